What follows belongs to an exercise in optimizing a design on an open flow for small area; a production flow would make more cautious choices.
Only simulation tests tie the RTL to the original design; equivalence was not proved.
Runs are listed by start time; runs that overlapped did not see each other's results, and the first one shown may already differ from the original design.
Not every run is shown, and edits may drop behaviour that the tests do not exercise.
Power and IR drop assume default switching activity. The clock port is modelled as an ideal driver; clocking choices that lean on that would not hold on a real chip.

File: flow/run.sh
#!/bin/bash
# synth_recipe.tcl (not shown) runs the flow's synth.tcl, then flattens the netlist and writes it again
# the make line also repeats each setting of config.mk as NAME=value (left out here)
make -C /OpenROAD-flow-scripts/flow DESIGN_CONFIG=/design/flow/config.mk WORK_HOME=/design/flow/orfs CLKGATE_MAP_FILE= SYNTH_SCRIPT=/design/flow/synth_recipe.tcl finish
File: flow/config.mk
export PLATFORM = sky130hd
export DESIGN_NAME = regfile
export DESIGN_NICKNAME = regfile
export VERILOG_FILES = /design/flow/design.v
export SDC_FILE = /design/flow/constraint.sdc
export NUM_CORES = 4
export LEC_CHECK = 0
export CAP_MARGIN = 20
export CORE_MARGIN = 2
export CORE_UTILIZATION = 30
export PLACE_DENSITY = 0.5
export SLEW_MARGIN = 20
export SYNTH_HIERARCHICAL = 1
File: flow/constraint.sdc
create_clock -name core_clock -period 5.0 [get_ports {clk_i}]
set_input_delay 1.0000 -clock core_clock [delete_from_list [all_inputs] [get_ports {clk_i}]]
set_output_delay 1.0000 -clock core_clock [all_outputs]
set_load 0.01 [all_outputs]
File: flow/design.v
`timescale 1ns / 1ps
module regfile_aoi222(
input wire [2:0] a,
input wire [2:0] b,
output wire y
    );
 assign y = ~|(a & b);
endmodule
module regfile_rdbit(
input wire [32:0] d,
input wire [32:0] s,
output wire y
    );
 wire [10:0] t;
 genvar g;
 generate for (g=0; g<11; g=g+1) begin : grp
  regfile_aoi222 u (.a(d[3*g+2:3*g]), .b(s[3*g+2:3*g]), .y(t[g]));
 end endgenerate
 assign y = ~&t;
endmodule
module regfile(
input wire clk_i,
input wire rst_n_i,
input wire [4:0] rs1_addr_i,
input wire [4:0] rs2_addr_i,
input wire [4:0] rsd_addr_i,
input wire [31:0] rsd_i,
input wire rd_wren_i,
output reg [31:0] rs1_data_o,
output reg [31:0] rs2_data_o
    );
 reg [31:0] array [0:31];
 reg [31:0] valid;
 wire       rden = rst_n_i & ~rd_wren_i;
 integer i;
 always @( posedge clk_i or negedge rst_n_i) begin
 if(!rst_n_i) begin
  valid <= 32'd0;
 end
 else if(rd_wren_i) begin
  valid[rsd_addr_i] <= 1'b1;
 end
 end
 always @( posedge clk_i) begin
 if(rd_wren_i) begin
  array[rsd_addr_i] <= rsd_i;
 end
 end
 reg [32:0] sel1, sel2;
 always @(*) begin
  for (i=0; i<32; i=i+1) begin
   sel1[i] = rden & valid[i] & (rs1_addr_i == i);
   sel2[i] = rden & valid[i] & (rs2_addr_i == i);
  end
  sel1[32] = ~rden;
  sel2[32] = ~rden;
 end
 wire [31:0] nxt1, nxt2;
 genvar b, r;
 generate for (b=0; b<32; b=b+1) begin : bit_g
  wire [32:0] d1, d2;
  for (r=0; r<32; r=r+1) begin : row_g
   assign d1[r] = array[r][b];
  end
  assign d1[32] = rs1_data_o[b];
  assign d2[31:0] = d1[31:0];
  assign d2[32] = rs2_data_o[b];
  regfile_rdbit u1 (.d(d1), .s(sel1), .y(nxt1[b]));
  regfile_rdbit u2 (.d(d2), .s(sel2), .y(nxt2[b]));
 end endgenerate
 always @( posedge clk_i) begin
  rs1_data_o <= nxt1;
  rs2_data_o <= nxt2;
 end
endmodule
==> flow_metrics.tcl, run 1 <==
set metrics [dict create \
    drtIter0Drc 7999 \
    criticalPathCategory "input pin to flop" \
    cts_buffers 113 \
    synth_nets 2420 \
    syn_area_mm2 0.04311 \
    gp_congestion 0.9281 \
    start_util 0.3012 \
    path_cells "clkdlybuf4s50_1 > nand3b_1 > nor2_1 > and3_2 > buf_4 > a222oi_1 > nand4_1 > or3_1" \
    dieArea_mm2 0.1468 \
    clkLatencyLatePin_ns 0.72 \
    clock.fmax_mhz 268.6 \
    cts_tree "yes" \
    first_global_vias 31340 \
    cts_buffer_depth 3 \
    rsz0062_at_grt "no" \
    powerDensity_mw_per_mm2 385.6 \
    ir_drop_mv 0.3186 \
    tns_ns 0 \
    ys_top_cells_by_area "edfxtp_1 71%, a222oi_1 16%, dfxtp_1 3.0%" \
    rows 139 \
    clk_pin_slew_ns 0.06 \
    io_pins 114 \
    crit_fanout 18 \
    cts_root_buffer "clkbuf_16" \
    syn_to_final_growth_pct 20.33 \
    fill_cells 13280 \
    slew_violations 0 \
    die_w_um 383.1 \
    num_vias 31950 \
    syn_area_per_cell_um2 18.22 \
    viasPerCell 6.768 \
    clock-sinks 1120 \
    start_kind "input pin" \
    dp_hpwl_um 108100 \
    ctsHoldBuffers 0 \
    detail-route-antenna-nets 0 \
    ys_types 40 \
    antenna_found_initial 16 \
    relSlewSlack 0.1483 \
    cts_resized 0 \
    drc 0 \
    final_util 0.3624 \
    grt_max_degree 44 \
    core_area_mm2 0.1431 \
    synth_edf_count 1024 \
    synth_top_area_frac 0.7132 \
    worstPathArrival_ns 4.32 \
    die_h_um 383.1 \
    period_share 0.7447 \
    track_usage 0.2377 \
    avgRoutedWirePerCell_um 38.28 \
    cap_violations 0 \
    hold_viol 0 \
    fin_nets 2763 \
    yosys_most_used_dff "edfxtp_1" \
    async_reset_ff_frac 0.02857 \
    min_path_type "input pin to async pin" \
    htree_levels 3 \
    cp-end-kind "flop" \
    setup_viol 0 \
    drive_above_1_share 0.1511 \
    path_buf_inv 2 \
    worst_slew_pin_slew_ns 1.278 \
    ys_warn_count 7 \
    required_ns 5.59 \
    fin_crit_ns 3.724 \
    synth_top_area_cell "edfxtp_1" \
    postCtsSetupBuffers 0 \
    slowest_delay_ns 0.67 \
    synthCells 2366 \
    fin_skew_ns 0.02445 \
    path_delay_family "simple AND/OR/NAND/NOR gates" \
    status "timing/DRC/antenna clean" \
    grt_first_pass_wirelength_um 246900 \
    slowest_stage "clkdlybuf4s50_1" \
    portBuffers 113 \
    yosysSeqAreaShare 0.7615 \
    firstDrtPassIters 14 \
    grt_overflow_total 0 \
    total_leakage_power_nw 16.60 \
    finalWirelength_um 180700 \
    ys_ff_latch 1120 \
]
routing by layer:
| layer | share of wire | vias up | wire length (um) | global-route usage |
|---|---|---|---|---|
| met3 | 0.13 | 453 | 23230 | 0.05778 |
| met2 | 0.45 | 2792 | 80600 | 0.3620 |
| met4 | 0.055 | 6 | 9876 | 0.1188 |
| li1 | - | 12370 | - | - |
| met1 | 0.37 | 16340 | 66950 | 0.3156 |
| met5 | 0.00023 | - | 41 | 0 |
per-stage QoR:
stage / power (mW) / hold WS (ns) / instance area, um2 / worst slack (ns) / instances
detailed placement: 11.50 / 0.4811 / 48100 / 0.6632 / 4497
CTS: 20.09 / 0.1983 / 51900 / 1.425 / 4710
finish: 20.01 / 0.2352 / 51880 / 1.276 / 4721
global placement: 11.49 / 0.4746 / 48180 / 0.7463 / 4497
global route: 20.51 / 0.2324 / 51860 / 1.273 / 4714
floorplan: 10.90 / 0.4332 / 43110 / 0.6076 / 2366
path summary, 6_finish.rpt:
path	start	to	slack, ns	cells past startpoint
setup / recovery	rd_wren_i	rs1_data_o[0]	1.28	8
hold / removal	rst_n_i	valid[27]	0.24	1
setup reg to reg	valid[27]	rs1_data_o[0]	2.15	5
hold reg to reg	valid[5]	valid[5]	0.50	2
max in group asynchronous	rst_n_i	valid[17]	4.10	2
min in group core_clock	valid[5]	valid[5]	0.50	2
per-module statistics from Yosys (local to each module, per instance):
module | flip-flops and latches | cells inside | copies in the design
regfile | 1120 | 1406 | 1
regfile_rdbit | 0 | 4 | 64
regfile_aoi222 | 0 | 1 | 704
synth_stat cells (2+ instances only):
master / instances
nor3b_1: 2
a222oi_1: 704
nor2_1: 61
a2bb2oi_1: 12
dfxtp_1: 64
mux2_2: 3
or3_1: 66
nand3_1: 69
or3b_2: 3
buf_2: 2
nor2b_1: 10
nor3_1: 15
nand4_1: 129
edfxtp_1: 1024
xnor2_1: 2
and2_0: 2
dfrtp_1: 32
a211oi_2: 3
mux2i_1: 6
a21oi_1: 9
ha_1: 4
nand3b_1: 7
buf_6: 2
inv_1: 17
and3_1: 66
clkbuf_1: 6
buf_1: 3
nand2_1: 10
and3b_1: 2
a31oi_1: 4
o31ai_1: 10
nand2b_1: 8
a211o_4: 2
area by class of cell:
cell class	instances	area (um2)	share of cell area
repair buffers	242	2347	0.04525
inverters	17	63.81	0.001230
diodes	11	27.53	0.0005306
clock inverters	59	591.8	0.01141
multi-input cells	1215	10430	0.2010
well taps	1903	2381	0.04590
clock buffers	154	3209	0.06186
flip-flops and latches	1120	32830	0.6329
cells in the final DEF, fill, tap and decap left out, types with 49 or more instances in the layout:
cell             count
clkbuf_16          119
clkdlybuf4s50_1     85
edfxtp_1          1024
dfxtp_1             64
nand3_1             69
and3_2              49
a222oi_1           704
nand4_1            129
or3_1               66
buf_4               98
cells by family (layout without fill, tap and decap cells):
group,Yosys count,in the layout,synth area share
compound gates,747,747,0.1715
xor+xnor,2,2,0.0004064
buf+inv,31,472,0.003134
fa+ha+maj,4,4,0.001161
simple gates,453,453,0.06010
other cells,0,11,0
flops,1120,1120,0.7615
mux,9,9,0.002177
registers in the layout (all words and copies together) (netlist names):
signal      cells
array        1024
rs1_data_o     32
rs2_data_o     32
valid          32
report_power, final:
group / switching [mW] / leakage (nW) / internal (mW)
combinational: 0.480 / 4.60 / 0.252
sequential: 0.188 / 10.1 / 10.4
clock: 3.65 / 1.85 / 5.05
==> run 2, diff against run 1 <==
--- a/flow/design.v
+++ b/flow/design.v
@@ -19,4 +19,23 @@
  assign y = ~&t;
 endmodule
+module regfile_dec #(parameter MASKED = 1) (
+input wire [4:0] a,
+input wire en,
+input wire [31:0] m,
+output wire [31:0] y
+    );
+ wire [3:0] lo;
+ wire [7:0] hi;
+ genvar g;
+ generate for (g=0; g<4; g=g+1) begin : lo_g
+  assign lo[g] = en & (a[1:0] == g);
+ end
+ for (g=0; g<8; g=g+1) begin : hi_g
+  assign hi[g] = (a[4:2] == g);
+ end
+ for (g=0; g<32; g=g+1) begin : y_g
+  assign y[g] = lo[g%4] & hi[g/4] & (m[g] | !MASKED);
+ end endgenerate
+endmodule
 module regfile(
 input wire clk_i,
@@ -33,27 +52,23 @@
  reg [31:0] valid;
  wire       rden = rst_n_i & ~rd_wren_i;
+ wire [31:0] dec1, dec2, decw;
  integer i;
+ regfile_dec #(.MASKED(0)) u_decw (.a(rsd_addr_i), .en(rd_wren_i), .m(32'hffffffff), .y(decw));
+ regfile_dec u_dec1 (.a(rs1_addr_i), .en(rden), .m(valid), .y(dec1));
+ regfile_dec u_dec2 (.a(rs2_addr_i), .en(rden), .m(valid), .y(dec2));
  always @( posedge clk_i or negedge rst_n_i) begin
  if(!rst_n_i) begin
   valid <= 32'd0;
  end
- else if(rd_wren_i) begin
-  valid[rsd_addr_i] <= 1'b1;
+ else begin
+  valid <= valid | decw;
  end
  end
  always @( posedge clk_i) begin
- if(rd_wren_i) begin
-  array[rsd_addr_i] <= rsd_i;
+ for (i=0; i<32; i=i+1)
+  if(decw[i]) array[i] <= rsd_i;
  end
- end
- reg [32:0] sel1, sel2;
- always @(*) begin
-  for (i=0; i<32; i=i+1) begin
-   sel1[i] = rden & valid[i] & (rs1_addr_i == i);
-   sel2[i] = rden & valid[i] & (rs2_addr_i == i);
-  end
-  sel1[32] = ~rden;
-  sel2[32] = ~rden;
- end
+ wire [32:0] sel1 = {~rden, dec1};
+ wire [32:0] sel2 = {~rden, dec2};
  wire [31:0] nxt1, nxt2;
  genvar b, r;
==> flow/flow/run.sh (new file) <==
#!/bin/bash
# The standard ORFS layout (standard.sh, standard synthesis unchanged) with two
# options changed through ORFS's own variables:
#  - clock tree synthesis without dummy loads, with the buffers and sink clusters set below;
#  - port buffers of cell buf_1 (every input and output port still gets its buffer).
set -euo pipefail
export CTS_ARGS="-sink_clustering_enable -repair_clock_nets -dont_use_dummy_load -buf_list {sky130_fd_sc_hd__clkbuf_8 sky130_fd_sc_hd__clkbuf_16} -root_buf sky130_fd_sc_hd__clkbuf_16 -tree_buf sky130_fd_sc_hd__clkbuf_16 -sink_clustering_buffer sky130_fd_sc_hd__clkbuf_8 -sink_clustering_size 16 -sink_clustering_max_diameter 50"
export BUFFER_PORTS_ARGS="-buffer_cell sky130_fd_sc_hd__buf_1"
bash standard.sh finish > flow_make.log 2>&1
==> flow/standard.sh (new file) <==
#!/bin/bash
# synth_recipe.tcl (not shown) runs the flow's synth.tcl, then flattens the netlist and writes it again
# the make line also repeats each setting of config.mk as NAME=value (left out here)
make -C /OpenROAD-flow-scripts/flow DESIGN_CONFIG=/design/flow/config.mk WORK_HOME=/design/flow/orfs CLKGATE_MAP_FILE= SYNTH_SCRIPT=/design/flow/synth_recipe.tcl "${@:-finish}"
--- a/flow/config.mk
+++ b/flow/config.mk
@@ -6,8 +6,8 @@
 export NUM_CORES = 4
 export LEC_CHECK = 0
-export CAP_MARGIN = 20
+export CAP_MARGIN = 0
 export CORE_MARGIN = 2
-export CORE_UTILIZATION = 30
-export PLACE_DENSITY = 0.5
-export SLEW_MARGIN = 20
+export CORE_UTILIZATION = 40
+export PLACE_DENSITY = 0.6
+export SLEW_MARGIN = 0
 export SYNTH_HIERARCHICAL = 1
removed: flow/run.sh
==> flow_metrics.tcl, run 2 <==
set metrics [dict create \
    combPwrFrac 0.054 \
    rrSetupSlack_ns 2.38 \
    die_h_um 329.8 \
    cap_violations 0 \
    hold_viol 0 \
    htree_levels 3 \
    finalWirelength_um 162800 \
    fin_cells 3968 \
    cts_buffer_depth 3 \
    synth_nets 2299 \
    grt_max_degree 65 \
    firstDrtPassIters 13 \
    mostFrequentLayoutCells "1024 x edfxtp_1, 704 x a222oi_1, 129 x nand4_1, 112 x buf_1, 108 x buf_4" \
    viasPerCell 7.685 \
    endpoint "rs2_data_o[6]" \
    setup_viol 0 \
    total_leakage_power_nw 14.83 \
    status "timing/DRC/antenna clean" \
    dp_hpwl_um 94610 \
    track_usage 0.2923 \
    portBuffers 113 \
    p_int_mw 12.78 \
    ctsHoldBuffers 0 \
    clock-sinks 1120 \
    slew_violations 0 \
    fin_crit_ns 3.560 \
    core_area_mm2 0.1053 \
    path_buf_inv 2 \
    drive_above_1_share 0.1141 \
    cts_root_buffer "clkbuf_16" \
    place_inst 3863 \
    path_depth 8 \
    grt_first_pass_wirelength_um 224400 \
    num_vias 30500 \
    post-layout-total-power_mw 16.59 \
    crit_fanout 27 \
    fin_nets 2628 \
    synthCells 2249 \
    path_cells "buf_1 > nor2b_1 > nor3b_2 > and3_2 > buf_4 > a222oi_1 > nand4_1 > or3_1" \
    rows 119 \
    pwr-share-clk 0.296 \
    cp-end-kind "flop" \
    cts_tree "yes" \
    syn_area_mm2 0.04247 \
    powerDensity_mw_per_mm2 350.4 \
    io_pins 114 \
    avgRoutedWirePerCell_um 41.02 \
    slowest_stage "and3_2" \
    syn_to_final_growth_pct 11.50 \
    seqPwrFrac 0.651 \
    worst_slew_pin_slew_ns 1.332 \
    period_share 0.7119 \
    ir_drop_mv 0.2467 \
    required_ns 5.56 \
    clk_pin_slew_ns 0.09 \
    detail-route-antenna-nets 0 \
    cts_resized 0 \
    drtIter0Drc 8026 \
    rsz0062_at_grt "no" \
    slowest_delay_ns 1.09 \
    min_path_type "input pin to async pin" \
    cts_buffers 103 \
    grt_overflow_total 0 \
    ys_warn_count 8 \
    final_util 0.4498 \
    r2r_end "rs2_data_o[18]" \
    clkLatencyLatePin_ns 0.66 \
    fin_skew_ns 0.07043 \
    syn_area_per_cell_um2 18.88 \
    timing.rr.start "valid[14]" \
    p_switching_mw 3.816 \
    antenna_found_initial 7 \
    first_global_vias 30450 \
    postCtsSetupBuffers 0 \
    drc 0 \
    dieArea_mm2 0.1088 \
    clock.fmax_mhz 280.9 \
    crit_path_start "rd_wren_i" \
    gp_congestion 0.8853 \
    criticalPathCategory "input pin to flop" \
    start_util 0.4034 \
    start_kind "input pin" \
    largest_reg_flops 1024 \
    die_w_um 329.8 \
    regMostFlops "array" \
    dpl_cell_area_mm2 0.04582 \
    path_delay_family "simple AND/OR/NAND/NOR gates" \
    r2r_cells 4 \
    design_area_mm2 0.04735 \
    final_common_cell "edfxtp_1" \
    relSlewSlack 0.1123 \
    tns_ns 0 \
    swShare 0.2300 \
    fill_cells 8935 \
    worstPathArrival_ns 4.12 \
]
run 2: layer usage:
| layer | GRT usage | share of wire | up-vias |
|---|---|---|---|
| met5 | 0 | 0.00031 | - |
| met4 | 0.1695 | 0.062 | 8 |
| met3 | 0.08485 | 0.16 | 507 |
| met2 | 0.4406 | 0.44 | 3055 |
| met1 | 0.3777 | 0.34 | 15160 |
| li1 | - | - | 11770 |
run 2: worst min path at each step:
stage	cells after the start	endpoint	start
detailed placement	1	valid[18]	valid[18]
CTS	2	valid[17]	rst_n_i
global route	2	valid[17]	rst_n_i
finish	2	valid[17]	rst_n_i
floorplan	1	valid[0]	valid[0]
global placement	1	valid[10]	valid[10]
run 2: final cells by class:
class,instances,area [um2],share of cell area
clock buffer,103,1519,0.03208
timing repair buffer,227,1351,0.02854
antenna,1,2.502,0.00005285
multi-input combinational,1126,9908,0.2092
sequential,1120,32830,0.6933
tap,1391,1740,0.03675
run 2: through the flow:
step,hold slack [ns],setup WS [ns]
floorplan,0.4371,1.577
global placement,0.4526,0.9581
detailed placement,0.4533,0.8978
CTS,0.4256,1.566
global route,0.4549,1.364
finish,0.4466,1.440
run 2: power by group through the flow:
stage | combinational [mW] | sequential, mW | clock [mW]
floorplan | 0.318 | 10.9 | 0
global placement | 0.861 | 11.0 | 0
detailed placement | 0.880 | 11.0 | 0
CTS | 0.881 | 10.8 | 4.93
global route | 0.942 | 10.8 | 5.27
finish | 0.890 | 10.8 | 4.91
run 2: worst register-to-register path: stages (launching register included):
cell      delay [ns]
dfrtp_1         0.39
and3_1          0.40
a222oi_1        0.70
nand4_1         0.53
or3_1           0.49
==> run 3, diff against run 2 <==
--- a/flow/design.v
+++ b/flow/design.v
@@ -51,17 +51,22 @@
  reg [31:0] array [0:31];
  reg [31:0] valid;
+ reg        rst_seen;
  wire       rden = rst_n_i & ~rd_wren_i;
+ wire       rsel = rden & rst_seen;
  wire [31:0] dec1, dec2, decw;
  integer i;
- regfile_dec #(.MASKED(0)) u_decw (.a(rsd_addr_i), .en(rd_wren_i), .m(32'hffffffff), .y(decw));
- regfile_dec u_dec1 (.a(rs1_addr_i), .en(rden), .m(valid), .y(dec1));
- regfile_dec u_dec2 (.a(rs2_addr_i), .en(rden), .m(valid), .y(dec2));
+ regfile_dec #(.MASKED(0)) u_decw (.a(rsd_addr_i), .en(rd_wren_i), .m(valid), .y(decw));  
+ regfile_dec u_dec1 (.a(rs1_addr_i), .en(rsel), .m(valid), .y(dec1));
+ regfile_dec u_dec2 (.a(rs2_addr_i), .en(rsel), .m(valid), .y(dec2));
  always @( posedge clk_i or negedge rst_n_i) begin
  if(!rst_n_i) begin
-  valid <= 32'd0;
+  rst_seen <= 1'b0;
  end
  else begin
-  valid <= valid | decw;
+  rst_seen <= rst_n_i;  
  end
+ end
+ always @( posedge clk_i) begin
+  valid <= (valid & {32{rst_seen}}) | decw;
  end
  always @( posedge clk_i) begin
==> flow/flow/run.sh (replaced) <==
#!/bin/bash
# The standard ORFS layout (standard.sh, standard synthesis unchanged) with two
# options changed through ORFS's own variables:
#  - clock tree synthesis without dummy loads, with the buffers and sink clusters set below;
#  - port buffers of cell buf_1 (every input and output port still gets its buffer).
set -euo pipefail
export CTS_ARGS="-sink_clustering_enable -repair_clock_nets -dont_use_dummy_load -buf_list sky130_fd_sc_hd__clkbuf_16 -root_buf sky130_fd_sc_hd__clkbuf_16 -tree_buf sky130_fd_sc_hd__clkbuf_16 -sink_clustering_buffer sky130_fd_sc_hd__clkbuf_16 -sink_clustering_size 28 -sink_clustering_max_diameter 80"
export BUFFER_PORTS_ARGS="-buffer_cell sky130_fd_sc_hd__buf_1"
bash standard.sh finish > flow_make.log 2>&1
==> flow_metrics.tcl, run 3 <==
set metrics [dict create \
    status "timing/DRC/antenna clean" \
    viasPerCell 7.761 \
    firstDrtPassIters 14 \
    htree_levels 2 \
    cts_root_buffer "clkbuf_16" \
    mostFrequentLayoutCells "1024 x edfxtp_1, 704 x a222oi_1, 129 x nand4_1, 118 x buf_4, 113 x buf_1" \
    ys_top_cells_by_area "edfxtp_1 72%, a222oi_1 17%, dfxtp_1 4.5%" \
    fill_cells 8994 \
    ctsHoldBuffers 0 \
    dp_hpwl_um 89950 \
    tns_ns 0 \
    setup_ws_ns 1.240 \
    fin_nets 2578 \
    cap_violations 0 \
    relSlewSlack 0.04788 \
    synth_nets 2304 \
    period_share 0.7521 \
    fin_skew_ns 0.06276 \
    synth_common_cells "1024 x edfxtp_1, 704 x a222oi_1, 129 x nand4_1" \
    synth_top_area_frac 0.7248 \
    rsz0062_at_grt "no" \
    pwr-share-clk 0.294 \
    yosysSeqAreaShare 0.7707 \
    grt_max_degree 42 \
    fin_cells 3918 \
    slew_violations 0 \
    slowest_delay_ns 1.22 \
    p_switching_mw 3.070 \
    drive_above_1_share 0.09066 \
    clk_pin_slew_ns 0.10 \
    avgRoutedWirePerCell_um 40.40 \
    portBuffers 113 \
    yosysMostFrequentCell "edfxtp_1" \
    clkLatencyLatePin_ns 0.66 \
    design_area_mm2 0.04689 \
    postCtsSetupBuffers 0 \
    ys_warn_count 8 \
    timing.rr.start "rst_seen" \
    path_cells "buf_1 > and3b_2 > nor3b_2 > and3_1 > buf_4 > a222oi_1 > nand4_1 > or3_1" \
    cts_resized 0 \
    ys_ff_latch 1121 \
    cts_buffers 48 \
    yosys_most_used_dff "edfxtp_1" \
    synth_top_area_cell "edfxtp_1" \
    cts_buffer_depth 3 \
    clock.fmax_mhz 265.9 \
    p_int_mw 12.10 \
    drtIter0Drc 8115 \
    criticalPathCategory "input pin to flop" \
    slowest_stage "and3_1" \
    syn_area_per_cell_um2 18.82 \
    place_inst 3869 \
    total_leakage_power_nw 14.93 \
    largest_reg_flops 1024 \
    cts_tree "yes" \
    crit_path_start "rd_wren_i" \
    grt_first_pass_wirelength_um 217900 \
    rows 119 \
    synthCells 2254 \
    final_common_cell "edfxtp_1" \
    async_reset_ff_frac 0.0008921 \
    num_vias 30410 \
    hold_viol 0 \
    ys_types 24 \
    combPwrFrac 0.021 \
    cp-end-kind "flop" \
    dieArea_mm2 0.1087 \
    post-place-ws_ns 0.9354 \
    detail-route-antenna-nets 0 \
    powerDensity_mw_per_mm2 323.6 \
    min_path_type "input pin to async pin" \
    post-layout-total-power_mw 15.17 \
    dpl_cell_area_mm2 0.04568 \
    fin_crit_ns 3.760 \
    drc 0 \
    finalWirelength_um 158300 \
    start_util 0.4030 \
    die_h_um 329.7 \
    start_kind "input pin" \
    seqPwrFrac 0.685 \
    core_area_mm2 0.1053 \
    syn_to_final_growth_pct 10.51 \
    ir_drop_mv 0.2442 \
    track_usage 0.2809 \
    worstPathArrival_ns 4.36 \
    clock-sinks 1121 \
    first_global_vias 29790 \
    syn_area_mm2 0.04242 \
    whs_ns 0.1865 \
    swShare 0.2023 \
    regMostFlops "array" \
    worst_slew_pin_slew_ns 1.428 \
    antenna_found_initial 4 \
    gp_congestion 0.8989 \
    required_ns 5.60 \
    crit_fanout 15 \
    grt_overflow_total 0 \
    final_util 0.4454 \
    io_pins 114 \
    die_w_um 329.7 \
    synth_edf_count 1024 \
    setup_viol 0 \
]
[run 3: final cells by class]
cell class / count / area [um2] / share of cell area
multi-input combinational: 1126 / 9935 / 0.2119
tap: 1391 / 1740 / 0.03712
sequential: 1121 / 32700 / 0.6974
clock buffer: 48 / 1201 / 0.02562
antenna: 1 / 2.502 / 0.00005337
timing repair buffer: 231 / 1310 / 0.02794
[run 3: final timing paths]
| check | to | cells after the start | slack, ns |
|---|---|---|---|
| max in group asynchronous | rst_seen | 1 | 4.64 |
| min reg2reg | valid[26] | 1 | 0.48 |
| max reg2reg | rs2_data_o[0] | 7 | 1.54 |
| min | rst_seen | 1 | 0.19 |
| min in group core_clock | valid[26] | 1 | 0.48 |
| max | rs2_data_o[0] | 8 | 1.24 |
[run 3: cell families after synthesis]
kind of cell	Yosys count	synth area share
flops	1121	0.7707
simple gates	390	0.05615
buf+inv	7	0.001327
compound gates	736	0.1718
[run 3: power groups by stage]
stage	clock network (mW)	logic (mW)	registers [mW]
after floorplan	0	0.0679	10.6
after global placement	0	0.299	10.6
after detailed placement	0	0.313	10.6
after CTS	4.48	0.312	10.4
after global routing	4.81	0.334	10.4
final	4.46	0.320	10.4
[run 3: modules after synthesis (local to each module, per instance), a selection]
module | flops+latches | cells inside
regfile | 1121 | 1159
regfile_dec | 0 | 44
regfile_aoi222 | 0 | 1
regfile_rdbit | 0 | 4
[run 3: worst max-delay path: cells and delay by family]
| kind | cells | cell delay, ns |
|---|---|---|
| compound gates | 1 | 0.14 |
| buf+inv | 2 | 0.57 |
| simple gates | 5 | 2.64 |
[run 3: routing by layer]
metal / routed length [um] / up-vias / GRT usage / part of all wire
met3: 25120 / 453 / 0.08125 / 0.16
met2: 69680 / 2974 / 0.4211 / 0.44
met1: 54920 / 15260 / 0.3750 / 0.35
met4: 8521 / 6 / 0.1388 / 0.054
met5: 32 / - / 0 / 0.00020
li1: - / 11710 / - / -
==> run 4, diff against run 3 <==
==> flow/flow/run.sh (replaced) <==
#!/bin/bash
# The standard ORFS layout (standard.sh, standard synthesis unchanged) with two
# options changed through ORFS's own variables:
#  - clock tree synthesis without dummy loads, with the buffers and sink clusters set below;
#  - port buffers of cell buf_1 (every input and output port still gets its buffer).
set -euo pipefail
export CTS_ARGS="-sink_clustering_enable -repair_clock_nets -dont_use_dummy_load -buf_list {sky130_fd_sc_hd__clkbuf_8 sky130_fd_sc_hd__clkbuf_16} -root_buf sky130_fd_sc_hd__clkbuf_16 -tree_buf sky130_fd_sc_hd__clkbuf_16 -sink_clustering_buffer sky130_fd_sc_hd__clkbuf_8 -sink_clustering_size 16 -sink_clustering_max_diameter 80"
export BUFFER_PORTS_ARGS="-buffer_cell sky130_fd_sc_hd__buf_1"
bash standard.sh finish > flow_make.log 2>&1
==> flow_metrics.tcl, run 4 <==
set metrics [dict create \
    status "timing/DRC/antenna clean" \
    synth_common_cells "1024 x edfxtp_1, 704 x a222oi_1, 129 x nand4_1" \
    fin_crit_ns 3.697 \
    dpl_cell_area_mm2 0.04568 \
    hold_viol 0 \
    synth_top_area_cell "edfxtp_1" \
    tns_ns 0 \
    avgRoutedWirePerCell_um 40.31 \
    synth_top_area_frac 0.7248 \
    synthCells 2254 \
    crit_fanout 15 \
    p_int_mw 11.99 \
    synth_nets 2304 \
    worst_slew_pin_slew_ns 1.423 \
    antenna_found_initial 6 \
    num_vias 30830 \
    start_util 0.4030 \
    viasPerCell 7.798 \
    crit_path_start "rd_wren_i" \
    cts_resized 0 \
    async_reset_ff_frac 0.0008921 \
    dieArea_mm2 0.1087 \
    relSlewSlack 0.05134 \
    rows 119 \
    yosysMostFrequentCell "edfxtp_1" \
    setup_ws_ns 1.303 \
    design_area_mm2 0.04689 \
    dp_hpwl_um 89950 \
    drive_above_1_share 0.1020 \
    die_h_um 329.7 \
    slowest_stage "and3_1" \
    seqPwrFrac 0.686 \
    post-layout-total-power_mw 15.13 \
    yosys_most_used_dff "edfxtp_1" \
    cap_violations 0 \
    pwr-share-clk 0.292 \
    die_w_um 329.7 \
    cp-end-kind "flop" \
    drtIter0Drc 7950 \
    cts_buffer_depth 3 \
    grt_max_degree 42 \
    mostFrequentLayoutCells "1024 x edfxtp_1, 704 x a222oi_1, 129 x nand4_1, 118 x buf_4, 113 x buf_1" \
    start_kind "input pin" \
    first_global_vias 30280 \
    ys_warn_count 8 \
    total_leakage_power_nw 14.96 \
    largest_reg_flops 1024 \
    worstPathArrival_ns 4.27 \
    postCtsSetupBuffers 0 \
    firstDrtPassIters 14 \
    ys_top_cells_by_area "edfxtp_1 72%, a222oi_1 17%, dfxtp_1 4.5%" \
    io_pins 114 \
    cts_tree "yes" \
    htree_levels 3 \
    post-place-ws_ns 0.9354 \
    track_usage 0.2837 \
    fin_nets 2610 \
    finalWirelength_um 159300 \
    ir_drop_mv 0.2126 \
    powerDensity_mw_per_mm2 322.7 \
    syn_area_per_cell_um2 18.82 \
    path_buf_inv 2 \
    drc 0 \
    rsz0062_at_grt "no" \
    setup_viol 0 \
    slowest_delay_ns 1.20 \
    timing.rr.start "rst_seen" \
    ys_ff_latch 1121 \
    clock-sinks 1121 \
    portBuffers 113 \
    syn_to_final_growth_pct 10.53 \
    fin_cells 3953 \
    final_common_cell "edfxtp_1" \
    criticalPathCategory "input pin to flop" \
    path_cells "buf_1 > and3b_2 > nor3b_2 > and3_1 > buf_4 > a222oi_1 > nand4_1 > or3_1" \
    core_area_mm2 0.1053 \
    gp_congestion 0.8989 \
    yosysSeqAreaShare 0.7707 \
    regMostFlops "array" \
    synth_edf_count 1024 \
    path_delay_family "simple AND/OR/NAND/NOR gates" \
    ctsHoldBuffers 0 \
    period_share 0.7394 \
    grt_first_pass_wirelength_um 219400 \
    ys_types 24 \
    place_inst 3869 \
    fill_cells 9003 \
    cts_root_buffer "clkbuf_16" \
    cts_buffers 80 \
    fin_skew_ns 0.05229 \
    swShare 0.2077 \
    syn_area_mm2 0.04242 \
    grt_overflow_total 0 \
    min_path_type "input pin to async pin" \
    p_switching_mw 3.144 \
    clkLatencyLatePin_ns 0.65 \
    slew_violations 0 \
    required_ns 5.57 \
    detail-route-antenna-nets 0 \
    combPwrFrac 0.021 \
    clk_pin_slew_ns 0.11 \
    clock.fmax_mhz 270.5 \
]
==> run 4: cell types whose count changed in the layout (fill, tap and decap cells not counted) <==
cell,change
clkbuf_8,+71
clkbuf_16,-39
diode_2,+3
==> run 4: per-layer routing <==
metal,share of wire,track usage,vias to the layer above
met5,0.00046,0,-
met4,0.057,0.1495,14
met3,0.17,0.08894,484
met2,0.44,0.4213,3210
met1,0.34,0.3738,15360
li1,-,-,11750
==> run 4: path summary, 6_finish.rpt <==
check	slack [ns]	depth (start not counted)	end
max	1.30	8	rs2_data_o[0]
min	0.19	1	rst_seen
max reg2reg	1.60	7	rs2_data_o[0]
min reg2reg	0.48	1	valid[26]
max in group asynchronous	4.64	1	rst_seen
min in group core_clock	0.48	1	valid[26]
==> run 4: cell type report <==
cell class                 instances  area [um2]  area share
antenna                            4       10.01   0.0002135
timing repair buffer             231        1310     0.02794
sequential                      1121       32700      0.6972
clock buffer                      80        1202     0.02564
tap                             1391        1740     0.03711
multi-input combinational       1126        9935      0.2119
==> run 4: per-stage QoR <==
stage / hold slack [ns] / util
6_report: 0.1859 / 0.4455
5_1_grt: 0.1644 / 0.4454
4_1_cts: 0.1695 / 0.4454
3_5_place_dp: 0.4543 / 0.4340
3_3_place_gp: 0.4481 / 0.4340
2_1_floorplan: 0.4361 / -
==> run 4: power by group through the flow <==
stage | registers [mW] | clock network [mW] | logic, mW
CTS | 10.4 | 4.44 | 0.312
floorplan | 10.6 | 0 | 0.0679
global route | 10.4 | 4.77 | 0.334
finish | 10.4 | 4.42 | 0.321
detailed placement | 10.6 | 0 | 0.313
global placement | 10.6 | 0 | 0.299
==> run 4: kinds of logic after synthesis <==
kind of cell | synth area share
simple gates | 0.05615
compound gates | 0.1718
flops | 0.7707
buf+inv | 0.001327
==> run 4: modules after synthesis (local to each module, per instance), a selection <==
| module | times used | flops+latches | cells | cell area, um2 |
|---|---|---|---|---|
| regfile | 1 | 1121 | 1159 | 33000 |
| regfile_dec | 2 | 0 | 44 | 312.8 |
| regfile_rdbit | 64 | 0 | 4 | 23.77 |
| regfile_aoi222 | 704 | 0 | 1 | 10.01 |
==> run 5, diff against run 4 <==
==> flow/flow/run.sh (replaced) <==
#!/bin/bash
# The standard ORFS layout (standard.sh, standard synthesis unchanged) with two
# options changed through ORFS's own variables:
#  - clock tree synthesis without dummy loads, with the buffers and sink clusters set below;
#  - port buffers of cell buf_1 (every input and output port still gets its buffer).
set -euo pipefail
export CTS_ARGS="-sink_clustering_enable -repair_clock_nets -dont_use_dummy_load -buf_list sky130_fd_sc_hd__clkbuf_16 -root_buf sky130_fd_sc_hd__clkbuf_16 -tree_buf sky130_fd_sc_hd__clkbuf_16 -sink_clustering_buffer sky130_fd_sc_hd__clkbuf_16 -sink_clustering_size 32 -sink_clustering_max_diameter 90"
export BUFFER_PORTS_ARGS="-buffer_cell sky130_fd_sc_hd__buf_1"
bash standard.sh finish > flow_make.log 2>&1
==> flow_metrics.tcl, run 5 <==
set metrics [dict create \
    status "timing/DRC/antenna clean" \
    ys_warn_count 8 \
    min_path_type "input pin to async pin" \
    synth_common_cells "1024 x edfxtp_1, 704 x a222oi_1, 129 x nand4_1" \
    fin_skew_ns 0.04653 \
    die_w_um 329.7 \
    ir_drop_mv 0.2360 \
    portBuffers 113 \
    finalWirelength_um 158200 \
    synth_edf_count 1024 \
    p_switching_mw 3.021 \
    rrSetupSlack_ns 1.56 \
    synth_top_area_frac 0.7248 \
    synth_nets 2304 \
    clkLatencyLatePin_ns 0.66 \
    grt_overflow_total 0 \
    period_share 0.7491 \
    setup_viol 0 \
    syn_to_final_growth_pct 10.17 \
    setup_ws_ns 1.255 \
    clock-sinks 1121 \
    slew_violations 0 \
    powerDensity_mw_per_mm2 319.4 \
    seqPwrFrac 0.696 \
    combPwrFrac 0.021 \
    viasPerCell 7.784 \
    num_vias 30460 \
    mostFrequentLayoutCells "1024 x edfxtp_1, 704 x a222oi_1, 129 x nand4_1, 118 x buf_4, 113 x buf_1" \
    ys_ff_latch 1121 \
    firstDrtPassIters 14 \
    antenna_found_initial 4 \
    cap_violations 0 \
    yosysSeqAreaShare 0.7707 \
    required_ns 5.58 \
    syn_area_mm2 0.04242 \
    regMostFlops "array" \
    drc 0 \
    largest_reg_flops 1024 \
    avgRoutedWirePerCell_um 40.42 \
    ys_types 24 \
    fin_crit_ns 3.745 \
    tns_ns 0 \
    ctsHoldBuffers 0 \
    drive_above_1_share 0.08849 \
    p_int_mw 11.91 \
    first_global_vias 29820 \
    cts_resized 0 \
    swShare 0.2024 \
    grt_max_degree 42 \
    syn_area_per_cell_um2 18.82 \
    worstPathArrival_ns 4.33 \
    async_reset_ff_frac 0.0008921 \
    synth_top_area_cell "edfxtp_1" \
    yosys_most_used_dff "edfxtp_1" \
    yosysMostFrequentCell "edfxtp_1" \
    rsz0062_at_grt "no" \
    dieArea_mm2 0.1087 \
    worst_slew_pin_slew_ns 1.453 \
    cp-end-kind "flop" \
    clock.fmax_mhz 267.0 \
    hold_viol 0 \
    io_pins 114 \
    fin_nets 2572 \
    cts_buffer_depth 3 \
    total_leakage_power_nw 14.85 \
    htree_levels 2 \
    core_area_mm2 0.1053 \
    die_h_um 329.7 \
    cts_buffers 42 \
    dp_hpwl_um 89950 \
    start_kind "input pin" \
    synthCells 2254 \
    post-place-ws_ns 0.9354 \
    ys_top_cells_by_area "edfxtp_1 72%, a222oi_1 17%, dfxtp_1 4.5%" \
    grt_first_pass_wirelength_um 217800 \
    cts_tree "yes" \
    final_common_cell "edfxtp_1" \
    relSlewSlack 0.03140 \
    start_util 0.4030 \
    criticalPathCategory "input pin to flop" \
    cts_root_buffer "clkbuf_16" \
    postCtsSetupBuffers 0 \
    detail-route-antenna-nets 0 \
    pwr-share-clk 0.283 \
    rows 119 \
    track_usage 0.2809 \
    clk_pin_slew_ns 0.12 \
    crit_fanout 15 \
    gp_congestion 0.8989 \
    drtIter0Drc 7936 \
]
==> run 5: cell types whose count changed in the layout (fill, tap and decap cells not counted), sizes merged <==
cell / previous run / this run
clkbuf: 80 / 42
diode: 4 / 2
==> run 5: path summary, 6_finish.rpt <==
kind | from | end | cells after the start
hold reg to reg | valid[25] | valid[25] | 1
hold / removal | rst_n_i | rst_seen | 1
max in group asynchronous | rst_n_i | rst_seen | 1
min in group core_clock | valid[25] | valid[25] | 1
setup reg to reg | rst_seen | rs2_data_o[0] | 7
setup / recovery | rd_wren_i | rs2_data_o[0] | 8
==> run 5: routing by layer <==
metal  global-route usage  up-vias  wire, um
met4               0.1442        4      8677
met5                    0        -        21
met1               0.3731    15360     54710
met2               0.4203     2969     69460
li1                     -    11680         -
met3              0.08173      438     25290
==> run 5: cell families (layout without fill, tap and decap cells) <==
family,count (synthesis),after routing,synth area share
other,0,2,0
flip-flops,1121,1121,0.7707
AND/OR/NAND/NOR,390,390,0.05615
buffers and inverters,7,273,0.001327
AO/OA/AOI/OAI,736,736,0.1718
==> run 5: metrics by stage <==
stage | hold WS, ns | area, um2 | power, mW | utilization | instances
final | 0.1880 | 46740 | 14.93 | 0.4440 | 3913
after CTS | 0.1635 | 46730 | 14.95 | 0.4439 | 3911
after global placement | 0.4481 | 45680 | 10.89 | 0.4340 | 3869
after floorplan | 0.4361 | 42420 | 10.65 | - | 2254
after global routing | 0.1773 | 46730 | 15.28 | 0.4440 | 3912
after detailed placement | 0.4543 | 45680 | 10.91 | 0.4340 | 3869
==> run 5: modules after synthesis (local to each module, per instance), a selection <==
module	cells	cell area [um2]	flops+latches
regfile_rdbit	4	23.77	0
regfile_dec	44	312.8	0
regfile	1159	33000	1121
regfile_aoi222	1	10.01	0
==> run 5: layout make-up <==
| cell class | instances | area (um2) |
|---|---|---|
| tap | 1391 | 1740 |
| sequential | 1121 | 32700 |
| clock buffer | 42 | 1051 |
| multi-input combinational | 1126 | 9935 |
| fill | 9015 | 58530 |
| antenna | 2 | 5.005 |
| timing repair buffer | 231 | 1310 |
==> run 5: worst max-delay path: stages <==
cell,delay (ns)
buf_1,0.18
and3b_2,0.36
nor3b_2,0.51
and3_1,1.23
buf_4,0.39
a222oi_1,0.14
nand4_1,0.33
or3_1,0.16
==> run 5: power by group through the flow <==
stage               Clock, mW  Sequential [mW]  Combinational (mW)
finish                   4.22             10.4               0.319
global route             4.54             10.4               0.333
CTS                      4.25             10.4               0.312
detailed placement          0             10.6               0.313
global placement            0             10.6               0.299
floorplan                   0             10.6              0.0679
==> run 6, diff against run 5 <==
==> flow/run.sh (new file) <==
#!/bin/bash
# synth_recipe.tcl (not shown) runs the flow's synth.tcl, then flattens the netlist and writes it again
# the make line also repeats each setting of config.mk as NAME=value (left out here)
make -C /OpenROAD-flow-scripts/flow DESIGN_CONFIG=/design/flow/config.mk WORK_HOME=/design/flow/orfs CLKGATE_MAP_FILE= SYNTH_SCRIPT=/design/flow/synth_recipe.tcl finish
--- a/flow/config.mk
+++ b/flow/config.mk
@@ -9,4 +9,7 @@
 export CORE_MARGIN = 2
 export CORE_UTILIZATION = 40
+export CTS_BUF_LIST = sky130_fd_sc_hd__clkbuf_16
+export CTS_CLUSTER_DIAMETER = 80
+export CTS_CLUSTER_SIZE = 28
 export PLACE_DENSITY = 0.6
 export SLEW_MARGIN = 0
removed: flow/flow/run.sh
removed: flow/standard.sh
==> flow_metrics.tcl, run 6 <==
set metrics [dict create \
    status "timing/DRC/antenna clean" \
    drc 0 \
    synthCells 2254 \
    async_reset_ff_frac 0.0008921 \
    antenna_found_initial 5 \
    cts_buffer_depth 3 \
    cts_buffers 49 \
    fin_nets 2577 \
    synth_top_area_frac 0.7248 \
    crit_path_start "rd_wren_i" \
    portBuffers 113 \
    cap_violations 0 \
    drive_above_1_share 0.09052 \
    crit_fanout 19 \
    setup_viol 0 \
    clk_pin_slew_ns 0.10 \
    hold_viol 0 \
    drtIter0Drc 8771 \
    mostFrequentLayoutCells "1024 x edfxtp_1, 704 x a222oi_1, 129 x nand4_1, 113 x clkdlybuf4s50_1, 107 x buf_4" \
    tns_ns 0 \
    num_vias 30630 \
    post-place-ws_ns 0.6050 \
    largest_reg_flops 1024 \
    r2r_end "rs1_data_o[27]" \
    viasPerCell 7.735 \
    final_common_cell "edfxtp_1" \
    cts_root_buffer "clkbuf_16" \
    finalWirelength_um 160700 \
    endpoint "rs1_data_o[27]" \
    cp-end-kind "flop" \
    track_usage 0.2854 \
    syn_area_mm2 0.04242 \
    ys_ff_latch 1121 \
    rsz0062_at_grt "no" \
    min_path_type "flop to flop" \
    dieArea_mm2 0.1087 \
    gp_congestion 0.8779 \
    place_inst 3867 \
    cts_resized 0 \
    rows 119 \
    wl_met2_um 69920 \
    core_area_mm2 0.1053 \
    total_leakage_power_nw 15.43 \
    start_kind "input pin" \
    ctsHoldBuffers 0 \
    clkLatencyLatePin_ns 0.67 \
    setup_ws_ns 1.169 \
    cts_tree "yes" \
    synth_nets 2304 \
    io_pins 114 \
    relSlewSlack 0.07264 \
    dr.max_layer_used "met5" \
    rrSetupSlack_ns 1.80 \
    ys_top_cells_by_area "edfxtp_1 72%, a222oi_1 17%, dfxtp_1 4.5%" \
    slew_violations 0 \
    yosys_most_used_dff "edfxtp_1" \
    dp_hpwl_um 92170 \
    wl_met3_um 26770 \
    required_ns 5.55 \
    yosysSeqAreaShare 0.7707 \
    r2r_cells 7 \
    detail-route-antenna-nets 0 \
    avgRoutedWirePerCell_um 40.57 \
    fin_cells 3960 \
    whs_ns 0.4794 \
    start_util 0.4030 \
    synth_common_cells "1024 x edfxtp_1, 704 x a222oi_1, 129 x nand4_1" \
    ir_drop_mv 0.3748 \
    yosysMostFrequentCell "edfxtp_1" \
    grt_first_pass_wirelength_um 219700 \
    die_w_um 329.7 \
    ys_warn_count 8 \
    clock-sinks 1121 \
    syn_to_final_growth_pct 13.09 \
    timing.rr.start "rst_seen" \
    postCtsSetupBuffers 0 \
    criticalPathCategory "input pin to flop" \
    worst_slew_pin_slew_ns 1.387 \
    fin_skew_ns 0.02777 \
    syn_area_per_cell_um2 18.82 \
    grt_max_degree 38 \
    powerDensity_mw_per_mm2 324.6 \
    clock.fmax_mhz 261.0 \
    fin_crit_ns 3.831 \
    synth_top_area_cell "edfxtp_1" \
    grt_overflow_total 0 \
    htree_levels 2 \
    period_share 0.7663 \
    firstDrtPassIters 15 \
    die_h_um 329.7 \
    first_global_vias 29970 \
    synth_edf_count 1024 \
    wl_met1_um 55390 \
    regMostFlops "array" \
    worstPathArrival_ns 4.38 \
    ys_types 24 \
    post-layout-total-power_mw 15.57 \
]
[run 6: changes by cell type in the layout (fill, tap and decap cells not counted), sizes merged]
cell           change
clkbuf             +9
inv               +24
clkdlybuf4s50    +113
clkinvlp           +4
clkinv             +8
diode              +4
buf              -115
[run 6: cell type report]
class	instances	area [um2]
Antenna cell	6	15.01
Clock buffer	51	1276
Clock inverter	36	214.0
Fill cell	8835	57290
Multi-Input combinational cell	1126	9922
Sequential cell	1121	32700
Tap cell	1391	1740
Timing Repair Buffer	229	2115
[run 6: logic make-up after synthesis]
kind of cell | count (synthesis) | share of synthesized area
AOI/OAI and AO/OA | 736 | 0.1718
buffers and inverters | 7 | 0.001327
DFF | 1121 | 0.7707
and+or+nand+nor | 390 | 0.05615
[run 6: worst min path at each step]
| stage | from | end | slack (ns) | depth (start not counted) |
|---|---|---|---|---|
| floorplan | valid[0] | valid[0] | 0.44 | 1 |
| global placement | valid[24] | valid[24] | 0.44 | 1 |
| detailed placement | valid[24] | valid[24] | 0.45 | 1 |
| CTS | valid[24] | valid[24] | 0.47 | 1 |
| global route | valid[7] | valid[7] | 0.49 | 1 |
| finish | valid[24] | valid[24] | 0.48 | 1 |
[run 6: report_power, final]
group	leakage (nW)	internal, mW	switching [mW]
registers	10.0	10.3	0.0645
clock network	0.789	1.91	2.93
logic	4.63	0.0754	0.262
[run 6: metrics by stage]
| step | instance area (um2) | util |
|---|---|---|
| floorplan | 42420 | - |
| global placement | 46470 | 0.4415 |
| detailed placement | 46470 | 0.4415 |
| CTS | 47960 | 0.4556 |
| global route | 47960 | 0.4556 |
| finish | 47980 | 0.4558 |
[run 6: Yosys stat by module (local to each module, per instance), excerpt]
| module | cell area, um2 | flip-flops and latches | copies in the design |
|---|---|---|---|
| regfile_aoi222 | 10.01 | 0 | 704 |
| regfile_dec | 312.8 | 0 | 2 |
| regfile_rdbit | 23.77 | 0 | 64 |
| regfile | 33000 | 1121 | 1 |
[run 6: routing by layer]
metal / vias to the layer above / global-route usage
li1: 11760 / -
met3: 464 / 0.08155
met4: 2 / 0.1384
met5: - / 0
met1: 15250 / 0.3846
met2: 3150 / 0.4258
[run 6: critical path, cell delays in order]
cell and delay (ns):
clkdlybuf4s50_1 0.63, and3b_2 0.30, and3b_1 0.30, and3_1 0.59, buf_12 0.35, a222oi_1 0.37
nand4_1 0.37, or3_1 0.44
==> run 7, diff against run 6 <==
--- a/flow/design.v
+++ b/flow/design.v
@@ -54,7 +54,8 @@
  wire       rden = rst_n_i & ~rd_wren_i;
  wire       rsel = rden & rst_seen;
- wire [31:0] dec1, dec2, decw;
+ wire [31:0] dec1, dec2, decw, decw2;
  integer i;
  regfile_dec #(.MASKED(0)) u_decw (.a(rsd_addr_i), .en(rd_wren_i), .m(valid), .y(decw));  
+ regfile_dec #(.MASKED(0)) u_decw2 (.a(rsd_addr_i), .en(rd_wren_i), .m(valid), .y(decw2));  
  regfile_dec u_dec1 (.a(rs1_addr_i), .en(rsel), .m(valid), .y(dec1));
  regfile_dec u_dec2 (.a(rs2_addr_i), .en(rsel), .m(valid), .y(dec2));
@@ -71,6 +72,8 @@
  end
  always @( posedge clk_i) begin
- for (i=0; i<32; i=i+1)
-  if(decw[i]) array[i] <= rsd_i;
+ for (i=0; i<32; i=i+1) begin
+  if(decw[i]) array[i][15:0] <= rsd_i[15:0];
+  if(decw2[i]) array[i][31:16] <= rsd_i[31:16];
+ end
  end
  wire [32:0] sel1 = {~rden, dec1};
==> flow/flow/run.sh (new file) <==
#!/bin/bash
# The standard ORFS layout (standard.sh, standard synthesis unchanged) with two
# options changed through ORFS's own variables:
#  - clock tree synthesis without dummy loads, with the buffers and sink clusters set below;
#  - port buffers of cell buf_1 (every input and output port still gets its buffer).
set -euo pipefail
export CTS_ARGS="-sink_clustering_enable -repair_clock_nets -dont_use_dummy_load -buf_list sky130_fd_sc_hd__clkbuf_16 -root_buf sky130_fd_sc_hd__clkbuf_16 -tree_buf sky130_fd_sc_hd__clkbuf_16 -sink_clustering_buffer sky130_fd_sc_hd__clkbuf_16 -sink_clustering_size 32 -sink_clustering_max_diameter 90"
export BUFFER_PORTS_ARGS="-buffer_cell sky130_fd_sc_hd__buf_1"
bash standard.sh finish > flow_make.log 2>&1
==> flow/standard.sh (new file) <==
#!/bin/bash
# synth_recipe.tcl (not shown) runs the flow's synth.tcl, then flattens the netlist and writes it again
# the make line also repeats each setting of config.mk as NAME=value (left out here)
make -C /OpenROAD-flow-scripts/flow DESIGN_CONFIG=/design/flow/config.mk WORK_HOME=/design/flow/orfs CLKGATE_MAP_FILE= SYNTH_SCRIPT=/design/flow/synth_recipe.tcl "${@:-finish}"
--- a/flow/config.mk
+++ b/flow/config.mk
@@ -9,7 +9,4 @@
 export CORE_MARGIN = 2
 export CORE_UTILIZATION = 40
-export CTS_BUF_LIST = sky130_fd_sc_hd__clkbuf_16
-export CTS_CLUSTER_DIAMETER = 80
-export CTS_CLUSTER_SIZE = 28
 export PLACE_DENSITY = 0.6
 export SLEW_MARGIN = 0
removed: flow/run.sh
==> flow_metrics.tcl, run 7 <==
set metrics [dict create \
    relSlewSlack 0.1631 \
    cap_violations 0 \
    io_pins 114 \
    criticalPathCategory "flop to flop" \
    gp_congestion 0.9229 \
    fin_cells 3987 \
    setup_viol 0 \
    async_reset_ff_frac 0.0008921 \
    cts_buffers 42 \
    synth_top_area_frac 0.7209 \
    largest_reg_flops 1024 \
    drc 0 \
    grt_overflow_total 0 \
    synth_edf_count 1024 \
    final_util 0.4459 \
    mostFrequentLayoutCells "1024 x edfxtp_1, 704 x a222oi_1, 145 x buf_4, 130 x nand4_1, 107 x buf_1" \
    yosysSeqAreaShare 0.7665 \
    cts_resized 0 \
    ir_drop_mv 0.2787 \
    rows 119 \
    setup_ws_ns 1.552 \
    post-layout-total-power_mw 14.90 \
    die_w_um 330.6 \
    path_buf_inv 1 \
    detail-route-antenna-nets 0 \
    first_global_vias 29130 \
    synth_top_area_cell "edfxtp_1" \
    cp-end-kind "flop" \
    slowest_delay_ns 0.96 \
    clk_pin_slew_ns 0.11 \
    start_kind "flop" \
    die_h_um 330.6 \
    ys_types 24 \
    tns_ns 0 \
    ctsHoldBuffers 0 \
    start_util 0.4041 \
    grt_max_degree 39 \
    cts_buffer_depth 3 \
    core_area_mm2 0.1056 \
    status "timing/DRC/antenna clean" \
    num_vias 30110 \
    finalWirelength_um 151300 \
    dp_hpwl_um 89940 \
    dieArea_mm2 0.1093 \
    cts_tree "yes" \
    min_path_type "input pin to async pin" \
    syn_area_mm2 0.04265 \
    fin_skew_ns 0.04929 \
    portBuffers 113 \
    hold_viol 0 \
    syn_area_per_cell_um2 18.54 \
    track_usage 0.2671 \
    yosysMostFrequentCell "edfxtp_1" \
    antenna_found_initial 15 \
    cts_root_buffer "clkbuf_16" \
    slew_violations 0 \
    path_cells "buf_4 > and3b_2 > nor3b_2 > and3_2 > a222oi_1 > nand4_1 > or3_1" \
    ys_ff_latch 1121 \
    powerDensity_mw_per_mm2 316.5 \
    fin_nets 2643 \
    drtIter0Drc 7732 \
    worstPathArrival_ns 4.03 \
    drive_above_1_share 0.1061 \
    yosys_most_used_dff "edfxtp_1" \
    clock-sinks 1121 \
    firstDrtPassIters 12 \
    grt_first_pass_wirelength_um 208500 \
    total_leakage_power_nw 15.07 \
    postCtsSetupBuffers 0 \
    period_share 0.6895 \
    clkLatencyLatePin_ns 0.66 \
    ys_warn_count 8 \
    synth_common_cells "1024 x edfxtp_1, 704 x a222oi_1, 130 x nand4_1" \
    regMostFlops "array" \
    path_delay_family "simple AND/OR/NAND/NOR gates" \
    post-place-ws_ns 0.9649 \
    viasPerCell 7.552 \
    worst_slew_pin_slew_ns 1.254 \
    final_common_cell "edfxtp_1" \
    clock.fmax_mhz 290.1 \
    avgRoutedWirePerCell_um 37.96 \
    slowest_stage "and3_2" \
    place_inst 3940 \
    synth_nets 2351 \
    crit_fanout 33 \
    required_ns 5.58 \
    rsz0062_at_grt "no" \
    ys_top_cells_by_area "edfxtp_1 72%, a222oi_1 17%, dfxtp_1 4.5%" \
    fill_cells 8927 \
    syn_to_final_growth_pct 10.35 \
    fin_crit_ns 3.448 \
    synthCells 2301 \
    htree_levels 2 \
]
run 7: cell count changes after synthesis, moves of 2 or more:
cell / previous run / this run
nor2_1: 32 / 64
clkbuf_1: 3 / 6
nand4b_1: 3 / 6
nand4bb_1: 3 / 6
nand2b_1: 3 / 5
run 7: per-stage QoR:
step                area [um2]  hold slack [ns]
CTS                      47050           0.1364
detailed placement       46000           0.4549
global placement         46000           0.4443
finish                   47070           0.1677
global route             47060           0.1500
floorplan                42650           0.4361
run 7: per-layer routing:
layer | up-vias | part of all wire | GRT usage
li1 | 11900 | - | -
met1 | 15190 | 0.35 | 0.3523
met2 | 2635 | 0.46 | 0.4226
met3 | 372 | 0.15 | 0.07019
met4 | 10 | 0.038 | 0.1064
met5 | - | 0.00044 | 0
run 7: area by class of cell:
type / count / area (um2) / area share
diodes: 5 / 12.51 / 0.0002658
well taps: 1391 / 1740 / 0.03698
flip-flops and latches: 1121 / 32700 / 0.6946
repair buffers: 258 / 1520 / 0.03230
multi-input cells: 1170 / 10050 / 0.2135
clock buffers: 42 / 1051 / 0.02233
run 7: final timing paths:
path                            from              to  slack [ns]  cells after the start
setup reg to reg            rst_seen  rs2_data_o[22]        1.55                      7
max in group asynchronous    rst_n_i        rst_seen        4.67                      1
hold reg to reg            valid[22]       valid[22]        0.48                      1
min in group core_clock    valid[22]       valid[22]        0.48                      1
hold / removal               rst_n_i        rst_seen        0.17                      1
setup / recovery            rst_seen  rs2_data_o[22]        1.55                      7
run 7: worst register-to-register path, stage by stage (launching register included):
cell and delay (ns):
dfrtp_1 0.34, buf_4 0.35, and3b_2 0.31, nor3b_2 0.65, and3_2 0.96, a222oi_1 0.23, nand4_1 0.39, or3_1 0.17
run 7: kinds of logic (layout without fill, tap and decap cells):
kind of cell | count (synthesis) | count (layout) | share of synthesized area
other | 0 | 5 | 0
AO/OA/AOI/OAI | 736 | 736 | 0.1709
flip-flops | 1121 | 1121 | 0.7665
buffers and inverters | 10 | 300 | 0.001584
AND/OR/NAND/NOR | 434 | 434 | 0.06098
run 7: modules after synthesis, one instance, submodules excluded, a selection:
module          times used  cells
regfile_dec              2     44
regfile_rdbit           64      4
regfile                  1   1159
regfile_aoi222         704      1
run 7: power by group:
part           switching, mW  internal, mW
combinational          0.277        0.0593
sequential            0.0639          10.3
clock                   2.65          1.53
==> run 8, diff against run 7 <==
--- a/flow/design.v
+++ b/flow/design.v
@@ -54,8 +54,7 @@
  wire       rden = rst_n_i & ~rd_wren_i;
  wire       rsel = rden & rst_seen;
- wire [31:0] dec1, dec2, decw, decw2;
+ wire [31:0] dec1, dec2, decw;
  integer i;
  regfile_dec #(.MASKED(0)) u_decw (.a(rsd_addr_i), .en(rd_wren_i), .m(valid), .y(decw));  
- regfile_dec #(.MASKED(0)) u_decw2 (.a(rsd_addr_i), .en(rd_wren_i), .m(valid), .y(decw2));  
  regfile_dec u_dec1 (.a(rs1_addr_i), .en(rsel), .m(valid), .y(dec1));
  regfile_dec u_dec2 (.a(rs2_addr_i), .en(rsel), .m(valid), .y(dec2));
@@ -72,8 +71,6 @@
  end
  always @( posedge clk_i) begin
- for (i=0; i<32; i=i+1) begin
-  if(decw[i]) array[i][15:0] <= rsd_i[15:0];
-  if(decw2[i]) array[i][31:16] <= rsd_i[31:16];
- end
+ for (i=0; i<32; i=i+1)
+  if(decw[i]) array[i] <= rsd_i;
  end
  wire [32:0] sel1 = {~rden, dec1};
--- a/flow/config.mk
+++ b/flow/config.mk
@@ -9,4 +9,5 @@
 export CORE_MARGIN = 2
 export CORE_UTILIZATION = 40
+export GPL_ROUTABILITY_DRIVEN = 0
 export PLACE_DENSITY = 0.6
 export SLEW_MARGIN = 0
==> flow_metrics.tcl, run 8 <==
set metrics [dict create \
    core_area_mm2 0.1053 \
    die_h_um 329.7 \
    io_pins 114 \
    cts_root_buffer "clkbuf_16" \
    slowest_delay_ns 1.23 \
    cap_violations 0 \
    grt_first_pass_wirelength_um 217800 \
    dp_hpwl_um 89950 \
    fin_crit_ns 3.745 \
    ctsHoldBuffers 0 \
    yosysMostFrequentCell "edfxtp_1" \
    largest_reg_flops 1024 \
    ys_types 24 \
    synth_top_area_cell "edfxtp_1" \
    htree_levels 2 \
    synthCells 2254 \
    start_util 0.4030 \
    path_buf_inv 2 \
    syn_area_mm2 0.04242 \
    fin_nets 2572 \
    crit_fanout 15 \
    synth_edf_count 1024 \
    grt_overflow_total 0 \
    drtIter0Drc 7936 \
    criticalPathCategory "input pin to flop" \
    crit_path_start "rd_wren_i" \
    path_depth 8 \
    die_w_um 329.7 \
    timing.rr.start "rst_seen" \
    setup_viol 0 \
    yosysSeqAreaShare 0.7707 \
    firstDrtPassIters 14 \
    portBuffers 113 \
    clkLatencyLatePin_ns 0.66 \
    synth_top_area_frac 0.7248 \
    post-layout-total-power_mw 14.93 \
    r2r_end "rs2_data_o[0]" \
    place_inst 3869 \
    first_global_vias 29820 \
    tns_ns 0 \
    postCtsSetupBuffers 0 \
    drc 0 \
    worstPathArrival_ns 4.33 \
    regMostFlops "array" \
    relSlewSlack 0.03140 \
    synth_common_cells "1024 x edfxtp_1, 704 x a222oi_1, 129 x nand4_1" \
    rrSetupSlack_ns 1.56 \
    worst_slew_pin_slew_ns 1.453 \
    final_common_cell "edfxtp_1" \
    synth_nets 2304 \
    finalWirelength_um 158200 \
    powerDensity_mw_per_mm2 319.4 \
    design_area_mm2 0.04674 \
    syn_to_final_growth_pct 10.17 \
    total_leakage_power_nw 14.85 \
    cts_resized 0 \
    cts_buffers 42 \
    syn_area_per_cell_um2 18.82 \
    start_kind "input pin" \
    num_vias 30460 \
    clk_pin_slew_ns 0.12 \
    cts_buffer_depth 3 \
    rsz0062_at_grt "no" \
    min_path_type "input pin to async pin" \
    ys_top_cells_by_area "edfxtp_1 72%, a222oi_1 17%, dfxtp_1 4.5%" \
    hold_viol 0 \
    fill_cells 9015 \
    slowest_stage "and3_1" \
    status "timing/DRC/antenna clean" \
    track_usage 0.2809 \
    ys_ff_latch 1121 \
    cp-end-kind "flop" \
    slew_violations 0 \
    detail-route-antenna-nets 0 \
    clock.fmax_mhz 267.0 \
    drive_above_1_share 0.08849 \
    fin_cells 3913 \
    avgRoutedWirePerCell_um 40.42 \
    cts_tree "yes" \
    required_ns 5.58 \
    dpl_cell_area_mm2 0.04568 \
    ir_drop_mv 0.2360 \
    dieArea_mm2 0.1087 \
    mostFrequentLayoutCells "1024 x edfxtp_1, 704 x a222oi_1, 129 x nand4_1, 118 x buf_4, 113 x buf_1" \
    clock-sinks 1121 \
    fin_skew_ns 0.04653 \
    viasPerCell 7.784 \
    async_reset_ff_frac 0.0008921 \
    yosys_most_used_dff "edfxtp_1" \
    antenna_found_initial 4 \
    ys_warn_count 8 \
    period_share 0.7491 \
    path_cells "buf_1 > and3b_2 > nor3b_2 > and3_1 > buf_4 > a222oi_1 > nand4_1 > or3_1" \
    grt_max_degree 42 \
    path_delay_family "simple AND/OR/NAND/NOR gates" \
    r2r_cells 7 \
    rows 119 \
]
-- run 8: how the worst max path moves through the flow --
| stage | endpoint | slack [ns] |
|---|---|---|
| after floorplan | array[3][0] | 1.56 |
| after global placement | rs2_data_o[0] | 1.05 |
| after detailed placement | rs2_data_o[0] | 0.94 |
| after CTS | rs2_data_o[0] | 1.61 |
| after global routing | rs2_data_o[0] | 1.27 |
| final | rs2_data_o[0] | 1.25 |
-- run 8: area by class of cell --
type | count | area (um2) | share of cell area
Timing Repair Buffer | 231 | 1310 | 0.02803
Multi-Input combinational cell | 1126 | 9935 | 0.2126
Tap cell | 1391 | 1740 | 0.03724
Antenna cell | 2 | 5.005 | 0.0001071
Sequential cell | 1121 | 32700 | 0.6996
Clock buffer | 42 | 1051 | 0.02249
-- run 8: per-module statistics from Yosys, one instance, submodules excluded, excerpt --
module	flops+latches	cells inside
regfile_rdbit	0	4
regfile_dec	0	44
regfile	1121	1159
regfile_aoi222	0	1
-- run 8: cell families (layout without fill, tap and decap cells) --
logic type             Yosys count  count (layout)  synth area share
DFF                           1121            1121            0.7707
AOI/OAI and AO/OA              736             736            0.1718
and+or+nand+nor                390             390           0.05615
buffers and inverters            7             273          0.001327
other                            0               2                 0
-- run 8: layer usage --
| layer | global-route usage | up-vias | share of wire |
|---|---|---|---|
| met1 | 0.3731 | 15360 | 0.35 |
| li1 | - | 11680 | - |
| met4 | 0.1442 | 4 | 0.055 |
| met5 | 0 | - | 0.00013 |
| met2 | 0.4203 | 2969 | 0.44 |
| met3 | 0.08173 | 438 | 0.16 |
-- run 8: power by group --
part | internal (mW) | total, mW | switching (mW)
registers | 10.3 | 10.4 | 0.0643
logic | 0.0536 | 0.319 | 0.266
clock network | 1.53 | 4.22 | 2.69
-- run 8: metrics by stage --
stage	setup slack (ns)	util	hold WS [ns]
floorplan	1.564	-	0.4361
global placement	1.047	0.4340	0.4481
detailed placement	0.9354	0.4340	0.4543
CTS	1.608	0.4439	0.1635
global route	1.269	0.4440	0.1773
finish	1.255	0.4440	0.1880
==> run 9, diff against run 8 <==
--- a/flow/config.mk
+++ b/flow/config.mk
@@ -8,7 +8,6 @@
 export CAP_MARGIN = 0
 export CORE_MARGIN = 2
-export CORE_UTILIZATION = 40
-export GPL_ROUTABILITY_DRIVEN = 0
-export PLACE_DENSITY = 0.6
+export CORE_UTILIZATION = 45
+export PLACE_DENSITY = 0.65
 export SLEW_MARGIN = 0
 export SYNTH_HIERARCHICAL = 1
==> flow_metrics.tcl, run 9 <==
set metrics [dict create \
    ys_top_cells_by_area "edfxtp_1 72%, a222oi_1 17%, dfxtp_1 4.5%" \
    criticalPathCategory "flop to flop" \
    cts_root_buffer "clkbuf_16" \
    slew_violations 0 \
    status "timing/DRC/antenna clean" \
    ys_ff_latch 1121 \
    regMostFlops "array" \
    yosys_most_used_dff "edfxtp_1" \
    p_switching_mw 2.953 \
    start_util 0.4546 \
    detail-route-antenna-nets 0 \
    synthCells 2254 \
    postCtsSetupBuffers 0 \
    cap_violations 0 \
    multi_input_area_mm2 0.009920 \
    fin_crit_ns 3.843 \
    cts_buffers 41 \
    rows 112 \
    drive_above_1_share 0.08446 \
    fin_skew_ns 0.02632 \
    grt_first_pass_wirelength_um 207800 \
    slowest_stage "dfrtp_1" \
    path_cells "and3b_2 > and3b_1 > and3_1 > buf_4 > a222oi_1 > nand4_1 > or3_1" \
    required_ns 5.50 \
    die_w_um 311.0 \
    ctsHoldBuffers 0 \
    ys_types 24 \
    dieArea_mm2 0.09675 \
    final_common_cell "edfxtp_1" \
    portBuffers 113 \
    seqPwrFrac 0.701 \
    combPwrFrac 0.021 \
    avgRoutedWirePerCell_um 39.35 \
    syn_area_mm2 0.04242 \
    setup_ws_ns 1.157 \
    num_vias 30070 \
    firstDrtPassIters 14 \
    mostFrequentLayoutCells "1024 x edfxtp_1, 704 x a222oi_1, 129 x nand4_1, 120 x buf_4, 113 x buf_1" \
    period_share 0.7685 \
    htree_levels 2 \
    hold_viol 0 \
    drtIter0Drc 8162 \
    syn_to_final_growth_pct 9.733 \
    gp_congestion 0.9417 \
    path_buf_inv 1 \
    async_reset_ff_frac 0.0008921 \
    antenna_found_initial 3 \
    finalWirelength_um 148600 \
    pwr-share-clk 0.278 \
    die_h_um 311.0 \
    worst_slew_pin_slew_ns 1.353 \
    start_kind "flop" \
    swShare 0.1992 \
    total_leakage_power_nw 14.87 \
    tns_ns 0 \
    clock-sinks 1121 \
    synth_top_area_cell "edfxtp_1" \
    io_pins 114 \
    relSlewSlack 0.09825 \
    synth_edf_count 1024 \
    post-layout-total-power_mw 14.82 \
    syn_area_per_cell_um2 18.82 \
    fin_nets 2574 \
    grt_max_degree 65 \
    largest_reg_flops 1024 \
    worstPathArrival_ns 4.34 \
    cts_resized 0 \
    track_usage 0.2951 \
    clock.fmax_mhz 260.2 \
    yosysSeqAreaShare 0.7707 \
    cts_tree "yes" \
    path_delay_family "simple AND/OR/NAND/NOR gates" \
    powerDensity_mw_per_mm2 318.4 \
    synth_common_cells "1024 x edfxtp_1, 704 x a222oi_1, 129 x nand4_1" \
    slowest_delay_ns 0.87 \
    fill_cells 7691 \
    crit_fanout 33 \
    setup_viol 0 \
    drc 0 \
    grt_overflow_total 0 \
    post-place-ws_ns 1.141 \
    cts_buffer_depth 3 \
    min_path_type "input pin to async pin" \
    first_global_vias 29340 \
    synth_nets 2304 \
    dp_hpwl_um 85200 \
    ir_drop_mv 0.2084 \
    core_area_mm2 0.09333 \
    rrSetupSlack_ns 1.16 \
    rsz0062_at_grt "no" \
    cp-end-kind "flop" \
    viasPerCell 7.961 \
    yosysMostFrequentCell "edfxtp_1" \
    clk_pin_slew_ns 0.12 \
    synth_top_area_frac 0.7248 \
    clkLatencyLatePin_ns 0.63 \
    p_int_mw 11.87 \
    ff_latch_area_mm2 0.03270 \
    ys_warn_count 8 \
]
-- run 9: cell counts after synthesis --
No cell type changed its count.
-- run 9: kinds of logic (layout without fill, tap and decap cells) --
logic type	Yosys count	after routing	synth area share
flip-flops	1121	1121	0.7707
other	0	1	0
AND/OR/NAND/NOR	390	390	0.05615
buffers and inverters	7	275	0.001327
AO/OA/AOI/OAI	736	736	0.1718
-- run 9: path summary, 6_finish.rpt --
check,from,end,cells after the start
worst max-delay path,rst_seen,rs2_data_o[10],7
worst min-delay path,rst_n_i,rst_seen,1
worst max register to register,rst_seen,rs2_data_o[10],7
worst min register to register,valid[17],valid[17],1
max in group asynchronous,rst_n_i,rst_seen,1
min in group core_clock,valid[17],valid[17],1
-- run 9: worst reg2reg max path: stages (launching register included) --
cell and delay (ns):
dfrtp_1 0.87, and3b_2 0.53, and3b_1 0.33, and3_1 0.23, buf_4 0.32, a222oi_1 0.57
nand4_1 0.41, or3_1 0.45
-- run 9: power by group through the flow --
stage          Sequential [mW]  Combinational [mW]  Clock (mW)
2_1_floorplan             10.6              0.0679           0
3_3_place_gp              10.6               0.284           0
3_5_place_dp              10.6               0.298           0
4_1_cts                   10.4               0.298        4.14
5_1_grt                   10.4               0.320        4.42
6_report                  10.4               0.305        4.13
-- run 9: area by class of cell --
| type | count | share of cell area |
|---|---|---|
| Multi-Input combinational cell | 1126 | 0.2131 |
| Sequential cell | 1121 | 0.7023 |
| Tap cell | 1254 | 0.03370 |
| Timing Repair Buffer | 234 | 0.02879 |
| Clock buffer | 41 | 0.02204 |
| Antenna cell | 1 | 0.00005375 |
-- run 9: Yosys stat by module (local to each module, per instance), excerpt --
module,flops+latches,cell area [um2],cells inside
regfile_aoi222,0,10.01,1
regfile,1121,33000,1159
regfile_rdbit,0,23.77,4
regfile_dec,0,312.8,44
-- run 9: metal layers --
layer	part of all wire	track usage
met1	0.34	0.4043
met5	0.000074	0
met2	0.44	0.4407
met3	0.16	0.07478
met4	0.055	0.1447
-- run 9: metrics by stage --
step,hold slack (ns),cell area [um2],utilization,std cells
final,0.1635,46550,0.4988,3777
after global routing,0.1690,46550,0.4988,3776
after CTS,0.1534,46540,0.4986,3775
after detailed placement,0.4524,45510,0.4876,3734
after global placement,0.4452,45510,0.4876,3734
after floorplan,0.4361,42420,-,2254

## port drivers added, routing unchanged
How much do the figures lean on ideal ports? The routed layouts below were timed once more, with nothing changed but the port constraints.
Step 1, drivers: a clkbuf_16 drives clk_i and a buf_2 each remaining input, both assumed.
Step 2 times the ports against the registers' clock, not the clock port: input delays grow and output delays shrink by t, the midpoint of the rising clock arrivals with the driver on.
Three values: ideal, step 1, step 2; two values: the first two.
run | t (ns) | setup WS [ns] | hold WS [ns] | worst setup path after step 2 | worst data-port slew with drivers (ns)
run 1 | 0.782 | 1.276 / 1.325 / 0.543 | 0.235 / 0.197 / 0.499 | input to register | 0.13
run 2 | 0.699 | 1.440 / 1.485 / 0.786 | 0.447 / 0.403 / 0.473 | input to register | 0.05
run 3 | 0.700 | 1.240 / 1.285 / 0.585 | 0.187 / 0.141 / 0.480 | input to register | 0.04
run 4 | 0.680 | 1.303 / 1.344 / 0.663 | 0.186 / 0.146 / 0.478 | input to register | 0.04
run 5 | 0.707 | 1.255 / 1.299 / 0.592 | 0.188 / 0.141 / 0.481 | input to register | 0.04
run 6 | 0.731 | 1.169 / 1.220 / 0.489 | 0.479 / 0.479 / 0.479 | input to register | 0.07
run 7 | 0.711 | 1.552 / 1.552 / 0.904 | 0.168 / 0.117 / 0.478 | input to register | 0.13
run 8 | 0.707 | 1.255 / 1.299 / 0.592 | 0.188 / 0.141 / 0.481 | input to register | 0.04
run 9 | 0.691 | 1.157 / 1.157 / 0.971 | 0.164 / 0.118 / 0.481 | input to register | 0.07
After both steps setup and hold are still met in every run listed. The setup slack of run 1, which loses most, moves by +0.049 ns with the drivers and by -0.733 ns with both steps.
